This is an optimization exercise on Yosys and OpenROAD, whose aim is small area, not a production implementation. In this exercise RTL edits were held to simulation tests only and were not proved equivalent to the original. The runs stand in the order in which they began. Some may have run side by side, so a run need not build on the results above it, and the first need not be the original design. The series may have gaps, and a smaller design here may also do less where the tests do not look. Power is estimated from default activity; no workload was simulated.

<file path="design/flow/design.v">
module UART_RX
#(parameter CLKS_PER_BIT)
(
    input clk,
	input rst_n,
	input rx_uart,
	output [7:0] rx_byte,
	output rx_valid
);
    enum {idle, start_bit, data_bits, stop_bit} curr_state;
    logic rx_bit;
    logic rx_bit_q;
    int clk_counter;
    int bit_index;
    logic [7:0] curr_data;
    logic rx_valid_q;
    assign rx_byte = curr_data;
    assign rx_valid = rx_valid_q;
    always_ff @(posedge clk or negedge rst_n) begin
        if(!rst_n) begin
            rx_bit <= 0;
            rx_bit_q <= 0;
        end else begin
            rx_bit <= rx_uart;
            rx_bit_q <= rx_bit;
        end
    end
    always_ff @(posedge clk or negedge rst_n) begin
        if(!rst_n) begin
            clk_counter <= '0;
            bit_index <= '0;
            curr_data <= '0;
            curr_state <= idle;
            rx_valid_q <= 0;
        end else begin
            clk_counter <= clk_counter;
            bit_index <= bit_index;
            curr_data <= curr_data;
            curr_state <= curr_state;
            rx_valid_q <= rx_valid_q;
            case(curr_state)
                idle: begin
                    rx_valid_q <= 0;
                    clk_counter <= '0;
                    bit_index <= '0;
                    if(rx_bit_q == 0)
                        curr_state <= start_bit;
                    else
                        curr_state <= idle;
                end
                start_bit: begin
                    if(clk_counter == (CLKS_PER_BIT-1)/2) begin
                        if(rx_bit_q == 0) begin
                            clk_counter <= '0;
                            curr_state <= data_bits;
                        end else begin
                            curr_state <= idle;
                        end
                    end else begin
                        clk_counter <= clk_counter + 1;
                        curr_state <= start_bit;
                    end
                end
                data_bits: begin
                    if(clk_counter < CLKS_PER_BIT-1) begin
                        clk_counter <= clk_counter + 1;
                        curr_state <= data_bits;
                    end else begin
                        clk_counter <= '0;
                        curr_data[bit_index] <= rx_bit_q;
                        if(bit_index < 7) begin
                            bit_index <= bit_index + 1;
                            curr_state <= data_bits;
                        end else begin
                            bit_index <= '0;
                            curr_state <= stop_bit;
                        end
                    end
                end
                stop_bit: begin
                    if(clk_counter < CLKS_PER_BIT - 1) begin
                        clk_counter <= clk_counter + 1;
                        curr_state <= stop_bit;
                    end else begin
                        rx_valid_q <= 1;
                        clk_counter <= '0;
                        curr_state <= idle;
                    end
                end
                default: curr_state <= idle;
            endcase
        end
    end
endmodule
module UART_TX
#(parameter CLKS_PER_BIT)
(
	input clk,
	input rst_n,
	input [7:0] tx_byte,
	input tx_valid,
	output tx_ready,
	output tx_uart,
	output tx_done
);
	enum {idle, start_bit, data_bits, stop_bit} curr_state;
	int clk_counter;
	int bit_index;
	logic [7:0] curr_data;
	logic tx_done_q;
	logic tx_ready_q;
	logic tx_uart_q;
	assign tx_ready = tx_ready_q;
	assign tx_done = tx_done_q;
	assign tx_uart = tx_uart_q;
	always_ff @(posedge clk or negedge rst_n) begin
		if(!rst_n) begin
			clk_counter <= '0;
			bit_index <= '0;
			curr_data <= '0;
			tx_done_q <= '0;
			tx_ready_q <= '0;
			tx_uart_q <= 1'b1;
			curr_state <= idle;
		end else begin
		    clk_counter <= clk_counter;
			bit_index <= bit_index;
			curr_data <= curr_data;
			tx_done_q <= tx_done_q;
			tx_ready_q <= tx_ready_q;
			tx_uart_q <= tx_uart_q;
			curr_state <= curr_state;
			case(curr_state)
				idle: begin
					tx_ready_q <= 1;
					tx_uart_q <= 1;
					tx_done_q <= 0;
					clk_counter <= 0;
					bit_index <= 0;
					if(tx_valid) begin
						curr_data <= tx_byte;
						curr_state <= start_bit;
						tx_ready_q <= 0;
					end else begin
						curr_state <= idle;
					end
				end
				start_bit: begin
					tx_ready_q <= 0;
					tx_uart_q <= 0;
					if(clk_counter < CLKS_PER_BIT-1) begin
						clk_counter <= clk_counter + 1;
						curr_state <= start_bit;
					end else begin
						clk_counter <= 0;
						curr_state <= data_bits;
					end
				end
				data_bits: begin
					tx_uart_q <= curr_data[bit_index];
					if(clk_counter < CLKS_PER_BIT-1) begin
						clk_counter <= clk_counter + 1;
						curr_state <= data_bits;
					end else begin
						clk_counter <= 0;
						if(bit_index < 7) begin
							bit_index <= bit_index + 1;
							curr_state <= data_bits;
						end else begin
							bit_index <= '0;
							curr_state <= stop_bit;
						end
					end
				end
				stop_bit: begin
					tx_uart_q <= 1;
					if(clk_counter < CLKS_PER_BIT-1) begin
						clk_counter <= clk_counter + 1;
						curr_state <= stop_bit;
					end else begin
						tx_done_q <= 1;
						clk_counter <= '0;
						curr_state <= idle;
						tx_ready_q <= 1;
					end
				end
				default: begin
					curr_state <= idle;
				end
			endcase
		end
	end
endmodule
module serial_interface(
    input clk,
    input rst_n,
    input rx_uart,
    output [7:0] rx_byte,
    output rx_valid,
    output tx_uart,
    input [7:0] tx_byte,
    input tx_valid,
    output tx_ready
);
    UART_RX #(
        .CLKS_PER_BIT(16)
    ) pkt_rx (
        .clk(clk),
        .rst_n(rst_n),
        .rx_uart(rx_uart),
        .rx_byte(rx_byte),
        .rx_valid(rx_valid)
    );
    UART_TX #(
        .CLKS_PER_BIT(16)
    ) pkt_tx (
        .clk(clk),
        .rst_n(rst_n),
        .tx_byte(tx_byte),
        .tx_valid(tx_valid),
        .tx_uart(tx_uart),
        .tx_ready(tx_ready)
    );
endmodule
module rv_fifo #(
  	parameter DATA_WIDTH = 8,
  	parameter FIFO_DEPTH = 16
) (
  	input clk,
  	input rst_n,
  	input [DATA_WIDTH-1:0] in_data,
  	input in_val,
  	output in_rdy,
  	output [DATA_WIDTH-1:0] out_data,
  	output out_val,
  	input out_rdy,
  	output [$clog2(FIFO_DEPTH):0] data_count,
  	output empty,
  	output full
);
	logic [DATA_WIDTH-1:0] mem [FIFO_DEPTH-1:0];
  	logic [$clog2(FIFO_DEPTH)-1:0] rd_ptr;
  	logic [$clog2(FIFO_DEPTH)-1:0] wr_ptr;
	logic in_xact;
	logic out_xact;
	logic [$clog2(FIFO_DEPTH):0] count_q;
	assign in_xact = in_val & in_rdy;
	assign out_xact = out_val & out_rdy;
  	assign out_data = mem[rd_ptr];
	assign empty = rd_ptr == wr_ptr;
	assign full = wr_ptr == rd_ptr - 1;
	assign out_val = !empty;
	assign in_rdy = !full;
	assign data_count = count_q;
  	always_ff @(posedge clk or negedge rst_n) begin
  	  	if(!rst_n) begin
  	  	  	rd_ptr <= '0;
  	  	  	wr_ptr <= '0;
			count_q <= '0;
	    end else begin
	        mem[wr_ptr] = in_data;
            if(in_xact && out_xact) begin
                rd_ptr <= rd_ptr + 1;
                wr_ptr <= wr_ptr + 1;
                count_q <= count_q;
            end else if(in_xact) begin
                rd_ptr <= rd_ptr;
                wr_ptr <= wr_ptr + 1;
                count_q <= count_q + 1;
            end else if(out_xact) begin
                rd_ptr <= rd_ptr + 1;
                wr_ptr <= wr_ptr;
                count_q <= count_q - 1;
            end else begin
                rd_ptr <= rd_ptr;
                wr_ptr <= wr_ptr;
                count_q <= count_q;
            end
        end
  	end
endmodule
module ctrl_logic #(
parameter DATA_WIDTH = 128
)(
    input clk,
    input rst_n,
    input [7:0] rx_data,
    input rx_valid,
    output logic rx_ready,
    output logic [7:0] tx_data,
    output logic tx_valid,
    input tx_ready,
    output logic [0:0] we,
    output logic [11:0] addr,
    output logic [511:0] dout,
    input [511:0] din
);
    enum {init, valid_pw, bad_pw, idle, get_data, set_data, tx_mem_data, output_done, wait_for_address, load_data, set_count, get_count} next_state, curr_state;
    logic [5:0] byte_counter;
    logic [5:0] byte_counter_d;
    logic [511:0] write_reg;
    logic [1:0] data_type;
    always_ff @(posedge clk or negedge rst_n) begin
        if(!rst_n) begin
            curr_state <= idle;
            byte_counter <= '0;
            write_reg <= 0;
            data_type <= 0;
            we <= 0;
            tx_valid <= 0;
            addr <= 0;
        end else begin
            curr_state <= curr_state;
            byte_counter <= byte_counter;
            tx_data <= '0;
            tx_valid <= 0;
            rx_ready <= 1;
            write_reg <= write_reg;
            data_type <= data_type;
            case (curr_state)
                idle: begin  
                    tx_valid <= 0;
                    we <= 0;
                    if(rx_valid == 1)
                        data_type <= rx_data[1:0];
                        if(rx_data[7] && rx_valid)  
                            if(rx_data[6:0] == 7'h7F)  
                                curr_state <= get_count;
                            else
                                curr_state <= get_data;  
                        else if(!rx_data[7] && rx_valid)  
                            if(rx_data[6:0] == 7'h7F)  
                                curr_state <= set_count;
                            else
                                curr_state <= set_data;  
                    else
                        curr_state <= idle;
                    byte_counter <= 0;
                end
                get_count: begin
                    tx_valid <= 0;
                    byte_counter <= 6'h00;
                    if(rx_valid) begin
                        addr <= 12'h000;  
                        curr_state <= wait_for_address;  
                    end
                end
                get_data: begin
                    tx_valid <= 0;
                    byte_counter <= 6'h00;
                    if(rx_valid) begin
                        addr <= {2'b00, rx_data+1, data_type};  
                        curr_state <= wait_for_address;  
                    end
                end
                wait_for_address: begin
                    byte_counter <= byte_counter + 1;
                    if(byte_counter == 6'h01) begin 
                        curr_state <= tx_mem_data;
                        byte_counter <= 6'h00;
                    end
                end
                tx_mem_data: begin
                    byte_counter <= byte_counter + 1;
                    tx_data <= din[byte_counter*8 +: 8];
                    tx_valid <= 1;
                    if(byte_counter == 6'h3F)  
                        curr_state <= idle;
                    else
                        curr_state <= tx_mem_data;
                end
                set_count: begin
                    tx_valid <= 0;
                    byte_counter <= 6'h3F;
                    if(rx_valid) begin
                        addr <= 12'h000;
                        curr_state <= load_data;
                        write_reg <= 0;
                    end
                end
                set_data: begin
                    tx_valid <= 0;
                    byte_counter <= 6'h3F;
                    if(rx_valid) begin
                        addr <= {2'b00, rx_data+1, data_type};  
                        curr_state <= load_data;
                        write_reg <= 0;
                    end
                end
                load_data: begin
                    if(rx_valid) begin
                        write_reg[byte_counter*8 +: 8] <= rx_data;
                        byte_counter <= byte_counter - 1; 
                        if(byte_counter == 6'h00) begin  
                            we <= 1;
                            dout[511:8] <= write_reg[511:8];
                            dout[7:0] <= rx_data;  
                            curr_state <= output_done;
                        end else begin
                            we <= 0;
                            curr_state <= load_data;
                        end
                    end
                end
                output_done: begin
                    byte_counter <= byte_counter + 1;
                    we <= 0;
                    if(byte_counter == 6'b000000) begin
                        addr <= 0;
                        tx_data <= 8'h65;  
                        tx_valid <= 1;
                        curr_state <= output_done;
                    end else if(byte_counter == 6'b000001) begin
                        we <= 0;
                        tx_data <= 8'h6e;  
                        tx_valid <= 1;
                        curr_state <= output_done;
                    end else if(byte_counter == 6'b000010) begin
                        tx_data <= 8'h6f;  
                        tx_valid <= 1;
                        curr_state <= output_done;
                    end else if(byte_counter == 6'b000011) begin
                        tx_data <= 8'h44;  
                        tx_valid <= 1;
                        curr_state <= idle;
                    end
                end
                default: curr_state <= idle;
            endcase
        end
    end
endmodule
module keylimepi_fpga_top (
    input clk,
    input rst,
    input uart_rx,
    output uart_tx,
    output pw_we,
    output [11:0] pw_addr,
    output [511:0] pw_wdata,
    input [511:0] pw_rdata
);
    logic [7:0] rx_byte;
    logic rx_valid;
    logic [7:0] tx_byte;
    logic tx_valid;
    logic tx_ready;
    logic [7:0] rx_fifo_out;
    logic rx_fifo_val;
    logic rx_fifo_rdy;
    logic [7:0] tx_fifo_in;
    logic tx_fifo_val;
    logic tx_fifo_rdy;
    logic [0:0] wea;
    logic [11:0] addra;
    logic [511:0] dina;
    logic [511:0] douta;
    assign pw_we = wea;
    assign pw_addr = addra;
    assign pw_wdata = douta;  
    assign dina = pw_rdata;
    ctrl_logic #(
  	    .DATA_WIDTH(8)
    ) u_ctrl_logic (
        .clk(clk),
        .rst_n(~rst),
        .rx_data(rx_fifo_out),
        .rx_valid(rx_fifo_val),
        .rx_ready(rx_fifo_rdy),
        .tx_data(tx_fifo_in),
        .tx_valid(tx_fifo_val),
        .tx_ready(tx_fifo_rdy),
        .we(wea),
        .addr(addra),
        .din(dina),
        .dout(douta)
    );
    rv_fifo #(
  	    .DATA_WIDTH(8),
  	    .FIFO_DEPTH(16)
    ) rx_fifo (
        .clk(clk),
        .rst_n(~rst),
        .in_data(rx_byte),
        .in_val(rx_valid),
        .in_rdy(),
        .out_data(rx_fifo_out),
        .out_val(rx_fifo_val),
        .out_rdy(rx_fifo_rdy),
        .data_count(),
        .empty(),
        .full()
    );
    rv_fifo #(
  	    .DATA_WIDTH(8),
  	    .FIFO_DEPTH(128)
    ) tx_fifo (
        .clk(clk),
        .rst_n(~rst),
        .in_data(tx_fifo_in),
        .in_val(tx_fifo_val),
        .in_rdy(tx_fifo_rdy),
        .out_data(tx_byte),
        .out_val(tx_valid),
        .out_rdy(tx_ready),
        .data_count(),
        .empty(),
        .full()
    );
    serial_interface u_serial_if (
        .clk(clk),
        .rst_n(~rst),
        .rx_uart(uart_rx),
        .rx_byte(rx_byte),
        .rx_valid(rx_valid),
        .tx_uart(uart_tx),
        .tx_byte(tx_byte),
        .tx_valid(tx_valid),
        .tx_ready(tx_ready)
    );
endmodule
</file>
<file path="design/flow/run.sh">
#!/bin/bash
# synth_recipe.tcl (not shown) runs the flow's synth.tcl, then flattens the netlist and writes it again
# the make line also repeats each setting of config.mk as NAME=value (left out here)
make -C /OpenROAD-flow-scripts/flow DESIGN_CONFIG=/design/flow/config.mk WORK_HOME=/design/flow/orfs CLKGATE_MAP_FILE= SYNTH_SCRIPT=/design/flow/synth_recipe.tcl finish
</file>
<file path="design/flow/config.mk">
export PLATFORM = sky130hd
export DESIGN_NAME = keylimepi_fpga_top
export DESIGN_NICKNAME = keylimepi_fpga_top
export VERILOG_FILES = /design/flow/design.v
export SDC_FILE = /design/flow/constraint.sdc
export NUM_CORES = 4
export LEC_CHECK = 0
export CAP_MARGIN = 20
export CORE_MARGIN = 2
export CORE_UTILIZATION = 40
export SLEW_MARGIN = 20
</file>
<file path="design/flow/constraint.sdc">
create_clock -name core_clock -period 10.0 [get_ports {clk}]
set_input_delay 2.0000 -clock core_clock [delete_from_list [all_inputs] [get_ports {clk}]]
set_output_delay 2.0000 -clock core_clock [all_outputs]
set_load 0.01 [all_outputs]
</file>
==> results of run 1 <==
## cell type report
type | instances | area share [%]
inverter | 54 | 0.170
antenna | 23 | 0.0475
multi-input combinational | 3680 | 22.5
sequential | 2376 | 56.0
timing repair buffer | 1355 | 10.7
tap | 3167 | 3.27
clock inverter | 126 | 1.17
clock buffer | 357 | 6.22
## cells in the final DEF, fill, tap and decap left out, types with 22 or more instances in the layout
cell type / netlist / layout
a21oi_1: 172 / 146
nand3_1: 137 / 136
ha_1: 35 / 34
a22o_1: 526 / 526
nor2_1: 375 / 321
clkdlybuf4s50_1: 0 / 1039
xnor2_1: 60 / 60
dfrtp_1: 701 / 695
nor2_2: 1 / 47
edfxtp_1: 1672 / 1672
nand2b_1: 38 / 34
and3_1: 57 / 56
bufinv_16: 0 / 28
mux2_2: 22 / 22
xor2_1: 52 / 52
inv_1: 50 / 49
clkinv_2: 0 / 38
clkbuf_16: 0 / 282
mux4_2: 173 / 173
o21ai_0: 234 / 227
nor4_1: 85 / 78
nor3_1: 201 / 146
a31oi_1: 28 / 23
nand4_1: 95 / 95
a22oi_1: 456 / 456
a222oi_1: 33 / 33
nand2_1: 402 / 400
nor3_2: 3 / 54
a21oi_2: 2 / 24
nor2b_1: 25 / 23
clkbuf_1: 220 / 55
clkinv_1: 2 / 32
or3_1: 22 / 22
o21ai_1: 74 / 78
buf_4: 6 / 300
diode_2: 0 / 23
## final timing paths
check	end	depth (start not counted)	slack, ns
min reg2reg	u_serial_if.pkt_rx.rx_bit_q	0	0.36
max reg2reg	tx_fifo.mem[102][0]	10	3.97
max in group asynchronous	u_ctrl_logic.write_reg[79]	6	4.91
min in group asynchronous	tx_fifo.wr_ptr[6]	3	2.02
min	u_serial_if.pkt_rx.rx_bit_q	0	0.36
max	tx_fifo.mem[102][0]	10	3.97
## kinds of logic after synthesis
kind of cell	Yosys count	synth area share, %
AOI/OAI and AO/OA	1735	13.3
xor gates and xnor gates	112	1.02
adders and majority gates	35	0.457
buffers and inverters	406	1.73
DFF	2376	70.8
muxes	208	4.46
other	1	0.00391
and+or+nand+nor	1589	8.23
## layer usage
metal  track usage [%]  wire [um]  vias up
met1              55.0     197000    38000
li1                  -          -    28400
met3              12.1      58600      888
met4              19.8      28900       28
met2              55.6     205000     5231
met5                 0        180        -
## power by group through the flow
| stage | registers [mW] | clock network [mW] | logic, mW |
|---|---|---|---|
| final | 14.1 | 10.2 | 10.8 |
| after global placement | 14.2 | 0 | 10.4 |
| after detailed placement | 14.2 | 0 | 10.4 |
| after CTS | 14.1 | 10.2 | 10.5 |
| after floorplan | 13.7 | 0 | 4.76 |
| after global routing | 14.2 | 10.6 | 10.9 |
## worst reg2reg max path, delay by kind of cell (launching register included)
family,cells,cell delay (ns)
fa+ha+maj,1,0.21
flops,1,0.47
compound gates,3,1.76
simple gates,4,2.85
buf+inv,2,0.39
==> flow_metrics.py, run 1 <==
metrics = {
    "pwr": {
        "leakage_nw": 44.4,
        "power_frac_seq_pct": 40.2,
        "p_switching_mw": 13.4,
        "ir_drop_mv": 0.274,
        "p_sw_share_pct": 38.2,
        "total_power_mw": 35.1,
        "pwr-share-comb_pct": 30.7,
        "clockPowerShare_pct": 29.0,
        "internal_power_mw": 21.7,
        "power_density_nw_per_um2": 289,
    },
    "timing": {
        "finalHoldViolCount": 0,
        "min_period_ns": 6.03,
        "tightest_slew_ns": 1.33,
        "relSlewSlack_pct": 11.2,
        "worst_slack_ns": 3.97,
        "tns_ns": 0,
        "holdWs_ns": 0.364,
        "rsz0062_at_grt": "no",
        "maxSlewViolCount": 0,
        "skew_ns": 0.105,
        "setup_viol": 0,
        "max_freq_mhz": 166,
        "post-route-period-util_pct": 60.3,
    },
    "global_route": {
        "grt_overflow": 0,
        "grt_max_degree": 169,
        "track_usage_pct": 39.4,
        "grt_first_pass_wirelength_mm": 640,
        "antenna_found_initial": 65,
        "first_global_vias": 66800,
    },
    "synth": {
        "synthTopCellsByCount": "edfxtp_1, dfrtp_1, a22o_1",
        "synth_area_leaders": "edfxtp_1, dfrtp_1, a22o_1",
        "ys_ff_latch": 2376,
        "ys_seq_area_share_pct": 70.8,
        "synth_edf_count": 1672,
        "synth_top_area_cell": "edfxtp_1",
        "synth.cell_area_um2": 95800,
        "syn_inst": 6462,
        "yosysUniqueCellTypes": 104,
        "yosysTopAreaCellShare_pct": 52.4,
        "synth_nets": 7012,
        "async_flop_share_pct": 29.6,
        "synth_ff_type": "edfxtp_1",
        "yosysMostFrequentCell": "edfxtp_1",
        "synth-warning-count": 7,
        "avgSynthCellArea_um2": 14.8,
    },
    "setup_path": {
        "crit_type": "flop to flop",
        "start_kind": "flop",
        "cp_slowest_cell": "a21oi_1",
        "crit_required_ns": 10.52,
        "crit_start": "tx_fifo.wr_ptr[0]",
        "cp_max_fo": 29,
        "cp_cell_sequence": "inv_1, ha_1, buf_4, nor2_2, o32a_1, o211ai_1, or4b_1, nor4_2, nand2_1, a21oi_1",
        "r2r_start": "tx_fifo.wr_ptr[0]",
        "max_stage_delay_ns": 1.20,
        "cp.arrival_ns": 6.55,
        "crit_family": "simple AND/OR/NAND/NOR gates",
        "cp-end-kind": "flop",
        "critPathBufInv": 2,
    },
    "place": {
        "globalplace.congestion": 1.05,
        "dp.cells": 10600,
        "numPortBuffers": 1039,
        "place_area_um2": 112000,
        "pre_cts_slack_ns": 3.68,
        "dpl.hpwl_mm": 358,
    },
    "cells_and_area": {
        "fillers": 19800,
        "drive_gt1_share_pct": 14.5,
        "fin_nets": 8295,
        "fin_util_pct": 50.9,
        "postLayoutCellArea_um2": 121000,
        "largest_register_ffs": 1024,
        "multi_input_area_um2": 27200,
        "final_cells": 11100,
        "seq_area_um2": 67800,
        "area_delta_synth_final_pct": 26.5,
    },
    "min_path": {
        "min-delay-start": "u_serial_if.pkt_rx.rx_bit",
        "hold_class": "flop to flop",
    },
    "floorplan": {
        "placementRows": 179,
        "num_io_pins": 1041,
        "dieHeight_um": 493,
        "core_area_um2": 238000,
        "initial_core_util_pct": 40.2,
        "die_w_um": 493,
        "dieArea_um2": 243000,
    },
    "cts": {
        "cts_sinks": 2376,
        "cts_tree": "done",
        "cts.clk_slew.worst_paths_ns": 0.06,
        "insertion_delay_ns": 0.99,
        "clockBufferDepth": 4,
        "cts-root-buf": "clkbuf_16",
        "cts_setup_buffers": 0,
        "cts_max_level": 5,
        "cts_hold_buf": 0,
        "numCtsBuffers": 278,
        "cts_resized": 0,
    },
    "routing": {
        "drt_iter0_drc": 12100,
        "wl_per_cell_um": 44.0,
        "drt-total-wl_mm": 490,
        "vias": 72500,
        "drt.antenna.violating_nets": 0,
        "drc_errors": 0,
        "firstDrtPassIters": 7,
        "vias_per_cell": 6.51,
    },
    "run_status": {
        "status": "complete, no violations",
    },
    "flow_run": {
        "cap_violations": 0,
    },
}
==> run 2, diff against run 1 <==
==> design/flow/design.v (replaced) <==
module keylimepi_fpga_top (
    input clk,
    input rst,
    input uart_rx,
    output uart_tx,
    output pw_we,
    output [11:0] pw_addr,
    output [511:0] pw_wdata,
    input [511:0] pw_rdata
);
    localparam [2:0] S_RXI = 3'd0,   
                     S_RXS = 3'd1,   
                     S_RXD = 3'd2,   
                     S_RXP = 3'd3,   
                     S_WW  = 3'd4,   
                     S_TXS = 3'd5,   
                     S_TXD = 3'd6,   
                     S_TXP = 3'd7;   
    localparam [31:0] DONE_MSG = 32'h446f6e65;
    logic [2:0] st;
    logic [3:0] cnt;        
    logic [9:0] n;          
    logic [8:0] q;          
    logic rx_s1, rx_s2;     
    logic pend, pv;         
    logic rd;               
    logic cf;               
    logic cy;               
    logic [10:0] addr;
    logic we_q;
    logic tx_q;
    logic [511:0] ring;
    wire tick   = &cnt;
    wire sample = tick && st == S_RXD;
    wire txbit  = tick && st == S_TXD;
    wire ins    = pv && &q[3:0];
    wire cy_in  = (n[3:0] == 4'd8) ? 1'b1 : cy;
    logic [511:0] rdata_rot;
    logic [31:0] msg_rot;
    always_comb begin
        for (int k = 0; k < 512; k++) rdata_rot[k] = pw_rdata[(k - 16) & 511];
        for (int k = 0; k < 32; k++) msg_rot[k] = DONE_MSG[(k - 16) & 31];
    end
    wire tx_data_bit = rd ? rdata_rot[n[8:0]] : msg_rot[n[4:0]];
    wire tx_last = rd ? (n == 10'd527) : (n == 10'd559);
    always_ff @(posedge clk or posedge rst) begin
        if (rst) begin
            st <= S_RXI;
            cnt <= 4'd8;
            n <= '0;
            q <= '0;
            rx_s1 <= 1'b1;
            rx_s2 <= 1'b1;
            pv <= 1'b0;
            we_q <= 1'b0;
            tx_q <= 1'b1;
        end else begin
            rx_s1 <= uart_rx;
            rx_s2 <= rx_s1;
            we_q <= 1'b0;
            case (st)
                S_RXI: cnt <= 4'd8;
                S_WW:  cnt <= 4'd0;
                default: cnt <= cnt + 4'd1;
            endcase
            if (!(sample || txbit)) q <= q + 9'd1;
            if (sample || txbit) n <= n + 10'd1;
            if (sample) pv <= 1'b1;
            else if (ins) pv <= 1'b0;
            case (st)
                S_RXI: if (!rx_s2) st <= S_RXS;
                S_RXS: if (tick) st <= rx_s2 ? S_RXI : S_RXD;
                S_RXD: if (tick && n[2:0] == 3'd7) st <= S_RXP;
                S_RXP: if (tick) begin
                    if (n == 10'd16) st <= rd ? S_TXS : S_RXI;
                    else if (n == 10'd528) st <= S_WW;
                    else st <= S_RXI;
                end
                S_WW: if (q == 9'd496) begin
                    we_q <= 1'b1;
                    st <= S_TXS;
                end
                S_TXS: if (tick) st <= S_TXD;
                S_TXD: if (tick) begin
                    if (tx_last) begin
                        st <= S_RXI;
                        n <= '0;
                    end else if (n[2:0] == 3'd7) st <= S_TXP;
                end
                S_TXP: if (tick) st <= S_TXS;
            endcase
            tx_q <= (st == S_TXS) ? 1'b0 : (st == S_TXD) ? tx_data_bit : 1'b1;
        end
    end
    always_ff @(posedge clk) begin
        pend <= sample ? rx_s2 : pend;
        if (sample && n[9:4] == 6'd0) begin
            case (n[3:0])
                4'd0: begin addr[0] <= rx_s2; cf <= rx_s2; end
                4'd1: begin addr[1] <= rx_s2; cf <= cf & rx_s2; end
                4'd2, 4'd3, 4'd4, 4'd5, 4'd6: cf <= cf & rx_s2;
                4'd7: begin
                    rd <= rx_s2;
                    if (cf) addr[1:0] <= 2'b00;
                end
                default: begin
                    addr[9:2] <= {(rx_s2 ^ cy_in) & ~cf, addr[9:3]};
                    cy <= rx_s2 & cy_in;
                    if (n[3:0] == 4'd15) addr[10] <= rx_s2 & cy_in & ~cf;
                end
            endcase
        end
    end
    genvar gp;
    generate
        for (gp = 0; gp < 512; gp++) begin : g_ring
            if (gp % 16 == 0) begin : g_ins
                wire here = ins && q[8:4] == 5'((gp / 16 + 31) % 32);
                always_ff @(posedge clk) ring[gp] <= here ? pend : ring[(gp + 511) % 512];
            end else begin : g_shift
                always_ff @(posedge clk) ring[gp] <= ring[gp - 1];
            end
        end
    endgenerate
    genvar gi, gb;
    generate
        for (gi = 0; gi < 64; gi++) begin : g_byte
            for (gb = 0; gb < 8; gb++) begin : g_bit
                assign pw_wdata[504 - 8*gi + gb] = ring[(1024 - (16 + 8*gi + gb)) % 512];
            end
        end
    endgenerate
    assign pw_we = we_q;
    assign pw_addr = {1'b0, addr};
    assign uart_tx = tx_q;
endmodule
==> flow_metrics.py, run 2 <==
metrics = {
    "synth": {
        "synthTopCellsByCount": "dfxtp_1, mux4_2, nand2_1",
        "synth_edf_count": 15,
        "synth_ff_type": "dfxtp_1",
        "avgSynthCellArea_um2": 14.9,
        "synth_top_area_cell": "dfxtp_1",
        "synth.cell_area_um2": 17300,
        "yosysTopAreaCellShare_pct": 59.4,
        "syn_inst": 1156,
        "synth_nets": 1681,
        "synth_area_leaders": "dfxtp_1, mux4_2, dfrtp_1",
        "ys_ff_latch": 558,
        "yosysMostFrequentCell": "dfxtp_1",
        "synth-warning-count": 1,
        "ys_seq_area_share_pct": 66.6,
        "yosysUniqueCellTypes": 60,
        "async_flop_share_pct": 5.56,
    },
    "floorplan": {
        "placementRows": 76,
        "die_w_um": 212,
        "initial_core_util_pct": 40.3,
        "dieHeight_um": 212,
    },
    "run_status": {
        "status": "did not finish",
        "stop_stage": "3_2_place_iop",
        "firstError": "[ERROR PPL-0024] Number of IO pins (1041) exceeds maximum number of available positions (760). Increase the die perimeter from 846.66um to 1415.76um.",
    },
}
[run 2: cell types whose count changed after synthesis, sizes merged, moves of 116 or more]
cell	delta
dfxtp	+512
edfxtp	-1657
a22o	-523
nor2	-329
a21oi	-161
nor3	-188
nand3	-116
o21ai	-292
clkbuf	-186
dfrtp	-674
a22oi	-423
nand2	-348
[run 2: cells by family after synthesis]
family / Yosys count / share of synthesized area, %
other: 1 / 0.0217
AND/OR/NAND/NOR: 201 / 5.66
AO/OA/AOI/OAI: 121 / 4.95
XOR/XNOR: 14 / 0.711
buffers and inverters: 74 / 2.10
flip-flops: 558 / 66.6
multiplexers: 177 / 19.3
adder cells (fa/ha/maj): 10 / 0.725
==> run 3, diff against run 2 <==
--- a/design/flow/design.v
+++ b/design/flow/design.v
@@ -43,3 +43,18 @@
     end
-    wire tx_data_bit = rd ? rdata_rot[n[8:0]] : msg_rot[n[4:0]];
+    wire [7:0] sel0 = 8'b1 << n[2:0];
+    wire [7:0] sel1 = 8'b1 << n[5:3];
+    wire [7:0] sel2 = 8'b1 << n[8:6];
+    wire [63:0] rmux1;
+    wire [7:0] rmux2;
+    genvar gm;
+    generate
+        for (gm = 0; gm < 64; gm++) begin : g_rmux1
+            assign rmux1[gm] = |(rdata_rot[8*gm +: 8] & sel0);
+        end
+        for (gm = 0; gm < 8; gm++) begin : g_rmux2
+            assign rmux2[gm] = |(rmux1[8*gm +: 8] & sel1);
+        end
+    endgenerate
+    wire rd_bit = |(rmux2 & sel2);
+    wire tx_data_bit = rd ? rd_bit : msg_rot[n[4:0]];
     wire tx_last = rd ? (n == 10'd527) : (n == 10'd559);
--- a/design/flow/config.mk
+++ b/design/flow/config.mk
@@ -8,4 +8,4 @@
 export CAP_MARGIN = 20
-export CORE_MARGIN = 2
-export CORE_UTILIZATION = 40
+export CORE_AREA = 2.5 2.5 367.5 367.5
+export DIE_AREA = 0 0 370 370
 export SLEW_MARGIN = 20
==> flow_metrics.py, run 3 <==
metrics = {
    "setup_path": {
        "cp.arrival_ns": 4.93,
        "crit_required_ns": 10.56,
        "crit_type": "flop to flop",
        "cp-end-kind": "flop",
        "reg2reg_setup_slack_ns": 5.63,
        "cp_max_fo": 52,
        "reg2reg_depth": 9,
        "start_kind": "flop",
    },
    "timing": {
        "min_period_ns": 4.37,
        "finalHoldViolCount": 0,
        "maxSlewViolCount": 0,
        "rsz0062_at_grt": "no",
        "worst_slack_ns": 5.63,
        "holdWs_ns": 0.336,
        "max_freq_mhz": 229,
        "skew_ns": 0.0302,
        "post-route-period-util_pct": 43.7,
        "tns_ns": 0,
        "relSlewSlack_pct": 18.4,
        "setup_viol": 0,
        "tightest_slew_ns": 1.22,
    },
    "routing": {
        "drc_errors": 0,
        "wl_per_cell_um": 25.7,
        "drt.antenna.violating_nets": 0,
        "drt_iter0_drc": 1634,
        "vias": 15600,
        "vias_per_cell": 3.80,
        "firstDrtPassIters": 10,
        "drt-total-wl_mm": 106,
    },
    "min_path": {
        "whs_path_depth": 0,
        "hold_class": "flop to flop",
    },
    "cells_and_area": {
        "final_cells": 4117,
        "drive_gt1_share_pct": 8.17,
        "fin_nets": 2816,
        "fin_util_pct": 23.3,
        "final_cell_mix": "clkdlybuf4s50_1, dfxtp_1, a222oi_1",
        "layout_commonest_cell": "clkdlybuf4s50_1",
        "postLayoutCellArea_um2": 30900,
        "largest_register_ffs": 512,
        "area_delta_synth_final_pct": 89.2,
    },
    "global_route": {
        "antenna_found_initial": 23,
        "track_usage_pct": 14.4,
        "grt_max_degree": 64,
        "grt_first_pass_wirelength_mm": 137,
        "first_global_vias": 16000,
        "grt_overflow": 0,
    },
    "pwr": {
        "internal_power_mw": 4.03,
        "leakage_nw": 11.0,
        "p_switching_mw": 1.56,
        "power_density_nw_per_um2": 181,
        "total_power_mw": 5.59,
        "ir_drop_mv": 0.190,
        "pwr-share-comb_pct": 17.6,
        "power_frac_seq_pct": 41.5,
        "clockPowerShare_pct": 40.9,
        "p_sw_share_pct": 27.9,
    },
    "synth": {
        "yosysUniqueCellTypes": 61,
        "synth_ff_type": "dfxtp_1",
        "syn_inst": 1261,
        "yosysMostFrequentCell": "dfxtp_1",
        "synth.cell_area_um2": 16400,
        "synth-warning-count": 1,
        "avgSynthCellArea_um2": 13.0,
        "synth_edf_count": 15,
        "async_flop_share_pct": 5.56,
        "ys_seq_area_share_pct": 70.2,
        "yosysTopAreaCellShare_pct": 62.7,
        "synth_nets": 1786,
        "synth_top_area_cell": "dfxtp_1",
        "ys_ff_latch": 558,
        "synth_area_leaders": "dfxtp_1, a222oi_1, dfrtp_1",
        "synthTopCellsByCount": "dfxtp_1, a222oi_1, clkbuf_1",
    },
    "floorplan": {
        "placementRows": 134,
        "dieArea_um2": 137000,
        "num_io_pins": 1041,
        "die_w_um": 370,
        "core_area_um2": 133000,
        "dieHeight_um": 370,
        "initial_core_util_pct": 12.3,
    },
    "place": {
        "place_area_um2": 28800,
        "dp.cells": 3997,
        "numPortBuffers": 1039,
        "globalplace.congestion": 0.896,
        "dpl.hpwl_mm": 85.3,
        "pre_cts_slack_ns": 4.92,
    },
    "cts": {
        "cts_resized": 0,
        "insertion_delay_ns": 0.66,
        "cts_tree": "done",
        "clockBufferDepth": 3,
        "cts_setup_buffers": 0,
        "cts_max_level": 2,
        "cts_hold_buf": 0,
        "numCtsBuffers": 59,
        "cts_sinks": 558,
        "cts-root-buf": "clkbuf_16",
        "cts.clk_slew.worst_paths_ns": 0.06,
    },
    "run_status": {
        "status": "complete, no violations",
    },
    "flow_run": {
        "cap_violations": 0,
    },
}
## run 3: cell types whose count changed after synthesis, sizes merged, moves of 11 or more
cell,before,now
a21oi,13,35
a222oi,0,132
a22o,3,14
clkbuf,35,70
mux2,33,45
mux2i,24,5
mux4,120,0
nor2,47,59
## run 3: cell type report
cell class	instances	area [um2]
timing repair buffer	1064	10600
clock buffer	86	1780
fill	14200	102000
clock inverter	21	284
multi-input combinational	598	4530
antenna	12	30.0
tap	1768	2210
sequential	558	11500
inverter	10	37.5
## run 3: routing by layer
| metal | vias to the layer above | track usage (%) | routed length [um] |
|---|---|---|---|
| met5 | - | 0 | 0 |
| met2 | 861 | 25.8 | 53700 |
| met3 | 136 | 3.68 | 7960 |
| li1 | 6869 | - | - |
| met1 | 7781 | 16.7 | 40700 |
| met4 | 0 | 4.64 | 3290 |
## run 3: path summary, 6_finish.rpt
path	start	endpoint
max in group asynchronous	rst	n[2]
setup reg to reg	n[2]	tx_q
setup / recovery	n[2]	tx_q
hold / removal	ring[450]	ring[451]
hold reg to reg	ring[450]	ring[451]
min in group asynchronous	rst	q[1]
## run 3: power by group through the flow
stage	clock network (mW)	logic (mW)	registers (mW)
after global routing	2.43	1.05	2.33
after floorplan	0	0.497	2.34
after global placement	0	0.986	2.36
after CTS	2.36	0.998	2.32
after detailed placement	0	0.992	2.37
final	2.29	0.983	2.32
## run 3: logic make-up after synthesis
logic type      count (synthesis)  share of synthesized area, %
other cells                     1                        0.0229
mux                            50                          3.40
fa+ha+maj                      10                         0.765
buf+inv                       105                          2.56
flops                         558                          70.2
xor+xnor                       17                         0.910
simple gates                  206                          6.00
compound gates                314                          16.2
## run 3: critical path: stages, from the launching register on
cell     delay, ns
dfrtp_4       0.65
buf_4         0.63
and2_2        0.48
buf_4         0.51
a22oi_1       0.21
a41o_1        0.31
a31oi_1       0.62
nor4_1        0.16
o221a_2       0.31
a41oi_1       0.20
==> run 4, diff against run 3 <==
==> design/flow/flow/run.sh (new file) <==
#!/bin/bash
# The standard layout (standard.sh, unchanged synthesis), except that the
# port buffers are the smallest buffer, sky130_fd_sc_hd__buf_1, instead of the
# weakest-drive buffer buffer_ports picks by default (a 10 um2 delay buffer).
# Every tool's output goes to the ORFS logs under orfs/logs; make's own output
# goes to standard.log here.
set -euo pipefail
bash standard.sh "BUFFER_PORTS_ARGS=-buffer_cell sky130_fd_sc_hd__buf_1" finish > standard.log 2>&1
==> design/flow/standard.sh (new file) <==
#!/bin/bash
# synth_recipe.tcl (not shown) runs the flow's synth.tcl, then flattens the netlist and writes it again
# the make line also repeats each setting of config.mk as NAME=value (left out here)
make -C /OpenROAD-flow-scripts/flow DESIGN_CONFIG=/design/flow/config.mk WORK_HOME=/design/flow/orfs CLKGATE_MAP_FILE= SYNTH_SCRIPT=/design/flow/synth_recipe.tcl "${@:-finish}"
removed: design/flow/run.sh
==> flow_metrics.py, run 4 <==
metrics = {
    "run_status": {
        "status": "complete, no violations",
    },
    "pwr": {
        "ir_drop_mv": 0.160,
        "power_density_nw_per_um2": 221,
        "leakage_nw": 8.37,
    },
    "global_route": {
        "grt_first_pass_wirelength_mm": 127,
        "grt_max_degree": 66,
        "track_usage_pct": 13.5,
        "antenna_found_initial": 32,
        "grt_overflow": 0,
        "first_global_vias": 15300,
    },
    "setup_path": {
        "reg2reg_setup_slack_ns": 5.78,
        "cp.arrival_ns": 4.82,
        "r2r_start": "n[0]",
        "worstReg2RegEnd": "tx_q",
        "cp-end-kind": "flop",
        "crit_type": "flop to flop",
        "start_kind": "flop",
        "crit_required_ns": 10.60,
        "crit_start": "n[0]",
        "reg2reg_depth": 11,
        "cp_max_fo": 65,
    },
    "cts": {
        "cts_resized": 0,
        "cts_hold_buf": 0,
        "cts.clk_slew.worst_paths_ns": 0.08,
        "insertion_delay_ns": 0.67,
        "cts_setup_buffers": 0,
        "cts-root-buf": "clkbuf_16",
        "cts_tree": "done",
        "cts_sinks": 558,
        "cts_max_level": 2,
        "clockBufferDepth": 3,
        "numCtsBuffers": 55,
    },
    "synth": {
        "synthTopCellsByCount": "dfxtp_1, a222oi_1, clkbuf_1",
        "avgSynthCellArea_um2": 13.0,
        "synth-warning-count": 1,
        "synth_edf_count": 15,
        "synth_area_leaders": "dfxtp_1, a222oi_1, dfrtp_1",
        "async_flop_share_pct": 5.56,
        "yosysUniqueCellTypes": 61,
        "synth.cell_area_um2": 16400,
        "yosysMostFrequentCell": "dfxtp_1",
        "synth_nets": 1786,
        "synth_top_area_cell": "dfxtp_1",
        "synth_ff_type": "dfxtp_1",
        "yosysTopAreaCellShare_pct": 62.7,
        "syn_inst": 1261,
        "ys_ff_latch": 558,
        "ys_seq_area_share_pct": 70.2,
    },
    "routing": {
        "drt_iter0_drc": 1776,
        "drt.antenna.violating_nets": 0,
        "drc_errors": 0,
        "vias_per_cell": 3.88,
        "firstDrtPassIters": 12,
        "drt-total-wl_mm": 99.5,
        "vias": 16000,
        "wl_per_cell_um": 24.2,
    },
    "cells_and_area": {
        "drive_gt1_share_pct": 8.18,
        "postLayoutCellArea_um2": 24300,
        "fin_nets": 2812,
        "area_delta_synth_final_pct": 48.8,
        "final_cells": 4110,
        "largest_register_ffs": 512,
        "final_cell_mix": "buf_1, dfxtp_1, a222oi_1",
        "layout_commonest_cell": "buf_1",
    },
    "floorplan": {
        "core_area_um2": 133000,
        "placementRows": 134,
        "num_io_pins": 1041,
        "dieArea_um2": 137000,
        "initial_core_util_pct": 12.3,
        "die_w_um": 370,
        "dieHeight_um": 370,
    },
    "timing": {
        "tns_ns": 0,
        "relSlewSlack_pct": 15.0,
        "rsz0062_at_grt": "no",
        "setup_viol": 0,
        "finalHoldViolCount": 0,
        "worst_slack_ns": 5.78,
        "tightest_slew_ns": 1.28,
        "skew_ns": 0.0675,
        "post-route-period-util_pct": 42.2,
        "min_period_ns": 4.22,
        "maxSlewViolCount": 0,
        "max_freq_mhz": 237,
    },
    "min_path": {
        "hold_class": "flop to flop",
        "holdPathEnd": "ring[388]",
        "whs_path_depth": 0,
        "min-delay-start": "ring[387]",
    },
    "place": {
        "pre_cts_slack_ns": 5.18,
        "place_area_um2": 22400,
        "dpl.hpwl_mm": 81.2,
        "dp.cells": 3998,
        "globalplace.congestion": 0.924,
        "numPortBuffers": 1039,
    },
    "flow_run": {
        "cap_violations": 0,
    },
}
run 4: worst max path at each step:
stage                     endpoint  depth (start not counted)
final                         tx_q                         11
after detailed placement      tx_q                          9
after CTS                     tx_q                         11
after global routing          tx_q                         11
after global placement        tx_q                          9
after floorplan               tx_q                          7
run 4: layout make-up:
type / count / area [um2]
Inverter: 10 / 37.5
Clock inverter: 32 / 403
Tap cell: 1768 / 2210
Fill cell: 14800 / 108000
Multi-Input combinational cell: 598 / 4530
Sequential cell: 558 / 11500
Timing Repair Buffer: 1064 / 4090
Clock buffer: 72 / 1560
Antenna cell: 8 / 20.0
run 4: report_power, final:
| part | switching, mW | internal [mW] |
|---|---|---|
| logic | 0.525 | 0.328 |
| registers | 0.0503 | 2.27 |
| clock network | 0.978 | 1.23 |
| total | 1.55 | 3.83 |
run 4: cell families after synthesis:
group,count (synthesis),share of synthesized area (%)
AOI/OAI and AO/OA,314,16.2
other,1,0.0229
muxes,50,3.40
and+or+nand+nor,206,6.00
buffers and inverters,105,2.56
xor gates and xnor gates,17,0.910
DFF,558,70.2
adders and majority gates,10,0.765
run 4: per-stage QoR:
| stage | hold slack [ns] | utilization, % | power [mW] |
|---|---|---|---|
| after global routing | 0.328 | 18.3 | 5.60 |
| final | 0.327 | 18.3 | 5.38 |
| after detailed placement | 0.334 | 16.8 | 3.22 |
| after floorplan | 0.345 | - | 2.84 |
| after CTS | 0.319 | 18.3 | 5.46 |
| after global placement | 0.331 | 16.8 | 3.21 |
run 4: critical path, cell delays in order, from the launching register on:
cell and delay [ns]:
dfrtp_1 0.45, inv_1 0.21, ha_4 0.39, buf_4 0.45, buf_4 0.66, nor2b_1 0.83, a222oi_1 0.15, a21oi_1 0.19
nor2_1 0.08, a41oi_1 0.27, o21ai_0 0.22, a41oi_1 0.22
run 4: layer usage:
layer	GRT usage (%)	up-vias	wire length [um]
li1	-	6849	-
met1	15.6	7875	37900
met2	23.2	1046	48300
met3	3.23	178	8050
met4	6.89	4	5260
met5	0	-	21
==> run 5, diff against run 4 <==
--- a/design/flow/design.v
+++ b/design/flow/design.v
@@ -24,3 +24,4 @@
     logic rx_s1, rx_s2;     
-    logic pend, pv;         
+    logic pend_a, pend_b;   
+    logic pv_a, pv_b;       
     logic rd;               
@@ -35,3 +36,6 @@
     wire txbit  = tick && st == S_TXD;
-    wire ins    = pv && &q[3:0];
+    wire ins_a  = pv_a && q[4:0] == 5'd31;
+    wire ins_b  = pv_b && q[4:0] == 5'd30;
+    wire ins    = ins_a || ins_b;
+    wire pend   = q[0] ? pend_a : pend_b;
     wire cy_in  = (n[3:0] == 4'd8) ? 1'b1 : cy;
@@ -63,8 +67,7 @@
             st <= S_RXI;
-            cnt <= 4'd8;
+            cnt <= 4'd0;
             n <= '0;
             q <= '0;
-            rx_s1 <= 1'b1;
-            rx_s2 <= 1'b1;
-            pv <= 1'b0;
+            pv_a <= 1'b0;
+            pv_b <= 1'b0;
             we_q <= 1'b0;
@@ -72,4 +75,2 @@
         end else begin
-            rx_s1 <= uart_rx;
-            rx_s2 <= rx_s1;
             we_q <= 1'b0;
@@ -82,4 +83,9 @@
             if (sample || txbit) n <= n + 10'd1;
-            if (sample) pv <= 1'b1;
-            else if (ins) pv <= 1'b0;
+            if (sample) begin
+                pv_a <= 1'b1;
+                pv_b <= pv_a && !ins_a;
+            end else begin
+                if (ins_a) pv_a <= 1'b0;
+                if (ins_b) pv_b <= 1'b0;
+            end
             case (st)
@@ -93,3 +99,3 @@
                 end
-                S_WW: if (q == 9'd496) begin
+                S_WW: if (q == 9'd496 && !pv_a && !pv_b) begin
                     we_q <= 1'b1;
@@ -110,3 +116,8 @@
     always_ff @(posedge clk) begin
-        pend <= sample ? rx_s2 : pend;
+        rx_s1 <= uart_rx;
+        rx_s2 <= rx_s1;
+        if (sample) begin
+            pend_a <= rx_s2;
+            pend_b <= pend_a;
+        end
         if (sample && n[9:4] == 6'd0) begin
@@ -131,4 +142,4 @@
         for (gp = 0; gp < 512; gp++) begin : g_ring
-            if (gp % 16 == 0) begin : g_ins
-                wire here = ins && q[8:4] == 5'((gp / 16 + 31) % 32);
+            if (gp % 32 == 0) begin : g_ins
+                wire here = ins && q[8:5] == 4'((gp / 32 + 15) % 16);
                 always_ff @(posedge clk) ring[gp] <= here ? pend : ring[(gp + 511) % 512];
==> design/flow/flow/run.sh (replaced) <==
#!/bin/bash
# The standard layout (standard.sh, unchanged synthesis), with:
# - port buffers of the smallest buffer, sky130_fd_sc_hd__buf_1, instead of the
#   weakest-drive buffer buffer_ports picks by default (a 10 um2 delay buffer);
# - a clock tree of clkbuf_4 cells over clusters of at most 10 flip-flops, and
#   no dummy loads (CTS otherwise adds clkbuf_16 cells and dummy inverters);
# - power recovery after global routing, which downsizes gates off the
#   critical path.
# Every tool's output goes to the ORFS logs under orfs/logs; make's own output
# goes to standard.log here.
set -euo pipefail
bash standard.sh \
  "BUFFER_PORTS_ARGS=-buffer_cell sky130_fd_sc_hd__buf_1" \
  "CTS_ARGS=-sink_clustering_enable -repair_clock_nets -dont_use_dummy_load -buf_list sky130_fd_sc_hd__clkbuf_4 -sink_clustering_size 10 -sink_clustering_max_diameter 40" \
  "RECOVER_POWER=100" \
  finish > standard.log 2>&1
==> flow_metrics.py, run 5 <==
metrics = {
    "run_status": {
        "status": "failed layout checks",
        "violations": "max-capacitance violations, max-slew violations",
    },
    "setup_path": {
        "cp_cell_sequence": "inv_1, clkbuf_1, a221oi_1, o21ai_0, a2111oi_0, a311oi_1, nor2_1, a41oi_1",
        "max_stage_delay_ns": 1.77,
        "cp-end-kind": "flop",
        "cp.arrival_ns": 6.25,
        "cp_max_fo": 52,
        "crit_type": "flop to flop",
        "cp_slowest_cell": "dfrtp_1",
        "crit_required_ns": 10.75,
        "critPathBufInv": 2,
        "start_kind": "flop",
        "crit_family": "compound AO/OA/AOI/OAI gates",
    },
    "cts": {
        "cts_hold_buf": 0,
        "cts_tree": "done",
        "cts.clk_slew.worst_paths_ns": 0.10,
        "cts_setup_buffers": 0,
        "insertion_delay_ns": 0.92,
        "numCtsBuffers": 77,
        "cts_resized": 0,
        "clockBufferDepth": 3,
        "cts-root-buf": "clkbuf_4",
        "cts_max_level": 3,
        "cts_sinks": 560,
    },
    "timing": {
        "skew_ns": 0.146,
        "post-route-period-util_pct": 55.0,
        "rsz0062_at_grt": "no",
        "tns_ns": 0,
        "relSlewSlack_pct": -59.8,
        "min_period_ns": 5.50,
        "setup_viol": 0,
        "finalHoldViolCount": 0,
        "tightest_slew_ns": 2.40,
        "max_freq_mhz": 182,
        "maxSlewViolCount": 119,
    },
    "pwr": {
        "leakage_nw": 7.65,
        "total_power_mw": 3.97,
        "pwr-share-comb_pct": 15.0,
        "p_switching_mw": 1.11,
        "clockPowerShare_pct": 26.7,
        "p_sw_share_pct": 28.0,
        "internal_power_mw": 2.86,
        "power_frac_seq_pct": 58.3,
        "power_density_nw_per_um2": 173,
        "ir_drop_mv": 0.115,
    },
    "global_route": {
        "antenna_found_initial": 28,
        "track_usage_pct": 12.3,
        "grt_max_degree": 53,
        "grt_overflow": 0,
        "first_global_vias": 15600,
        "grt_first_pass_wirelength_mm": 118,
    },
    "floorplan": {
        "dieArea_um2": 137000,
        "die_w_um": 370,
        "initial_core_util_pct": 12.4,
        "dieHeight_um": 370,
        "num_io_pins": 1041,
        "core_area_um2": 133000,
        "placementRows": 134,
    },
    "synth": {
        "yosysUniqueCellTypes": 67,
        "avgSynthCellArea_um2": 13.0,
        "synthTopCellsByCount": "dfxtp_1, nand2_1, a222oi_1",
        "synth-warning-count": 1,
        "syn_inst": 1272,
        "ys_seq_area_share_pct": 69.7,
        "yosysTopAreaCellShare_pct": 62.3,
        "synth_ff_type": "dfxtp_1",
        "synth.cell_area_um2": 16500,
        "ys_ff_latch": 560,
        "synth_top_area_cell": "dfxtp_1",
        "yosysMostFrequentCell": "dfxtp_1",
        "synth_edf_count": 16,
        "async_flop_share_pct": 5.36,
        "synth_area_leaders": "dfxtp_1, dfrtp_1, a222oi_1",
        "synth_nets": 1799,
    },
    "cells_and_area": {
        "area_delta_synth_final_pct": 39.2,
        "fillers": 15000,
        "final_cell_mix": "buf_1, dfxtp_1, clkbuf_4",
        "largest_register_ffs": 512,
        "drive_gt1_share_pct": 5.90,
        "fin_nets": 2853,
        "layout_commonest_cell": "buf_1",
    },
    "routing": {
        "drc_errors": 0,
        "vias_per_cell": 3.84,
        "firstDrtPassIters": 9,
        "wl_per_cell_um": 21.9,
        "drt-total-wl_mm": 89.9,
        "vias": 15800,
        "drt.antenna.violating_nets": 0,
        "drt_iter0_drc": 1539,
    },
    "place": {
        "numPortBuffers": 1039,
        "globalplace.congestion": 0.974,
        "dpl.hpwl_mm": 73.3,
    },
    "min_path": {
        "hold_class": "flop to flop",
    },
    "flow_run": {
        "cap_violations": 3,
    },
}
## run 5: changes by cell type after synthesis, sizes merged, moves of 17 or more
cell	before	now
a221oi	9	43
o21ai	7	45
clkbuf	70	31
a222oi	132	53
nor2	59	41
mux2i	5	41
buf	25	54
o22a	1	18
## run 5: final cells by class
type	instances	area (um2)	share of cell area [%]
well taps	1768	2210	9.62
clock buffers	77	578	2.51
diodes	14	35.0	0.152
multi-input cells	613	4560	19.8
flip-flops and latches	560	11500	50.1
repair buffers	1060	4050	17.6
inverters	14	52.6	0.228
## run 5: metal layers
| metal | GRT usage (%) | up-vias | wire length (um) |
|---|---|---|---|
| met4 | 3.94 | 0 | 2500 |
| met3 | 3.90 | 139 | 8950 |
| met2 | 20.2 | 1015 | 42100 |
| met1 | 15.1 | 7743 | 36400 |
| li1 | - | 6855 | - |
| met5 | 0 | - | 0 |
## run 5: cell families (layout without fill, tap and decap cells)
family | after synthesis | after routing | share of synthesized area, %
AO/OA/AOI/OAI | 333 | 333 | 15.5
XOR/XNOR | 16 | 16 | 0.848
adder cells (fa/ha/maj) | 12 | 12 | 0.909
buffers and inverters | 99 | 1151 | 2.89
flip-flops | 560 | 560 | 69.7
multiplexers | 77 | 77 | 5.01
other | 1 | 15 | 0.0227
AND/OR/NAND/NOR | 174 | 174 | 5.10
## run 5: stage by stage
stage | setup slack [ns] | hold slack (ns) | instances | util (%) | area, um2
final | 4.50 | 0.203 | 4106 | 17.3 | 23000
after global routing | 4.19 | 0.173 | 4100 | 17.3 | 23000
after CTS | 5.98 | 0.187 | 4092 | 17.3 | 23000
after detailed placement | 5.65 | 0.318 | 4015 | 16.9 | 22400
after global placement | 5.61 | 0.317 | 4015 | 16.9 | 22400
after floorplan | 6.57 | 0.310 | 1272 | - | 16500
## run 5: path summary, 6_finish.rpt
check	from	end	slack, ns	depth (start not counted)
setup reg to reg	n[2]	tx_q	4.50	8
hold / removal	ring[316]	ring[317]	0.20	0
max in group asynchronous	rst	n[7]	6.99	3
min in group asynchronous	rst	q[3]	1.79	3
setup / recovery	n[2]	tx_q	4.50	8
hold reg to reg	ring[316]	ring[317]	0.20	0
## run 5: power groups by stage
| stage | sequential, mW | combinational, mW | clock [mW] |
|---|---|---|---|
| after floorplan | 2.35 | 0.337 | 0 |
| after global placement | 2.36 | 0.587 | 0 |
| after detailed placement | 2.36 | 0.589 | 0 |
| after CTS | 2.31 | 0.592 | 1.11 |
| after global routing | 2.32 | 0.642 | 1.19 |
| final | 2.31 | 0.597 | 1.06 |
==> run 6, diff against run 5 <==
--- a/design/flow/flow/run.sh
+++ b/design/flow/flow/run.sh
@@ -5,5 +5,3 @@
 # - a clock tree of clkbuf_4 cells over clusters of at most 10 flip-flops, and
-#   no dummy loads (CTS otherwise adds clkbuf_16 cells and dummy inverters);
-# - power recovery after global routing, which downsizes gates off the
-#   critical path.
+#   no dummy loads (CTS otherwise adds clkbuf_16 cells and dummy inverters).
 # Every tool's output goes to the ORFS logs under orfs/logs; make's own output
@@ -14,3 +12,2 @@
   "CTS_ARGS=-sink_clustering_enable -repair_clock_nets -dont_use_dummy_load -buf_list sky130_fd_sc_hd__clkbuf_4 -sink_clustering_size 10 -sink_clustering_max_diameter 40" \
-  "RECOVER_POWER=100" \
   finish > standard.log 2>&1
==> flow_metrics.py, run 6 <==
metrics = {
    "pwr": {
        "power_density_nw_per_um2": 172,
        "ir_drop_mv": 0.115,
        "leakage_nw": 7.66,
    },
    "cts": {
        "cts_hold_buf": 0,
        "cts_sinks": 560,
        "cts_tree": "done",
        "cts_max_level": 3,
        "cts.clk_slew.worst_paths_ns": 0.10,
        "cts_resized": 0,
        "numCtsBuffers": 77,
        "insertion_delay_ns": 0.92,
        "cts_setup_buffers": 0,
        "clockBufferDepth": 3,
        "cts-root-buf": "clkbuf_4",
    },
    "synth": {
        "async_flop_share_pct": 5.36,
        "synthTopCellsByCount": "dfxtp_1, nand2_1, a222oi_1",
        "synth_edf_count": 16,
        "synth.cell_area_um2": 16500,
        "yosysMostFrequentCell": "dfxtp_1",
        "synth_top_area_cell": "dfxtp_1",
        "yosysTopAreaCellShare_pct": 62.3,
        "ys_ff_latch": 560,
        "syn_inst": 1272,
        "yosysUniqueCellTypes": 67,
        "synth_ff_type": "dfxtp_1",
        "avgSynthCellArea_um2": 13.0,
        "ys_seq_area_share_pct": 69.7,
        "synth-warning-count": 1,
        "synth_area_leaders": "dfxtp_1, dfrtp_1, a222oi_1",
        "synth_nets": 1799,
    },
    "setup_path": {
        "cp_max_fo": 52,
        "cp_common_cell": "buf_4",
        "cp-end-kind": "flop",
        "crit_required_ns": 10.76,
        "crit_start": "n[2]",
        "reg2reg_setup_slack_ns": 5.92,
        "crit_type": "flop to flop",
        "cp.arrival_ns": 4.84,
        "start_kind": "flop",
        "cp_slowest_cell": "dfrtp_4",
        "max_stage_delay_ns": 0.88,
        "cp_cell_sequence": "buf_4, buf_4, mux2i_1, o22ai_1, nand3b_1, a32oi_1, o211ai_1, nand4_1, a41oi_1",
        "r2r_start": "n[2]",
    },
    "routing": {
        "drt_iter0_drc": 1561,
        "wl_per_cell_um": 21.9,
        "drt.antenna.violating_nets": 0,
        "vias_per_cell": 3.85,
        "drt-total-wl_mm": 89.9,
        "drc_errors": 0,
        "vias": 15800,
        "firstDrtPassIters": 7,
    },
    "timing": {
        "finalHoldViolCount": 0,
        "rsz0062_at_grt": "no",
        "tightest_slew_ns": 1.11,
        "relSlewSlack_pct": 25.5,
        "worst_slack_ns": 5.92,
        "setup_viol": 0,
        "post-route-period-util_pct": 40.8,
        "skew_ns": 0.145,
        "max_freq_mhz": 245,
        "maxSlewViolCount": 0,
        "tns_ns": 0,
        "min_period_ns": 4.08,
    },
    "place": {
        "globalplace.congestion": 0.974,
        "dpl.hpwl_mm": 73.3,
        "numPortBuffers": 1039,
        "pre_cts_slack_ns": 5.65,
    },
    "cells_and_area": {
        "largest_register_ffs": 512,
        "final_cell_mix": "buf_1, dfxtp_1, clkbuf_4",
        "seq_area_um2": 11500,
        "area_delta_synth_final_pct": 39.3,
        "multi_input_area_um2": 4560,
        "drive_gt1_share_pct": 6.45,
        "fillers": 15000,
        "layout_commonest_cell": "buf_1",
        "fin_nets": 2853,
    },
    "floorplan": {
        "initial_core_util_pct": 12.4,
        "dieArea_um2": 137000,
        "num_io_pins": 1041,
        "die_w_um": 370,
        "core_area_um2": 133000,
        "placementRows": 134,
        "dieHeight_um": 370,
    },
    "min_path": {
        "min-delay-start": "ring[316]",
        "hold_class": "flop to flop",
    },
    "run_status": {
        "status": "complete, no violations",
    },
    "global_route": {
        "grt_first_pass_wirelength_mm": 118,
        "track_usage_pct": 12.3,
        "grt_max_degree": 53,
        "grt_overflow": 0,
        "antenna_found_initial": 28,
        "first_global_vias": 15600,
    },
    "flow_run": {
        "cap_violations": 0,
    },
}
## run 6: cell type report
class / instances / area share, %
repair buffers: 1060 / 17.6
diodes: 15 / 0.163
flip-flops and latches: 560 / 50.1
inverters: 14 / 0.228
well taps: 1768 / 9.61
multi-input cells: 613 / 19.8
clock buffers: 77 / 2.51
## run 6: logic make-up (layout without fill, tap and decap cells)
group                    after synthesis  count (layout)  share of synthesized area [%]
XOR/XNOR                              16              16                          0.848
adder cells (fa/ha/maj)               12              12                          0.909
buffers and inverters                 99            1151                           2.89
AND/OR/NAND/NOR                      174             174                           5.10
AO/OA/AOI/OAI                        333             333                           15.5
multiplexers                          77              77                           5.01
other                                  1              16                         0.0227
flip-flops                           560             560                           69.7
## run 6: stage by stage
| stage | instances | utilization, % | instance area [um2] | hold slack, ns | total power [mW] |
|---|---|---|---|---|---|
| after detailed placement | 4015 | 16.9 | 22400 | 0.318 | 2.95 |
| after CTS | 4092 | 17.3 | 23000 | 0.187 | 4.01 |
| after global routing | 4100 | 17.3 | 23000 | 0.173 | 4.15 |
| final | 4107 | 17.3 | 23000 | 0.205 | 3.97 |
| after global placement | 4015 | 16.9 | 22400 | 0.317 | 2.95 |
| after floorplan | 1272 | - | 16500 | 0.310 | 2.69 |
## run 6: metal layers
layer	up-vias	wire (um)	GRT usage, %
met3	146	9070	3.90
li1	6855	-	-
met1	7753	36300	15.1
met5	-	0	0
met4	0	2540	3.94
met2	1045	42000	20.2
## run 6: path summary, 6_finish.rpt
check | endpoint | cells after the start
min in group asynchronous | q[3] | 3
worst min register to register | ring[317] | 0
worst max register to register | tx_q | 9
worst max-delay path | tx_q | 9
worst min-delay path | ring[317] | 0
max in group asynchronous | tx_q | 3
## run 6: where the power goes
part	switching [mW]	total [mW]	internal [mW]
Clock	0.705	1.06	0.353
Combinational	0.364	0.598	0.234
Sequential	0.0418	2.31	2.27
## run 6: worst max-delay path, delay by kind of cell, from the launching register on
kind / cells / cell delay, ns
AOI/OAI and AO/OA: 4 / 1.27
DFF: 1 / 0.88
muxes: 1 / 0.15
buffers and inverters: 2 / 1.23
and+or+nand+nor: 2 / 0.34
==> run 7, diff against run 6 <==
--- a/design/flow/design.v
+++ b/design/flow/design.v
@@ -47,17 +47,9 @@
     end
-    wire [7:0] sel0 = 8'b1 << n[2:0];
-    wire [7:0] sel1 = 8'b1 << n[5:3];
-    wire [7:0] sel2 = 8'b1 << n[8:6];
-    wire [63:0] rmux1;
-    wire [7:0] rmux2;
+    wire [3:0] sel0 = 4'b1 << n[1:0];
+    wire [127:0] rmux1;
     genvar gm;
-    generate
-        for (gm = 0; gm < 64; gm++) begin : g_rmux1
-            assign rmux1[gm] = |(rdata_rot[8*gm +: 8] & sel0);
-        end
-        for (gm = 0; gm < 8; gm++) begin : g_rmux2
-            assign rmux2[gm] = |(rmux1[8*gm +: 8] & sel1);
-        end
-    endgenerate
-    wire rd_bit = |(rmux2 & sel2);
+    generate for (gm = 0; gm < 128; gm++) begin : g_rmux1
+        assign rmux1[gm] = |(rdata_rot[4*gm +: 4] & sel0);
+    end endgenerate
+    wire rd_bit = rmux1[n[8:2]];
     wire tx_data_bit = rd ? rd_bit : msg_rot[n[4:0]];
@@ -67,3 +59,2 @@
             st <= S_RXI;
-            cnt <= 4'd0;
             n <= '0;
@@ -76,7 +67,2 @@
             we_q <= 1'b0;
-            case (st)
-                S_RXI: cnt <= 4'd8;
-                S_WW:  cnt <= 4'd0;
-                default: cnt <= cnt + 4'd1;
-            endcase
             if (!(sample || txbit)) q <= q + 9'd1;
@@ -116,2 +102,7 @@
     always_ff @(posedge clk) begin
+        case (st)
+            S_RXI: cnt <= 4'd8;
+            S_WW:  cnt <= 4'd0;
+            default: cnt <= cnt + 4'd1;
+        endcase
         rx_s1 <= uart_rx;
==> flow_metrics.py, run 7 <==
metrics = {
    "synth": {
        "yosysMostFrequentCell": "dfxtp_1",
        "yosysUniqueCellTypes": 56,
        "yosysTopAreaCellShare_pct": 63.3,
        "syn_inst": 1288,
        "ys_ff_latch": 560,
        "synth_ff_type": "dfxtp_1",
        "avgSynthCellArea_um2": 12.7,
        "synth.cell_area_um2": 16400,
        "synthTopCellsByCount": "dfxtp_1, a22oi_1, a21oi_1",
        "synth_edf_count": 16,
        "synth_nets": 1814,
        "synth_top_area_cell": "dfxtp_1",
        "synth_area_leaders": "dfxtp_1, a22oi_1, dfrtp_1",
        "ys_seq_area_share_pct": 70.2,
        "synth-warning-count": 1,
        "async_flop_share_pct": 4.64,
    },
    "setup_path": {
        "worstReg2RegEnd": "tx_q",
        "crit_required_ns": 10.73,
        "cp_max_fo": 66,
        "reg2reg_depth": 11,
        "crit_type": "flop to flop",
        "cp-end-kind": "flop",
        "start_kind": "flop",
        "reg2reg_setup_slack_ns": 5.28,
        "cp.arrival_ns": 5.45,
        "r2r_start": "n[0]",
    },
    "floorplan": {
        "core_area_um2": 133000,
        "die_w_um": 370,
        "num_io_pins": 1041,
        "dieHeight_um": 370,
        "initial_core_util_pct": 12.3,
        "placementRows": 134,
        "dieArea_um2": 137000,
    },
    "min_path": {
        "min-delay-start": "ring[97]",
        "whs_path_depth": 0,
        "hold_class": "flop to flop",
        "holdPathEnd": "ring[98]",
    },
    "routing": {
        "vias_per_cell": 3.76,
        "wl_per_cell_um": 20.7,
        "drt-total-wl_mm": 84.9,
        "drt_iter0_drc": 961,
        "firstDrtPassIters": 5,
        "drt.antenna.violating_nets": 0,
        "drc_errors": 0,
        "vias": 15400,
    },
    "cts": {
        "insertion_delay_ns": 0.87,
        "cts.clk_slew.worst_paths_ns": 0.10,
        "cts-root-buf": "clkbuf_4",
        "clockBufferDepth": 3,
        "cts_tree": "done",
        "cts_max_level": 3,
        "cts_hold_buf": 0,
        "cts_setup_buffers": 0,
        "cts_sinks": 560,
        "numCtsBuffers": 78,
        "cts_resized": 0,
    },
    "timing": {
        "maxSlewViolCount": 0,
        "max_freq_mhz": 212,
        "holdWs_ns": 0.268,
        "tns_ns": 0,
        "rsz0062_at_grt": "no",
        "tightest_slew_ns": 0.994,
        "setup_viol": 0,
        "min_period_ns": 4.72,
        "post-route-period-util_pct": 47.2,
        "finalHoldViolCount": 0,
        "relSlewSlack_pct": 33.1,
        "skew_ns": 0.103,
    },
    "place": {
        "numPortBuffers": 1039,
        "place_area_um2": 22200,
        "globalplace.congestion": 0.964,
        "dpl.hpwl_mm": 68.8,
    },
    "run_status": {
        "status": "complete, no violations",
    },
    "cells_and_area": {
        "layout_commonest_cell": "buf_1",
        "area_delta_synth_final_pct": 39.3,
        "drive_gt1_share_pct": 6.04,
        "postLayoutCellArea_um2": 22800,
        "fin_nets": 2862,
        "final_cell_mix": "buf_1, dfxtp_1, a22oi_1",
        "fin_util_pct": 17.2,
        "largest_register_ffs": 512,
    },
    "global_route": {
        "grt_first_pass_wirelength_mm": 113,
        "grt_max_degree": 67,
        "grt_overflow": 0,
        "track_usage_pct": 11.6,
        "first_global_vias": 15300,
        "antenna_found_initial": 16,
    },
    "pwr": {
        "ir_drop_mv": 0.116,
        "leakage_nw": 7.77,
        "power_density_nw_per_um2": 198,
    },
    "flow_run": {
        "cap_violations": 0,
    },
}
==> run 7: per-stage QoR <==
stage / worst slack (ns) / instances / total power, mW
5_1_grt: 4.87 / 4107 / 4.75
3_5_place_dp: 4.90 / 4023 / 3.49
4_1_cts: 4.99 / 4101 / 4.57
6_report: 5.28 / 4111 / 4.51
3_3_place_gp: 4.95 / 4023 / 3.49
2_1_floorplan: 6.39 / 1288 / 3.07
==> run 7: layer usage <==
layer	wire length, um	track usage, %	up-vias
li1	-	-	6869
met1	35500	14.5	7536
met2	39400	18.9	888
met3	7370	3.76	132
met4	2540	4.15	14
met5	91	0	-
==> run 7: cell type report <==
class                           instances  area [um2]
Inverter                               14        52.6
Clock buffer                           78         586
Tap cell                             1768        2210
Sequential cell                       560       11500
Timing Repair Buffer                 1060        4060
Antenna cell                            9        22.5
Multi-Input combinational cell        622        4400
Fill cell                           14900      110000
==> run 7: worst max path at each step <==
stage,to,startpoint
after global placement,tx_q,pw_rdata[257]
final,tx_q,n[0]
after global routing,tx_q,n[0]
after floorplan,tx_q,pw_rdata[361]
after CTS,tx_q,n[0]
after detailed placement,tx_q,pw_rdata[257]
==> run 7: cell families (layout without fill, tap and decap cells) <==
logic type	Yosys count	after routing	synth area share [%]
compound gates	416	416	18.4
simple gates	159	159	4.89
flops	560	560	70.2
fa+ha+maj	11	11	0.840
xor+xnor	14	14	0.748
other cells	1	10	0.0229
buf+inv	106	1152	3.36
mux	21	21	1.57
==> run 7: critical path, cell delays in order (launching register included) <==
cell and delay [ns]:
dfrtp_1 0.48, inv_1 0.25, ha_4 0.43, buf_4 0.43, buf_4 0.69, a22oi_1 0.19, a21oi_1 0.70, nor4_1 0.32
a211oi_1 0.42, o211a_1 0.23, a2111oi_2 0.06, o31ai_1 0.28
==> run 7: report_power, final <==
group / internal [mW] / switching [mW]
Combinational: 0.403 / 0.708
Sequential: 2.28 / 0.0526
Clock: 0.357 / 0.716
Total: 3.04 / 1.48
==> run 8, diff against run 7 <==
--- a/design/flow/design.v
+++ b/design/flow/design.v
@@ -48,8 +48,15 @@
     wire [3:0] sel0 = 4'b1 << n[1:0];
+    wire [3:0] sel1 = 4'b1 << n[3:2];
     wire [127:0] rmux1;
+    wire [31:0] rmux2;
     genvar gm;
-    generate for (gm = 0; gm < 128; gm++) begin : g_rmux1
-        assign rmux1[gm] = |(rdata_rot[4*gm +: 4] & sel0);
-    end endgenerate
-    wire rd_bit = rmux1[n[8:2]];
+    generate
+        for (gm = 0; gm < 128; gm++) begin : g_rmux1
+            assign rmux1[gm] = |(rdata_rot[4*gm +: 4] & sel0);
+        end
+        for (gm = 0; gm < 32; gm++) begin : g_rmux2
+            assign rmux2[gm] = |(rmux1[4*gm +: 4] & sel1);
+        end
+    endgenerate
+    wire rd_bit = rmux2[n[8:4]];
     wire tx_data_bit = rd ? rd_bit : msg_rot[n[4:0]];
==> flow_metrics.py, run 8 <==
metrics = {
    "run_status": {
        "status": "complete, no violations",
    },
    "setup_path": {
        "cp_max_fo": 67,
        "cp.arrival_ns": 5.45,
        "cp-end-kind": "flop",
        "crit_family": "compound AO/OA/AOI/OAI gates",
        "critPathBufInv": 2,
        "cp_slowest_cell": "ha_4",
        "crit_required_ns": 10.74,
        "start_kind": "flop",
        "cp_cell_sequence": "inv_1, ha_4, buf_4, a22o_1, a221oi_1, o22ai_1, nor3_1, or4_1, a221oi_1, a311oi_1, o311ai_1",
        "max_stage_delay_ns": 0.71,
        "crit_type": "flop to flop",
        "cp_common_cell": "a221oi_1",
    },
    "timing": {
        "finalHoldViolCount": 0,
        "skew_ns": 0.101,
        "setup_viol": 0,
        "tightest_slew_ns": 0.995,
        "relSlewSlack_pct": 33.2,
        "min_period_ns": 4.71,
        "post-route-period-util_pct": 47.1,
        "tns_ns": 0,
        "max_freq_mhz": 212,
        "rsz0062_at_grt": "no",
        "maxSlewViolCount": 0,
    },
    "synth": {
        "synth_top_area_cell": "dfxtp_1",
        "syn_inst": 1281,
        "ys_ff_latch": 560,
        "ys_seq_area_share_pct": 70.3,
        "synth_nets": 1807,
        "synth_area_leaders": "dfxtp_1, a22oi_1, dfrtp_1",
        "yosysMostFrequentCell": "dfxtp_1",
        "avgSynthCellArea_um2": 12.8,
        "synth_edf_count": 16,
        "synthTopCellsByCount": "dfxtp_1, a22oi_1, a21oi_1",
        "synth.cell_area_um2": 16400,
        "yosysTopAreaCellShare_pct": 63.4,
        "synth-warning-count": 1,
        "synth_ff_type": "dfxtp_1",
        "yosysUniqueCellTypes": 65,
        "async_flop_share_pct": 4.64,
    },
    "global_route": {
        "grt_overflow": 0,
        "track_usage_pct": 11.5,
        "grt_first_pass_wirelength_mm": 112,
        "first_global_vias": 15300,
        "grt_max_degree": 74,
        "antenna_found_initial": 12,
    },
    "cts": {
        "cts_tree": "done",
        "cts.clk_slew.worst_paths_ns": 0.10,
        "cts_setup_buffers": 0,
        "cts_sinks": 560,
        "clockBufferDepth": 3,
        "cts_hold_buf": 0,
        "numCtsBuffers": 79,
        "insertion_delay_ns": 0.88,
        "cts_resized": 0,
        "cts-root-buf": "clkbuf_4",
        "cts_max_level": 3,
    },
    "cells_and_area": {
        "postLayoutCellArea_um2": 22800,
        "layout_commonest_cell": "buf_1",
        "fin_nets": 2852,
        "drive_gt1_share_pct": 5.72,
        "area_delta_synth_final_pct": 39.3,
        "final_cell_mix": "buf_1, dfxtp_1, a22oi_1",
        "largest_register_ffs": 512,
    },
    "routing": {
        "vias": 15300,
        "wl_per_cell_um": 20.6,
        "firstDrtPassIters": 5,
        "vias_per_cell": 3.74,
        "drt.antenna.violating_nets": 0,
        "drt_iter0_drc": 990,
        "drt-total-wl_mm": 84.7,
        "drc_errors": 0,
    },
    "place": {
        "numPortBuffers": 1039,
        "globalplace.congestion": 0.999,
        "place_area_um2": 22200,
        "dpl.hpwl_mm": 68.9,
    },
    "floorplan": {
        "num_io_pins": 1041,
        "die_w_um": 370,
        "core_area_um2": 133000,
        "dieArea_um2": 137000,
        "initial_core_util_pct": 12.3,
        "placementRows": 134,
        "dieHeight_um": 370,
    },
    "pwr": {
        "ir_drop_mv": 0.113,
        "leakage_nw": 7.55,
        "power_density_nw_per_um2": 193,
        "total_power_mw": 4.39,
    },
    "flow_run": {
        "cap_violations": 0,
    },
    "min_path": {
        "hold_class": "flop to flop",
    },
}
-- run 8: changes by cell type in the layout (fill, tap and decap cells not counted), moves of 5 or more --
cell / before / now
a22oi_1: 161 / 183
nor2_1: 41 / 27
nand2_1: 24 / 35
a22o_1: 46 / 37
o22ai_1: 23 / 17
nor2b_1: 4 / 9
nor3_1: 20 / 15
-- run 8: path summary, 6_finish.rpt --
check,startpoint,to,slack (ns),depth (start not counted)
setup / recovery,n[0],tx_q,5.29,11
hold / removal,ring[451],ring[452],0.28,0
setup reg to reg,n[0],tx_q,5.29,11
hold reg to reg,ring[451],ring[452],0.28,0
max in group asynchronous,rst,we_q,8.43,3
min in group asynchronous,rst,n[9],1.23,3
-- run 8: metal layers --
metal	wire length (um)	GRT usage, %	part of all wire, %
met5	23	0	0.027
met3	7430	3.69	8.8
met2	39800	18.8	47
met4	2440	3.92	2.9
met1	35000	14.2	41
-- run 8: layout make-up --
type / instances / area, um2
Tap cell: 1768 / 2210
Multi-Input combinational cell: 619 / 4380
Fill cell: 15000 / 110000
Clock buffer: 79 / 593
Timing Repair Buffer: 1056 / 4030
Sequential cell: 560 / 11500
Inverter: 10 / 37.5
Antenna cell: 13 / 32.5
-- run 8: power by group --
part / switching (mW) / internal [mW] / total [mW]
registers: 0.0508 / 2.28 / 2.33
logic: 0.625 / 0.373 / 0.998
clock network: 0.709 / 0.361 / 1.07
-- run 8: logic make-up after synthesis --
| family | count (synthesis) | share of synthesized area [%] |
|---|---|---|
| other | 1 | 0.0229 |
| AOI/OAI and AO/OA | 414 | 18.0 |
| buffers and inverters | 102 | 3.30 |
| xor gates and xnor gates | 15 | 0.803 |
| DFF | 560 | 70.3 |
| muxes | 22 | 1.71 |
| adders and majority gates | 11 | 0.841 |
| and+or+nand+nor | 156 | 5.06 |
-- run 8: through the flow --
step | std cells | hold slack, ns | setup WS (ns) | utilization (%)
3_5_place_dp | 4013 | 0.319 | 5.39 | 16.7
6_report | 4105 | 0.277 | 5.29 | 17.2
2_1_floorplan | 1281 | 0.310 | 6.43 | -
3_3_place_gp | 4013 | 0.318 | 5.35 | 16.7
4_1_cts | 4092 | 0.213 | 5.34 | 17.1
5_1_grt | 4094 | 0.249 | 5.14 | 17.1

==> static timing again, ports no longer ideal <==
The flow's constraints put no driver on any port. The routed layouts listed below were extracted and timed again, unchanged, in two steps.
Step 1: set_driving_cell puts a clkbuf_16 on clk and a buf_2 on each other input, an assumption about the parent block.
Step 2 adds t to the input delays and takes it off the output delays; t is the mean of the earliest and latest rising clock arrival at the registers after step 1. Input paths then give back, and output paths get back, about the clock's delay inside the block.
a / b / c = ideal / step 1 / step 2; a / b = the first two.
| run | shift t [ns] | slack for setup (ns) | worst setup path after step 2 |
|---|---|---|---|
| run 1 | 1.037 | 3.974 / 3.974 / 3.305 | input to register |
| run 3 | 0.725 | 5.630 / 5.630 / 5.066 | input to register |
| run 4 | 0.717 | 5.780 / 5.780 / 5.379 | input to register |
| run 5 | 0.923 | 4.503 / 4.503 / 4.503 | register to register |
| run 6 | 0.924 | 5.918 / 5.918 / 5.621 | input to register |
| run 7 | 0.903 | 5.280 / 5.280 / 5.062 | input to register |
| run 8 | 0.881 | 5.293 / 5.293 / 5.293 | register to register |
The setup slack of run 1, which loses most, moves by 0.000 ns with the drivers and by -0.669 ns with both steps.
